Source: an optimization exercise on an open RTL-to-GDS flow (aim: small area). Production flows keep margins and buffers that such runs may drop.
RTL that was checked went through simulation tests only; none was proved equivalent to the original.
Order is by start time. A run may have started before the one above it ended, and the first run may already hold edits.
The series may have gaps, and a smaller design here may also do less where the tests do not look.
Function not checked in runs 2, 3 and 10: the RTL went through the layout flow alone.
In runs 5 to 11 and 15 the design's own scripts or RTL, not TritonCTS, make the clock network.
The clock port is modelled as an ideal driver, which makes a skipped or thinned clock tree look cheaper than it is; a real chip needs a root buffer or a tree.
Power figures rest on the tool's default switching activity, not on a simulated workload.

[design/flow/run.sh]
#!/bin/bash
# synth_recipe.tcl (not shown) runs the flow's synth.tcl, then flattens the netlist and writes it again
# the make line also repeats each setting of config.mk as NAME=value (left out here)
make -C /OpenROAD-flow-scripts/flow DESIGN_CONFIG=/design/flow/config.mk WORK_HOME=/design/flow/orfs CLKGATE_MAP_FILE= SYNTH_SCRIPT=/design/flow/synth_recipe.tcl finish
[design/flow/config.mk]
export PLATFORM = sky130hd
export DESIGN_NAME = vending_machine
export DESIGN_NICKNAME = vending_machine
export VERILOG_FILES = /design/flow/design.v
export SDC_FILE = /design/flow/constraint.sdc
export NUM_CORES = 4
export LEC_CHECK = 0
export CAP_MARGIN = 20
export CORE_MARGIN = 2
export CORE_UTILIZATION = 40
export SLEW_MARGIN = 20
[design/flow/constraint.sdc]
create_clock -name core_clock -period 10.0 [get_ports {CLK}]
set_input_delay 2.0000 -clock core_clock [delete_from_list [all_inputs] [get_ports {CLK}]]
set_output_delay 2.0000 -clock core_clock [all_outputs]
set_load 0.01 [all_outputs]
[design/flow/design.v]
module vending_machine(input CLK,
		       input RESET,
		       input RELOAD,
		       input CARD_IN,
		       input [3:0] ITEM_CODE,
		       input KEY_PRESS,
		       input VALID_TRAN,
		       input DOOR_OPEN,
		       output reg VEND,
		       output reg INVALID_SEL,
		       output reg [2:0] COST,
		       output reg FAILED_TRAN
		       );
   reg [3:0] 		      current_state;
   reg [3:0] 		      next_state; 		      
   reg [3:0] 		      counters [19:0];
   reg [3:0] 		      num1;
   reg [3:0] 		      num2; 		      
   reg 			      DOOR_CYCLED;
   reg 			      DOOR_OPENED;
   reg 			      INVALID_SEL_DETECT;
   reg 			      CODE1_STORED;
   reg 			      CODE2_STORED;			      
   parameter IDLE = 4'd0;
   parameter RELOADING = 4'd1;
   parameter CODE1 = 4'd2;
   parameter CODE2 = 4'd3;
   parameter TRANSACT = 4'd4;
   parameter VENDING = 4'd5;
   parameter RESETTING = 4'd6;
   reg [2:0] 		      TIMER;
   reg 			      TIMEOUT;
   reg [3:0] 		      timer_state;			      
   reg [4:0] 		      index;
   reg 			      decremented;
   reg [8:0] 		      tmp; 
   always@ (posedge CLK) begin
      if (RESET) begin
	 current_state <= RESETTING;
	 TIMER <= 0;
	 TIMEOUT <= 0;
      end else begin
	 TIMER <= TIMER + 3'b1;
	 if (next_state != current_state) begin
	    TIMER <= 0;
	    TIMEOUT <= 0;
	 end else if (TIMER + 3'b1 == 3'd5) begin
	    TIMEOUT <= 1;
	 end
	 current_state <= next_state;
      end
   end
   always @(*) begin
     case(current_state)
       RESETTING: begin
	  if (RESET)
	    next_state = RESET;
	  else
	    next_state = IDLE;
       end
       IDLE: begin
	  if (RELOAD) begin
	     next_state = RELOADING;
	  end
	  else if (CARD_IN)
	    next_state = CODE1;
	  else
	    next_state = IDLE;
       end
       RELOADING: begin
	  next_state = RELOADING;
	  if (!RELOAD)
	    next_state = IDLE;
       end
       CODE1: begin
	  if (CODE1_STORED) begin
	     next_state = CODE2;
	  end
	  else if (!KEY_PRESS && TIMEOUT)
	    next_state = IDLE;
	  else
	    next_state = CODE1;
       end
       CODE2: begin
	  if (CODE2_STORED) begin
	     next_state = TRANSACT;
	  end
	  else if (!KEY_PRESS && TIMEOUT)
	    next_state = IDLE;
	  else
	    next_state = CODE2;
       end
       TRANSACT: begin
	  if (INVALID_SEL || (!VALID_TRAN && TIMEOUT))
	    next_state = IDLE;
	  else if (VALID_TRAN) begin
	     next_state = VENDING;
	  end else
	    next_state = TRANSACT;
       end
       VENDING: begin
	  if (DOOR_OPEN) begin
	     next_state = VENDING;
	  end else if (DOOR_CYCLED) begin
	     next_state = IDLE;
	  end else if (TIMEOUT)
	    next_state = IDLE;
	  else
	    next_state = VENDING;
       end
       default: begin
	  next_state = IDLE;
       end
     endcase  
   end
   always @(*) begin
      VEND = 0;
      INVALID_SEL = 0;
      FAILED_TRAN = 0;
      COST = 0;
      DOOR_CYCLED = 0;
      case (current_state)
	CODE1: begin
	   if (!KEY_PRESS && TIMEOUT)
	     INVALID_SEL = 1'b1;
	end
	CODE2: begin
	   if (!KEY_PRESS && TIMEOUT)
	     INVALID_SEL = 1'b1;
	end
	TRANSACT: begin
	   if (INVALID_SEL_DETECT)
	     INVALID_SEL = 1'b1;
	   else if (!VALID_TRAN && TIMEOUT)
	     FAILED_TRAN = 1'b1;
	   else begin
	      COST = find_cost(num1, num2);
	   end
	end
	VENDING: begin
	   VEND = 1'b1;
	   if (!DOOR_OPEN && TIMEOUT)
	     VEND = 0;
	   COST = find_cost(num1, num2);
	end
      endcase  
      if (DOOR_OPENED && (DOOR_OPEN == 0))
	DOOR_CYCLED = 1'b1;
   end
   integer 		      i;
   always @(posedge CLK) begin
      case (current_state)
	RESETTING: begin
	   for(i=0; i<=19; i=i+1) begin
	      counters[i] <= 0;
	   end
	end
	IDLE: begin
	   DOOR_OPENED <= 0;
	   decremented <= 0;
	   INVALID_SEL_DETECT <= 0;
	   CODE1_STORED <= 0;
	   CODE2_STORED <= 0;
	end
	RELOADING: begin
	   for(i=0; i<=19; i=i+1) begin
	      counters[i] <= 4'd10;   
	   end
	end
	CODE1: begin
	   if (KEY_PRESS) begin
	      num1 <= ITEM_CODE;
 	      if ((ITEM_CODE != 4'd0) && (ITEM_CODE != 4'd1)) begin
		 INVALID_SEL_DETECT <= 1'b1;
	      end
	      CODE1_STORED <= 1'b1;
	   end
	end
	CODE2: begin
	   if (KEY_PRESS) begin
	      num2 <= ITEM_CODE;
	      tmp = num1*10;
	      index <= ITEM_CODE + tmp[4:0];
	      if (ITEM_CODE > 4'd9) begin
		 INVALID_SEL_DETECT <= 1'b1;
	      end else if (counters[ITEM_CODE + tmp[4:0]] == 0) begin
		 INVALID_SEL_DETECT <= 1'b1;
	      end
	      CODE2_STORED <= 1'b1;
	   end
	end
	VENDING: begin
	   if (!decremented) begin
	      counters[index] <= counters[index] - 1'b1;
	      decremented <= 1'b1;
	   end
	   if (DOOR_OPEN == 1'b1)
	     DOOR_OPENED <= 1'b1;
	end
      endcase  
   end
   function [2:0] find_cost (input [3:0] num1, num2);
      begin
	 if (num1 == 4'd0) begin
	    if ((num2 >= 4'd0) && (num2 <= 4'd3))
	      find_cost = 3'd1;
	    else if ((num2 >= 4'd4) && (num2 <= 4'd7))
	      find_cost = 3'd2;
	    else
	      find_cost = 3'd3;
	 end
	 else begin  
	    if ((num2 >= 4'd0) && (num2 <= 4'd1))
	      find_cost = 3'd3;
	    else if ((num2 >= 4'd2) && (num2 <= 4'd5))
	      find_cost = 3'd4;
	    else if ((num2 >= 4'd6) && (num2 <= 4'd7))
	      find_cost = 3'd5;
	    else
	      find_cost = 3'd6;
	 end
      end
   endfunction  
endmodule  
==> run notes, run 1 <==
Yosys mapped a number of flops with a built-in enable equal to ~150. The signed area change from the synthesized netlist to the final layout came out at 12.1%. The floorplan has 51 rows. Before antenna repair, the detailed router went through 5 iterations. The floorplan die height came out at 144 um. The data required time at the worst endpoint is 8.00 ns. The number of levels the H-tree was split into came out at 4. In the post-synthesis netlist, the cell with the most instances is edfxtp_1.

The global-route usage over all layers is around a fifth. The time the worst path needs with I/O delays and setup came out at 5.77 ns. The via count of the first global-routing pass came to between 5000 and 6000. The number of antenna violations at the first check in global routing is 0.

The synthesized area per cell is around 12 sq um. Using the TritonRoute via totals, the vias-per-cell ratio works out to 6.01. For this run the aggregate overflow at the end of global routing stands at 0. The data arrival time at the worst-slack endpoint came out at 3.77 ns. Detailed placement ended at an HPWL of about 14 mm. STA classifies the critical path startpoint as an input port. The number of hold-repair buffers added at the cts stage is 0.

The fraction of final layout cells with drive strength greater than 1 is about an eighth. The later-pin clock latency in the skew report is about 0.43 ns. The setup skew after layout is around 0.012 ns. The area after detailed placement came out at 8280 sq um.

The placeable core area is roughly 19000 sq um. The commonest cells after synthesis are edfxtp_1, nor2_1, nand2_1, clkbuf_1, o21ai_0. Counting along the longest clock path gives a buffer depth of 2. The TritonCTS buffer count is 17. The final RePlAce weighted congestion came out at 0.899. The count of endpoints failing setup in the final report came out at 0. The number of buffers inserted by post-CTS setup repair came out at 0.

The finished layout holds roughly 930 standard cells, fillers aside. Static timing analysis puts the maximum clock frequency at ~0.17 GHz. Yosys attributes the largest share of cell area to edfxtp_1, mux4_2, nor2_1. The diode insertion count for antenna repair came out at 0.

The total design power is 1.67 mW. The run finished with no timing, DRC or antenna violations. The TritonCTS clock tree is yes. The tool flagged a number of max-cap violations equal to 0.

The detailed router's first-iteration violation count is approximately 600. Across all hold checks on the routed design, the worst slack comes to 0.452 ns. Setup repair after global routing left no endpoint under its margin.

The signal on the critical path passes through clkdlybuf4s50_1 > nand2b_1 > nand4b_1 > and2_1 > nor3_1 > clkdlybuf4s50_1. The number of design rule violations left after detail routing is 0. The most critical setup path has its startpoint at VALID_TRAN. The count of clock tree sinks is between 150 and 200.

The total negative slack for setup checks is 0 ns. The count of pins over their slew limit is 0. The slew at the pin with the worst max-slew slack came out at around 1.1 ns.

After clock tree synthesis, the clock-pin slew on the worst setup and hold paths is about 0.06 ns. The worst setup path is captured at a primary output. The power per cell area came out at around 190 nW/um^2. The most instantiated flip-flop cell in the synthesis netlist is edfxtp_1.

The portion of synthesized cell area occupied by the leading cell type is 55.2%. The master cell of the clock root buffer is clkbuf_16. The post-detailed-routing wire length came out at 20.3 mm. The first-pass GRT wire length came out at approximately 32 mm. The number of placed instances with taps included came out at 899. The detailed router placed roughly 5600 vias in this run. The post-cts sizing count is 0.

Entering global routing, the biggest net connects 37 pins. The portion of the post-synthesis area used by sequential elements is roughly 58%. The buffers plus inverters on the worst setup path is 2. The maximum fanout along the worst path came out at 3. The number of different library cells in the post-synthesis netlist came out at 55. The starting density of the core came out at 40.7%.

The floorplan step defined a die boundary enclosing 20900 sq um. The net count of the mapped netlist came out at 670. For this design, the slowest cell found on the critical path is clkdlybuf4s50_1. The number of top-level pins is 17. The post-route antenna net violation count came out at 0. For this run, the slowest stage of the critical path takes 0.56 ns. The flip-flop and latch count after synthesis came out at around 160. After the last flow step, the layout net total stands at roughly 670. The worst-case IR drop observed on VDD is ~0.14 mV. The post-synthesis instance total is about 650.

The number of endpoints with negative hold slack in the final report came to 0. The overall die width is between 100 and 150 um. Of all cell types, the one taking the most synthesized area is edfxtp_1. The relative slew slack is 27.0%. The number of warnings reported in the yosys synthesis log is 1. By instance count, the cell type seen most on the critical path is clkdlybuf4s50_1.

After routing the design area is roughly 9000 sq um. The period utilization is between 50% and 60%. In the final routed layout, each cell accounts on average for about 22 um.

Broken down by cell family, the worst path's largest delay share belongs to buffers and inverters. In this run the cell area of the synthesized design comes to about 7900 sq um. The startpoint identified for the worst hold timing path is TIMER[0]. For this run, asynchronously set or reset flops after synthesis account for 0%. By startpoint and endpoint, the worst setup path is classified as in -> out.

The number of port buffers came out at 16. The leakage power figure came out at between 3 and 4 nW. In this run the worst hold path is classified as reg -> reg.
-- worst paths after layout --
kind | to | slack [ns] | depth (start not counted)
hold / removal | TIMER[0] | 0.45 | 1
setup / recovery | COST[2] | 4.23 | 6
setup reg to reg | counters[28][1] | 5.26 | 9
hold reg to reg | TIMER[0] | 0.45 | 1
-- routing by layer --
| layer | track usage (%) | vias up | routed length [um] |
|---|---|---|---|
| li1 | - | 2508 | - |
| met1 | 28.0 | 2816 | 8620 |
| met2 | 34.0 | 246 | 9980 |
| met3 | 4.17 | 26 | 1360 |
| met4 | 7.46 | 0 | 361 |
| met5 | 0 | - | 0 |
-- cell type report --
cell class,instances,area (sq um)
fill,1797,10600
sequential,157,4590
multi-input combinational,429,3040
clock buffer,18,429
tap,265,332
timing repair buffer,25,228
clock inverter,14,138
inverter,23,86.3
-- worst reg2reg max path, delay by kind of cell (launching register included) --
family                     cells  cell delay (ns)
buffers and inverters          3             1.44
adders and majority gates      1             1.06
and+or+nand+nor                2             0.88
AOI/OAI and AO/OA              2             0.51
DFF                            1             0.31
muxes                          1             0.17
-- through the flow --
step,setup WS [ns],utilization [%]
after CTS,4.25,45.6
after floorplan,5.28,-
final,4.23,45.6
after global placement,4.26,42.7
after global routing,4.15,45.6
after detailed placement,4.24,42.7
-- power by group --
group,switching [mW],total [mW],internal (mW)
clock,0.269,0.616,0.347
sequential,0.0334,0.819,0.786
combinational,0.161,0.235,0.0739
total,0.464,1.67,1.21
-- state kept, by name (all words and copies together) (netlist names), 3 cells and up, named ones only --
name / count
current_state: 3
num2: 4
counters: 128
index: 4
num1: 4
TIMER: 3
-- kinds of logic after synthesis --
family          after synthesis  share of synthesized area (%)
simple gates                247                           15.7
xor+xnor                      7                          0.777
fa+ha+maj                     8                           1.36
mux                          52                           10.9
buf+inv                      65                           3.36
flops                       157                           58.2
compound gates              115                           9.65
-- placed cells by master, fill, tap and decap left out, types with 17 or more instances in the layout --
| master | instances |
|---|---|
| inv_1 | 21 |
| mux4_2 | 26 |
| o21ai_0 | 29 |
| mux2i_1 | 22 |
| edfxtp_1 | 145 |
| or4_1 | 24 |
| nor2_1 | 82 |
| nand2_1 | 65 |
| a21oi_1 | 19 |
| clkbuf_16 | 17 |
==> run 2: changes to the inputs <==
==> design/flow/design.v (replaced) <==
module vending_machine(input CLK,
		       input RESET,
		       input RELOAD,
		       input CARD_IN,
		       input [3:0] ITEM_CODE,
		       input KEY_PRESS,
		       input VALID_TRAN,
		       input DOOR_OPEN,
		       output reg VEND,
		       output reg INVALID_SEL,
		       output reg [2:0] COST,
		       output reg FAILED_TRAN
		       );
   localparam [2:0] IDLE = 3'd0, RELOADING = 3'd1, CODE1 = 3'd2, CODE2 = 3'd3,
		    TRANSACT = 3'd4, VENDING = 3'd5, RESETTING = 3'd6;
   reg [2:0] st;
   reg 	     flag;    
   reg [2:0] tm;      
   reg 	     det;     
   reg 	     n1;      
   reg [3:0] num2;    
   reg [79:0] cnt;    
   wire tmo   = tm[2] & ~tm[1];
   wire first = ~tm[2] & ~tm[0];
   wire [2:0] tm_inc = tmo ? tm : {tm[1], tm[0], ~tm[2]};
   wire s_c1 = (st == CODE1);
   wire s_c2 = (st == CODE2);
   wire s_tr = (st == TRANSACT);
   wire s_vd = (st == VENDING);
   wire b3 = num2[3], b2 = num2[2], b1 = num2[1];
   wire [2:0] cost;
   assign cost[2] = n1 & (b3 | b2 | b1);
   assign cost[1] = n1 ? (b3 | ~(b2 | b1)) : (b3 | b2);
   assign cost[0] = n1 ? (~(b3 | b2 | b1) | (b2 & b1)) : (b3 | ~b2);
   wire [19:0] isel, dsel, empty;
   wire vsel = s_vd & first;
   item_decode udec (.n1(n1), .num2(num2), .en(vsel), .isel(isel), .dsel(dsel));
   wire zsel = |(isel & empty);
   wire inv2 = (num2[3] & (num2[2] | num2[1])) | zsel;
   wire bad1 = (ITEM_CODE[3:1] != 3'd0);
   wire invalid = det | inv2;
   always @(*) begin
      VEND = 1'b0;
      INVALID_SEL = 1'b0;
      FAILED_TRAN = 1'b0;
      COST = 3'd0;
      if (s_c1 | s_c2)
	INVALID_SEL = ~KEY_PRESS & tmo;
      if (s_tr) begin
	 INVALID_SEL = invalid;
	 FAILED_TRAN = ~invalid & ~VALID_TRAN & tmo;
	 if (~invalid & (VALID_TRAN | ~tmo))
	   COST = cost;
      end
      if (s_vd) begin
	 VEND = DOOR_OPEN | ~tmo;
	 COST = cost;
      end
   end
   reg [2:0] nst;
   reg 	     stay;
   always @(*) begin
      nst = IDLE;
      stay = 1'b0;
      case (st)
	IDLE: nst = RELOAD ? RELOADING : (CARD_IN ? CODE1 : IDLE);
	RELOADING: nst = RELOAD ? RELOADING : IDLE;
	CODE1: begin
	   stay = ~flag & (KEY_PRESS | ~tmo);
	   nst = flag ? CODE2 : (stay ? CODE1 : IDLE);
	end
	CODE2: begin
	   stay = ~flag & (KEY_PRESS | ~tmo);
	   nst = flag ? TRANSACT : (stay ? CODE2 : IDLE);
	end
	TRANSACT: begin
	   stay = ~invalid & ~VALID_TRAN & ~tmo;
	   nst = (invalid | (tmo & ~VALID_TRAN)) ? IDLE : (VALID_TRAN ? VENDING : TRANSACT);
	end
	VENDING: begin
	   stay = DOOR_OPEN | (~flag & ~tmo);
	   nst = stay ? VENDING : IDLE;
	end
	default: nst = IDLE;
      endcase
   end
   always @(posedge CLK) begin
      st <= RESET ? RESETTING : nst;
      tm <= stay ? tm_inc : 3'b000;
      flag <= stay & (flag | ((s_c1 | s_c2) & KEY_PRESS) | (s_vd & DOOR_OPEN));
      det <= (s_c1 & (det | (KEY_PRESS & bad1))) | (s_c2 & (det | (flag & inv2)));
      if (s_c1 & KEY_PRESS)
	n1 <= ITEM_CODE[0];
      if (s_c2 & KEY_PRESS)
	num2 <= ITEM_CODE;
   end
   wire clr = (st == RESETTING);
   wire rld = (st == RELOADING);
   genvar gi;
   generate
      for (gi = 0; gi < 20; gi = gi + 1) begin : stock
	 wire [3:0] d;
	 stock_next u (.q(cnt[4*gi +: 4]), .sel(dsel[gi]), .clr(clr), .rld(rld), .d(d), .empty(empty[gi]));
	 always @(posedge CLK)
	   cnt[4*gi +: 4] <= d;
      end
   endgenerate
endmodule
module item_decode(input n1, input [3:0] num2, input en, output [19:0] isel, output [19:0] dsel);
   wire [3:0] lo;
   wire [5:0] hi;
   assign lo[0] = ~num2[1] & ~num2[0];
   assign lo[1] = ~num2[1] &  num2[0];
   assign lo[2] =  num2[1] & ~num2[0];
   assign lo[3] =  num2[1] &  num2[0];
   assign hi[0] = ~n1 & ~num2[3] & ~num2[2];
   assign hi[1] = ~n1 & ~num2[3] &  num2[2];
   assign hi[2] = ~n1 &  num2[3] & ~num2[2] & ~num2[1];
   assign hi[3] =  n1 & ~num2[3] & ~num2[2];
   assign hi[4] =  n1 & ~num2[3] &  num2[2];
   assign hi[5] =  n1 &  num2[3] & ~num2[2] & ~num2[1];
   genvar i;
   generate
      for (i = 0; i < 20; i = i + 1) begin : d
	 localparam H = (i / 10) * 3 + (i % 10) / 4;
	 assign isel[i] = hi[H] & lo[(i % 10) % 4];
	 assign dsel[i] = isel[i] & en;
      end
   endgenerate
endmodule
module stock_next(input [3:0] q, input sel, input clr, input rld, output [3:0] d, output empty);
   wire hold = ~(sel | clr | rld);
   assign d[3] = (hold & q[3]) | (sel & q[2]) | rld;
   assign d[2] = (hold & q[2]) | (sel & q[1]) | clr;
   assign d[1] = (hold & q[1]) | (sel & q[0]) | clr;
   assign d[0] = (hold & q[0]) | (sel & ~(q[0] & q[3]));
   assign empty = ~(q[0] | q[3]);
endmodule
--- a/design/flow/config.mk
+++ b/design/flow/config.mk
@@ -6,4 +6,5 @@
 export NUM_CORES = 4
 export LEC_CHECK = 0
+export ABC_AREA = 1
 export CAP_MARGIN = 20
 export CORE_MARGIN = 2
==> run 2 against run 1 <==
Combinational power shrank 54%. Synthesized cell count decreased by 15%. Still clean on timing, DRC and antenna. Flip-flop and latch count down 64. Largest power group unchanged. Clock power fell by 54%. Design area decreased by 49%. Worst setup slack gained 0.25 ns.
==> run notes, run 2 <==
In this run the remaining antenna-violating nets after routing total 0. For this run, the slowest stage of the critical path takes 0.56 ns. Across the run, the number of max-cap violations was 0. The worst slack at placement is roughly 4.5 ns. The TritonCTS buffer count is 9. The number of top-level pins is 17.

The share of the synthesized netlist area taken by xor and xnor gates is 0%. The type of the tightest min-delay check is reg -> reg. The leakage power figure is roughly 2.0 nW. The synthesized area per cell is about 7.2 sq um.

The highest attainable clock frequency came out at between 0.15 and 0.2 GHz. The sequential cell area is approximately 1900 sq um. The number of detailed-route iterations in the first pass came out at 6. The first global-routing pass estimated between 10 and 15 mm of wire.

In this run the horizontal extent of the chip is 104 um. The buffers plus inverters on the worst setup path came out at 3. Walking the worst path, the cells encountered are clkdlybuf4s50_1 > inv_1 > nand2_1 > nand4_2 > a21oi_1 > clkdlybuf4s50_1. Sorting the synthesized cells by area gives the leading types as dfxtp_1, nand2_1, nand3_1.

The data required time at the worst endpoint is 8.00 ns. Counting flops per register, the top entry is cnt. The number of warnings reported in the yosys synthesis log came out at 1.

The maximum number of pins on one net before global-route repair is 41. The largest registers in the layout are cnt: 80 flops, num2: 4 flops. STA classifies the critical path endpoint as a primary output.

The flip-flop count of the largest register after layout is 80. The final RePlAce weighted congestion is roughly 0.84. The HPWL after detailed placement is between 6 and 7 mm. The count of pins over their slew limit is 0. In this run the cell area measured after placement is approximately 4300 sq um. The time the worst path needs with I/O delays and setup is 5.52 ns. The worst supply voltage drop on vdd is approximately 0.087 mV. Along the worst path, the maximum fanout reaches 4.

The starting density of the core came out at about two fifths. The portion of synthesized cell area occupied by the leading cell type is about 44%. The count of endpoints failing setup in the final report came out at 0.

The number of buffers inserted by post-CTS setup repair is 0. Summing internal, switching and leakage power gives between 800 and 900 uW. The flip-flop and latch count after synthesis came out at slightly above 90. The die outline area is about 11000 sq um. The number of placed instances with taps included is around 700. The worst setup path is launched from an input port.

The via count is approximately 3600. The floorplan die height is around 100 um. The synthesized area came out at between 3000 and 4000 sq um. During placement, the flow inserted port buffers numbering 16. The number of nets in the finished design came out at between 500 and 600.

The post-cts sizing count came out at 0. The clock drives between 90 and 100 sinks. The TritonCTS clock tree is yes.

The diode insertion count for antenna repair is 0. The finished layout cell area is 4510 sq um. The count of placed standard cells in the final layout, fillers left out came out at 709. The library cell appearing most often on the critical path is clkdlybuf4s50_1.

By area, the combinational part of the netlist is dominated by simple AND/OR/NAND/NOR gates. Setup repair after global routing left no endpoint under its margin. The post-synthesis adder-cell area fraction is 0%.

The clock tree buffer depth came out at 2. The biggest area contributor in the post-synthesis netlist is dfxtp_1. The power per cell area came out at about 190 nW/um^2. The final core utilization is between 40 and 50%.

Sequential cells were found to cover between 40% and 50% of the synthesized design area. In the synthesized netlist the dominant register cell turns out to be dfxtp_1. Data on the critical path arrives at its endpoint at ~3.5 ns.

The master cell of the clock root buffer is clkbuf_8. The vias per cell came out at approximately 5. The via count of the first global-routing pass came out at approximately 3200. The number of design rule violations left after detail routing is 0. The most frequent standard cell in the layout excluding fill and tap cells is nand2_1.

Sorting the synthesized cells by how often they occur yields nand2_1, dfxtp_1, nor2_1, nand3_1, inv_1. The count of fill cells added during filler insertion is a little over 1000. The multi-input combinational cells in the finished layout cover a total of 1890 sq um. The number of antenna violations at the first check in global routing came out at 0. The placeable core area is 9730 sq um. The async set-reset flop share out of synthesis came out at 0%. The critical path is of the in -> out type. The fraction of final layout cells with drive strength greater than 1 is a little over 7%. The share of synthesized area spent on multiplexers came out at 0%. The flow ran to the end and the layout has no timing, DRC or antenna violations.

The number of hold-repair buffers added at the cts stage is 0. nand2_1 is the most common cell in the netlist. The slew at the pin with the worst max-slew slack came out at around 0.95 ns. The signed area change from the synthesized netlist to the final layout came out at 12.9%. Global routing used between 10% and 20% of the available tracks across all layers. The total negative slack for setup checks is 0 ns. The later pin in the worst-skew pair is clocked with a latency of 0.36 ns. The detailed router's first-iteration violation count is approximately 160.

The top cell types in the final layout, fill and taps aside, are nand2_1, dfxtp_1, nor2_1. The number of different library cells in the post-synthesis netlist came out at 31. The post-synthesis instance total came out at 553. The relative slew slack is a little over a third. The setup skew after layout is approximately 0.010 ns.

The number of levels the H-tree was split into came out at 3. The floorplan row count came out at 36. The cell with the largest stage delay on the worst path is clkdlybuf4s50_1. The worst hold margin came out at around 0.47 ns.

The count of flip-flops with a built-in enable after synthesis is 5. The number of endpoints with negative hold slack in the final report came out at 0. The worst path uses 55.2% of the clock period. The routed wire length per instance came out at between 10 and 15 um. The post-detailed-routing wire length is around 8.7 mm. On the critical path the largest part of the delay comes from buffers and inverters.

Of the total synthesized cell area, the portion taken by AND, OR, NAND and NOR gates is between 30% and 40%. The final worst slack is around 4.5 ns. The complex-gate fraction of the synthesized area is under 10%.

Clock-pin slew was measured on the worst setup and hold paths at around 0.090 ns. The overall overflow remaining after global route is 0. The net count of the mapped netlist is approximately 560.
-- run 2: tightest hold or removal path, stage by stage (launching register included) --
cell	delay [ns]
dfxtp_1	0.34
nand2_1	0.05
nand3_1	0.05
-- run 2: routing by layer --
metal	track usage, %	wire length, um	vias up
li1	-	-	1859
met1	21.2	4150	1629
met2	28.0	4120	62
met3	2.88	270	15
met4	7.43	167	0
met5	0	0	-
-- run 2: area by class of cell --
type | count | share of cell area [%]
sequential | 93 | 42.4
multi-input combinational | 412 | 41.9
timing repair buffer | 18 | 3.88
tap | 133 | 3.69
inverter | 37 | 3.08
clock buffer | 10 | 3.05
clock inverter | 6 | 2.03
-- run 2: power by group --
part           switching (mW)  internal [mW]  leakage, nW  total, mW
clock network           0.136          0.150        0.118      0.286
registers              0.0295          0.427        0.771      0.457
logic                  0.0674         0.0401         1.15      0.107
total                   0.232          0.617         2.04      0.850
-- run 2: kinds of logic (layout without fill, tap and decap cells) --
logic type / Yosys count / count (layout)
AOI/OAI and AO/OA: 61 / 61
and+or+nand+nor: 351 / 351
buffers and inverters: 48 / 71
DFF: 93 / 93
-- run 2: final timing paths --
| path | cells past startpoint | from | slack (ns) | to |
|---|---|---|---|---|
| setup / recovery | 6 | VALID_TRAN | 4.48 | COST[1] |
| hold / removal | 2 | cnt[62] | 0.47 | cnt[62] |
| setup reg to reg | 6 | st[0] | 7.49 | cnt[44] |
| hold reg to reg | 2 | cnt[62] | 0.47 | cnt[62] |
==> run 3: changes to the inputs <==
--- a/design/flow/config.mk
+++ b/design/flow/config.mk
@@ -9,4 +9,6 @@
 export CAP_MARGIN = 20
 export CORE_MARGIN = 2
-export CORE_UTILIZATION = 40
+export CORE_UTILIZATION = 65
+export CTS_BUF_LIST = sky130_fd_sc_hd__clkbuf_4 sky130_fd_sc_hd__clkbuf_8
+export CTS_CLUSTER_SIZE = 30
 export SLEW_MARGIN = 20
==> run 3 against run 2 <==
First-iteration DRC count is 35% higher. Cell count is 8.0% lower. Die area is 37% lower. Synthesized area stayed put. Synthesized cell count stayed put. Sequential share of layout area is 0.68 points higher. Combinational power hardly changed. Clock skew is 0.0011 ns higher. Sequential power hardly changed. Critical path type unchanged. Highest routed layer unchanged.
==> run notes, run 3 <==
The number of levels the H-tree was split into came out at 3. The diode insertion count for antenna repair is 0. The post-route netlist has 7.28% of its cells at a drive strength greater than 1. The post-route antenna net violation count is 0. The category of the critical setup timing path is in -> out.

VDD sags by at most ~0.12 mV. The count of endpoints failing setup in the final report came out at 0. The overall die width came out at roughly 80 um. The number of detailed-route iterations in the first pass is 5. The number of endpoints with negative hold slack in the final report is 0.

The via count of the first global-routing pass came out at 3331. Sorting the synthesized cells by area gives the leading types as dfxtp_1, nand2_1, nand3_1. STA classifies the critical path startpoint as an input port.

The portion of the post-synthesis area used by sequential elements came out at approximately 48%. The placed wire-length estimate is between 6 and 7 mm. Across all hold checks on the routed design, the worst slack comes to 0.463 ns. At the end of the flow the core is filled with cells to between 70% and 80%. In the synthesized netlist, the number of instances is about 550. TritonCTS built the clock tree. CTS placed an instance of clkbuf_8 at the clock tree root. The final RePlAce weighted congestion is between 0.8 and 0.9. Ranked by instance count, the synthesized netlist is headed by nand2_1, dfxtp_1, nor2_1, nand3_1, inv_1. The data arrival time at the worst-slack endpoint is about 3.5 ns. Setup repair after global routing left no endpoint under its margin.

Max-cap violations in this run came to 0. Between clock sinks in the finished design, the worst skew comes to about 0.011 ns. Counting flops with an async set or reset pin after synthesis yields a share of 0%. The largest registers in the layout are cnt: 80 flops, num2: 4 flops. The highest attainable clock frequency is about 0.18 GHz. The vias per cell is approximately 5.5.

After clock tree synthesis, the clock-pin slew on the worst setup and hold paths is approximately 0.090 ns. The count of placed standard cells in the final layout, fillers left out came out at approximately 650. The final route contains 3589 vias. Once the floorplan was initialized, standard cells occupied between 60% and 70% of the core. Of the post-synthesis cell area, the dominant cell type holds around 44%. In this run the static leakage power is slightly above 2 nW. The count of pins over their slew limit is 0. The flow ran to the end and the layout has no timing, DRC or antenna violations. The later-pin clock latency in the skew report came out at between 0.3 and 0.4 ns.

STA classifies the critical path endpoint as a primary output. The type of the tightest min-delay check is reg -> reg. The maximum fanout along the worst path is 4. The maximum number of pins on one net before global-route repair came out at 41. The number of placed instances with taps included is about 640.

The number of design rule violations left after detail routing came out at 0. The placeable core area is 5920 sq um. The post-cts sizing count came out at 0. The most common cell in the synthesized netlist is nand2_1. The detailed router's first-iteration violation count is 220.

No sink is reached through more buffers than the 2 on the longest clock path. The routed wire length per instance came out at around 13 um. The relative slew slack is 56.4%. The number of antenna violations at the first check in global routing is 0. The synthesized area per cell is around 7.2 sq um.

The number of warnings reported in the yosys synthesis log is 1. The first-pass GRT wire length came out at approximately 14 mm. The number of port buffers came out at 16. The overall overflow remaining after global route is 0. The most area-hungry cell type in the Yosys netlist is dfxtp_1. The power per cell area came out at roughly 190 nW/um^2. Global routing used between 20 and 30% of the available tracks across all layers.

At the worst endpoint, the required time is roughly 8 ns. The die outline area came out at just under 7000 sq um. The count of flip-flops with a built-in enable after synthesis came out at 5. Synthesis inferred 93 register bits. For this run, the post-layout net count is between 500 and 600. The floorplan die height came out at roughly 82 um. The floorplan row count is 28. The total negative slack for setup checks came out at 0 ns. The time the worst path needs with I/O delays and setup is around 5.5 ns. The net count of the mapped netlist is 564. The clock drives between 90 and 100 sinks. After synthesis the cells add up to roughly 4000 sq um. The post-detailed-routing wire length is 8.68 mm.

The number of hold-repair buffers added at the cts stage came out at 0. Yosys mapped the design onto 31 distinct sky130hd cell types. The TritonCTS buffer count came out at 9.

The library cells used most frequently in the layout, excluding fill and tap cells, are nand2_1, dfxtp_1, nor2_1. Leaving out fill and tap cells, the most frequent cell in the layout is nand2_1. The signed area change from the synthesized netlist to the final layout came out at 11.1%.

The largest register by flop count is cnt. For this run, the leading register cell type out of synthesis is dfxtp_1. For the pin with the worst max-slew slack, the measured transition is 0.653 ns. After clock tree synthesis, the setup repair step added 0 buffers.

The period utilization came out at between 50% and 60%. For this design the top-level I/O count stands at 17. The register with the most flip-flops in the layout has 80 of them.
## run 3: cell counts after synthesis
No cell type changed its count.
## run 3: layout make-up
cell class,instances,area (sq um)
Inverter,37,139
Clock inverter,7,98.8
Tap cell,75,93.8
Clock buffer,9,124
Sequential cell,93,1910
Multi-Input combinational cell,412,1890
Timing Repair Buffer,19,183
Fill cell,479,1480
## run 3: worst paths after layout
kind	startpoint	depth (start not counted)	slack, ns	end
setup / recovery	VALID_TRAN	6	4.46	COST[0]
hold / removal	cnt[9]	2	0.46	cnt[9]
setup reg to reg	st[2]	7	8.07	cnt[12]
hold reg to reg	cnt[9]	2	0.46	cnt[9]
## run 3: where the power goes
group	internal, mW	switching (mW)	total (mW)
registers	0.427	0.0289	0.456
clock network	0.143	0.134	0.277
logic	0.0408	0.0684	0.109
total	0.611	0.232	0.842
## run 3: cells by family (layout without fill, tap and decap cells)
kind of cell / Yosys count / after routing / synth area share, %
buffers and inverters: 48 / 72 / 4.86
AO/OA/AOI/OAI: 61 / 61 / 8.80
AND/OR/NAND/NOR: 351 / 351 / 38.5
flip-flops: 93 / 93 / 47.9
## run 3: layer usage
metal	GRT usage [%]	up-vias	routed length [um]
met5	0	-	0
met1	33.6	1644	4040
met4	8.17	0	72
met2	47.7	81	4160
li1	-	1857	-
met3	4.57	7	403
## run 3: worst max-delay path, stage by stage
cell	delay [ns]
clkdlybuf4s50_1	0.49
inv_1	0.07
nand2_1	0.08
nand4_2	0.14
a21oi_1	0.18
clkdlybuf4s50_1	0.57
## run 3: per-stage QoR
stage	cell area [sq um]	power [mW]	setup slack (ns)
after detailed placement	4220	0.574	4.46
after global routing	4440	0.880	4.34
after global placement	4220	0.566	4.54
after floorplan	3990	0.540	5.53
final	4440	0.842	4.46
after CTS	4440	0.843	4.47
==> run 4: changes to the inputs <==
--- a/design/flow/design.v
+++ b/design/flow/design.v
@@ -21,4 +21,5 @@
    reg [3:0] num2;    
    reg [79:0] cnt;    
+   reg 	      allz;   
    wire tmo   = tm[2] & ~tm[1];
    wire first = ~tm[2] & ~tm[0];
@@ -36,5 +37,5 @@
    wire vsel = s_vd & first;
    item_decode udec (.n1(n1), .num2(num2), .en(vsel), .isel(isel), .dsel(dsel));
-   wire zsel = |(isel & empty);
+   wire zsel = allz | (|(isel & empty));
    wire inv2 = (num2[3] & (num2[2] | num2[1])) | zsel;
    wire bad1 = (ITEM_CODE[3:1] != 3'd0);
@@ -97,9 +98,11 @@
    wire clr = (st == RESETTING);
    wire rld = (st == RELOADING);
+   always @(posedge CLK)
+     allz <= clr | (allz & ~rld);
    genvar gi;
    generate
       for (gi = 0; gi < 20; gi = gi + 1) begin : stock
 	 wire [3:0] d;
-	 stock_next u (.q(cnt[4*gi +: 4]), .sel(dsel[gi]), .clr(clr), .rld(rld), .d(d), .empty(empty[gi]));
+	 stock_next u (.q(cnt[4*gi +: 4]), .sel(dsel[gi]), .rld(rld), .d(d), .empty(empty[gi]));
 	 always @(posedge CLK)
 	   cnt[4*gi +: 4] <= d;
@@ -129,9 +132,9 @@
    endgenerate
 endmodule
-module stock_next(input [3:0] q, input sel, input clr, input rld, output [3:0] d, output empty);
-   wire hold = ~(sel | clr | rld);
+module stock_next(input [3:0] q, input sel, input rld, output [3:0] d, output empty);
+   wire hold = ~(sel | rld);
    assign d[3] = (hold & q[3]) | (sel & q[2]) | rld;
-   assign d[2] = (hold & q[2]) | (sel & q[1]) | clr;
-   assign d[1] = (hold & q[1]) | (sel & q[0]) | clr;
+   assign d[2] = (hold & q[2]) | (sel & q[1]);
+   assign d[1] = (hold & q[1]) | (sel & q[0]);
    assign d[0] = (hold & q[0]) | (sel & ~(q[0] & q[3]));
    assign empty = ~(q[0] | q[3]);
==> design/flow/flow/run.sh (new file) <==
#!/bin/bash
# Own layout flow: the standard flow (standard.sh), with
#  - synthesis by synth_recipe.tcl with an area-oriented ABC script (flow/abc_proc.tcl),
#  - port buffers of the smallest buffer cell,
#  - a clock tree of clkbuf_8 cells without dummy loads.
set -euo pipefail
W=$PWD
export MY_ABC_SCRIPT=$W/flow/abc_area.script
export BUFFER_PORTS_ARGS="-buffer_cell sky130_fd_sc_hd__buf_1"
export CTS_ARGS="-sink_clustering_enable -repair_clock_nets -dont_use_dummy_load -buf_list sky130_fd_sc_hd__clkbuf_8 -sink_clustering_size 50"
cat flow/abc_proc.tcl synth_recipe.tcl > my_synth.tcl
sed "s|SYNTH_SCRIPT=[^ ]*|SYNTH_SCRIPT=$W/my_synth.tcl|" standard.sh > my_standard.sh
grep -q "SYNTH_SCRIPT=$W/my_synth.tcl" my_standard.sh
bash my_standard.sh synth > synth.log 2>&1
bash my_standard.sh > layout.log 2>&1
==> design/flow/flow/abc_area.script (new file) <==
&get -n
&st
&dch
&nf -a
&put
topo
==> design/flow/flow/abc_proc.tcl (new file) <==
# Prepended to synth_recipe.tcl: ABC maps the logic with an area-oriented script
# (flow/abc_area.script) instead of ORFS's, and without a delay target.
proc abc {args} {
  set out {}
  set skip 0
  foreach a $args {
    if {$skip} { set skip 0; continue }
    if {$a in {-script -constr -D}} { set skip 1; continue }
    lappend out $a
  }
  yosys abc -script $::env(MY_ABC_SCRIPT) {*}$out
}
==> design/flow/standard.sh (new file) <==
#!/bin/bash
# synth_recipe.tcl (not shown) runs the flow's synth.tcl, then flattens the netlist and writes it again
# the make line also repeats each setting of config.mk as NAME=value (left out here)
make -C /OpenROAD-flow-scripts/flow DESIGN_CONFIG=/design/flow/config.mk WORK_HOME=/design/flow/orfs CLKGATE_MAP_FILE= SYNTH_SCRIPT=/design/flow/synth_recipe.tcl "${@:-finish}"
==> design/flow/config.mk (replaced) <==
export PLATFORM = sky130hd
export DESIGN_NAME = vending_machine
export DESIGN_NICKNAME = vending_machine
export VERILOG_FILES = /design/flow/design.v
export SDC_FILE = /design/flow/constraint.sdc
export NUM_CORES = 4
export LEC_CHECK = 0
export CAP_MARGIN = 20
export CORE_MARGIN = 2
export CORE_UTILIZATION = 40
export SLEW_MARGIN = 20
removed: design/flow/run.sh
==> run 4 against run 3 <==
Wire length decreased by 11%. Die area increased by 43%. Flip-flop and latch count increased by 1. Clock skew increased by 0.0047 ns. Core utilization decreased by 30 points. Critical path depth increased by 1. Sequential power increased by 2%.
==> run notes, run 4 <==
The run finished with no timing, DRC or antenna violations. The diode insertion count for antenna repair came out at 0. The post-synthesis instance total is approximately 360. The flip-flop count of the largest register after layout came out at 80. The leakage power figure is ~1.4 nW. The number of design rule violations left after detail routing is 0. The async set-reset flop share out of synthesis is 0%. For this run, the number of standard cells in the final layout without fillers is approximately 500. The layer flagged by global routing as most heavily used is met2.

The number of different library cells in the post-synthesis netlist is 39. Data arrives at the worst endpoint at 3.06 ns. The buffers plus inverters on the worst setup path is 1. The final RePlAce weighted congestion is around 0.84. The sequential cell area came out at between 1500 and 2000 sq um. The most area-hungry cell type in the Yosys netlist is dfxtp_1. The count of fill cells added during filler insertion came out at 828. The maximum fanout along the worst path came out at 11. The register clock-pin slew on the reported worst setup and hold paths is 0.07 ns. The count of endpoints failing setup in the final report is 0.

The fraction of final layout cells with drive strength greater than 1 is between 3 and 4%. Global routing consumed, on the met2 layer, 25.5% of the routing resources. The worst supply voltage drop on vdd came out at ~0.08 mV. The largest register by flop count is cnt. Dividing the detail-routed via count by the number of cells gives 5.81. The global-route usage over all layers is about 16%. The number of endpoints with negative hold slack in the final report is 0. The clock tree buffer depth came out at 2. Dividing the detail-routed wire length by the instance count gives around 16 um. The via count is approximately 2900. The worst pin sits at a relative slew slack of about two fifths. Counting instances in the post-synthesis netlist gives the leading cell types as dfxtp_1, a22o_1, nor2_1, nand2_1, a22oi_1. At the pin with the least slew margin, the transition time is between 0.9 and 1 ns.

Clock tree synthesis found a total of 94 sinks. The TritonCTS buffer count came out at 9. The portion of the post-synthesis area used by sequential elements came out at between 50% and 60%. The largest registers in the layout are cnt: 80 flops, num2: 4 flops. The number of nets in the finished design is roughly 400.

The overall overflow remaining after global route is 0. The wire-length estimate of the detail-placed layout is approximately 5.2 mm. The starting density of the core came out at between 40% and 50%. The delay of the slowest cell on the worst path is ~0.65 ns.

The count of flip-flops with a built-in enable after synthesis is 5. The total negative slack for setup checks is 0 ns. Before antenna repair, the detailed router went through 5 iterations. The count of pins over their slew limit came out at 0. The maximum number of pins on one net before global-route repair is 41. The number of max-capacitance violations reported came out at 0. The via count of the first global-routing pass came out at about 2600. The period utilization came out at 50.6%. The number of port buffers came out at 16.

The overall die width came out at about 98 um. The post-detailed-routing wire length came out at 7.72 mm. The signal on the critical path passes through or2_0 > a211oi_1 > o31ai_1 > nor4_1 > nand3_1 > a2111oi_0 > buf_1. The power per cell area came out at between 150 and 200 nW/um^2. The synthesized area per cell came out at roughly 9.9 sq um. The number of levels the H-tree was split into is 3. For met3 alone, demand over resource in global routing was between 3 and 4%. Ranked by total cell area, the synthesized netlist is headed by dfxtp_1, a22o_1, a22oi_1. Leaving out fill and tap cells, the most frequent cells in the layout are dfxtp_1, a22o_1, nor2_1. The worst setup path is captured at a primary output. STA classifies the critical path startpoint as a flop. Setup repair after global routing left no endpoint under its margin. 17 I/O pins were placed.

The net count of the mapped netlist is 370. The signed area change from the synthesized netlist to the final layout is 9.52%. The most common cell in the synthesized netlist is dfxtp_1. In the synthesized netlist the dominant register cell turns out to be dfxtp_1. For this design, the slowest cell found on the critical path is nor4_1. The synthesized area came out at 3560 sq um. The number of antenna violations at the first check in global routing is 0. The floorplan step defined a die boundary enclosing between 9000 and 10000 sq um. Timing would allow up to just under 0.2 GHz.

The placeable core area is slightly below 9000 sq um. The time the worst path needs with I/O delays and setup is ~5.1 ns. In the final layout, the multi-input gates occupy around 1600 sq um. The floorplan row count is 34. Clock tree synthesis selected as its root buffer the cell clkbuf_8.

Broken down by cell family, the worst path's largest delay share belongs to simple AND/OR/NAND/NOR gates. On the final layout, the worst clock skew is 0.0158 ns. The synthesized design contains 94 register bits. The library cell used most frequently in the layout, excluding fill and tap cells, is dfxtp_1. The post-route antenna net violation count came out at 0. Buffers added to address setup during post-CTS repair amount to 0.

The first global-routing pass estimated around 13 mm of wire. The data required time at the worst endpoint came out at ~8 ns. The post-cts sizing count is 0. The type of the tightest min-delay check is reg -> reg. The clock reaches the later pin of the worst-skew pair after 0.35 ns.

The setup path with the least slack is of type reg -> out. Overall power consumption after layout is estimated at 728 uW. After the first detailed-routing iteration, the DRC count stood at 107. The worst hold margin came out at between 0.4 and 0.5 ns. The die is approximately 98 um tall. The met1 capacity usage during global routing is 21.9%. TritonCTS built the clock tree.

The portion of synthesized cell area occupied by the leading cell type is around 50%. Once placement completed, the tool counted placed cells totaling between 400 and 500. The number of warnings reported in the yosys synthesis log came out at 1. The number of hold-repair buffers added at the cts stage is 0.
run 4: changes by cell type after synthesis, sizes merged, moves of 7 or more:
cell	change
clkbuf	-7
a21oi	-7
a22o	+40
a22oi	+24
nor2	-45
nand2	-156
nand3	-61
nor4	+18
nand4	-7
a31oi	+7
inv	-36
run 4: worst reg2reg max path, stage by stage (launching register included):
cell	delay (ns)
dfxtp_1	0.55
nand3b_1	0.21
or3_1	0.65
nor4_1	0.80
nor2_1	0.17
a22oi_1	0.19
nand2_1	0.07
run 4: power breakdown:
group | leakage [nW] | internal [mW] | switching, mW
Combinational | 0.562 | 0.0358 | 0.0361
Sequential | 0.771 | 0.425 | 0.0393
Clock | 0.0647 | 0.0809 | 0.111
run 4: area by class of cell:
type,instances,area share (%)
multi-input cells,259,41.3
inverters,6,0.577
clock buffers,9,3.18
repair buffers,18,1.92
flip-flops and latches,94,49.5
well taps,108,3.46
run 4: cell families after synthesis:
logic type             share of synthesized area, %
buffers and inverters                         0.632
and+or+nand+nor                                19.5
AOI/OAI and AO/OA                              25.6
DFF                                            54.2
run 4: path summary, 6_finish.rpt:
path / start / endpoint / slack [ns] / cells after the start
max: num2[1] / COST[1] / 4.94 / 7
min: tm[0] / tm[1] / 0.46 / 2
max reg2reg: st[2] / cnt[59] / 7.26 / 6
min reg2reg: tm[0] / tm[1] / 0.46 / 2
run 4: per-stage QoR:
step | util [%] | worst slack, ns | area (sq um)
6_report | 45.0 | 4.94 | 3900
5_1_grt | 45.0 | 4.48 | 3900
4_1_cts | 45.0 | 4.91 | 3900
3_3_place_gp | 43.5 | 5.02 | 3780
2_1_floorplan | - | 5.06 | 3560
3_5_place_dp | 43.5 | 4.99 | 3780
run 4: layer usage:
layer / vias to the layer above / share of wire [%]
li1: 1473 / -
met1: 1332 / 50
met2: 57 / 46
met3: 10 / 2.7
met4: 0 / 1.4
met5: - / 0
==> run 5: changes to the inputs <==
==> design/flow/flow/run.sh (replaced) <==
#!/bin/bash
# Own layout flow: the standard flow (standard.sh), with
#  - synthesis by synth_recipe.tcl with an area-oriented ABC script (flow/abc_proc.tcl),
#  - port buffers of the smallest buffer cell,
#  - a small clock tree built by flow/clock_buf.tcl in place of clock_tree_synthesis.
set -euo pipefail
W=$PWD
export MY_ABC_SCRIPT=$W/flow/abc_area.script
export BUFFER_PORTS_ARGS="-buffer_cell sky130_fd_sc_hd__buf_1"
export PRE_CTS_TCL=$W/flow/clock_buf.tcl
export CLOCK_BUF_CELL=sky130_fd_sc_hd__clkbuf_8
export CLOCK_BUF_COUNT=${CLOCK_BUF_COUNT:-6}
export CLOCK_ROOT_CELL=sky130_fd_sc_hd__clkbuf_4
cat flow/abc_proc.tcl synth_recipe.tcl > my_synth.tcl
sed "s|SYNTH_SCRIPT=[^ ]*|SYNTH_SCRIPT=$W/my_synth.tcl|" standard.sh > my_standard.sh
grep -q "SYNTH_SCRIPT=$W/my_synth.tcl" my_standard.sh
bash my_standard.sh synth > synth.log 2>&1
bash my_standard.sh > layout.log 2>&1
==> design/flow/flow/clock_buf.tcl (new file) <==
proc clock_buf_centre {items} {
  set xs 0.0; set ys 0.0
  foreach it $items { set xs [expr {$xs + [lindex $it 1]}]; set ys [expr {$ys + [lindex $it 2]}] }
  return [list [expr {$xs / [llength $items]}] [expr {$ys / [llength $items]}]]
}

proc clock_tree_synthesis {args} {
  set block [ord::get_db_block]
  set dbu [$block getDbUnitsPerMicron]
  set net [$block findNet CLK]
  set items {}
  foreach it [$net getITerms] {
    set inst [$it getInst]
    set bb [$inst getBBox]
    lappend items [list "[$inst getName]/[[$it getMTerm] getName]" \
      [expr {([$bb xMin] + [$bb xMax]) / 2.0 / $dbu}] [expr {([$bb yMin] + [$bb yMax]) / 2.0 / $dbu}]]
  }
  # k-means on the register positions, started from a split along x
  set k $::env(CLOCK_BUF_COUNT)
  set items [lsort -real -index 1 $items]
  set n [llength $items]
  set centres {}
  for {set i 0} {$i < $k} {incr i} {
    lappend centres [clock_buf_centre [lrange $items [expr {$i * $n / $k}] [expr {($i + 1) * $n / $k - 1}]]]
  }
  for {set iter 0} {$iter < 50} {incr iter} {
    set groups {}
    for {set i 0} {$i < $k} {incr i} { lappend groups {} }
    foreach it $items {
      set best 0; set bd 1e30
      for {set i 0} {$i < $k} {incr i} {
        lassign [lindex $centres $i] cx cy
        set d [expr {abs([lindex $it 1] - $cx) + abs([lindex $it 2] - $cy)}]
        if {$d < $bd} { set bd $d; set best $i }
      }
      lset groups $best [concat [lindex $groups $best] [list $it]]
    }
    set centres {}
    foreach g $groups { if {[llength $g]} { lappend centres [clock_buf_centre $g] } }
    set k [llength $centres]
  }
  set i 0
  foreach g $groups {
    if {![llength $g]} { continue }
    lassign [clock_buf_centre $g] x y
    set pins {}
    foreach it $g { lappend pins [get_pins [lindex $it 0]] }
    set sbuf [insert_buffer -buffer_cell $::env(CLOCK_BUF_CELL) -net CLK -load_pins $pins \
      -location [list $x $y] -buffer_name clkbuf_$i -net_name clknet_$i]
    set buf [$block findInst [get_full_name $sbuf]]
    set out [[$buf findITerm X] getNet]
    $out setSigType CLOCK
    puts "clock_buf: [$buf getName] ([[$buf getMaster] getName]) at ($x, $y) drives [llength $g] clock pins"
    incr i
  }
  if {[info exists ::env(CLOCK_ROOT_CELL)] && $::env(CLOCK_ROOT_CELL) ne ""} {
    lassign [clock_buf_centre $items] x y
    set sbuf [insert_buffer -buffer_cell $::env(CLOCK_ROOT_CELL) -net CLK \
      -location [list $x $y] -buffer_name clkbuf_root -net_name clknet_root]
    set buf [$block findInst [get_full_name $sbuf]]
    [[$buf findITerm X] getNet] setSigType CLOCK
    puts "clock_buf: [$buf getName] ([[$buf getMaster] getName]) at ($x, $y) drives the $i buffers"
  }
  set_propagated_clock [all_clocks]
}
==> run 5 against run 4 <==
Sequential power is essentially flat. Core utilization decreased by 0.39 points. Critical endpoint is now COST[0]. Wire length fell by 1.2%. Cell count shrank 0.40%. Critical path depth unchanged. Worst setup slack lost 0.097 ns. Still clean. Highest routed layer unchanged.
==> run notes, run 5 <==
The run finished with no timing, DRC or antenna violations. The period utilization came out at between 50% and 60%. The flip-flop and latch count after synthesis is 94.

The net count of the mapped netlist is 370. The routed wire length per instance is about 16 um. The post-synthesis adder-cell area fraction came out at 0%. The HPWL after detailed placement is roughly 5.2 mm. The number of antenna violations at the first check in global routing came to 0.

The synthesized area is approximately 3600 sq um. The flop-to-flop setup slack came out at 7.26 ns. In this run the most critical hold path is launched from cnt[43]. The total negative slack for setup checks is 0 ns. The count of endpoints failing setup in the final report came out at 0. The final RePlAce weighted congestion is approximately 0.84. The vias per cell is just under 6. The switching component of the power is around 180 uW. Setup repair after global routing left no endpoint under its margin. Data arrives at the worst endpoint at around 3.2 ns.

The switching power as a share of total power came out at around a quarter. The number of cells on the worst hold path came out at 1. After detailed placement, the design holds a cell count of just under 500. During placement, the flow inserted port buffers numbering 16. The total design power came out at 700 uW. The overall overflow remaining after global route came out at 0. The diode insertion count for antenna repair is 0. The most instantiated flip-flop cell in the synthesis netlist is dfxtp_1. The simple-gate share of the synthesized area is approximately a fifth. For this design the ratio of total power to cell area is approximately 180 nW/um^2. The maximum number of pins on one net before global-route repair is 41. The post-route antenna net violation count is 0.

The synthesized area per cell came out at slightly below 10 sq um. The end point of the most critical hold path is cnt[40]. The most area-hungry cell type in the Yosys netlist is dfxtp_1. The number of max-capacitance violations reported is 0. OpenSTA, run right after detailed placement, puts the worst setup slack at approximately 5.0 ns. The register clock-pin slew on the reported worst setup and hold paths came out at 0.10 ns. The relative slew slack is 40.4%.

Combinational cells account for approximately 10% of the total power. The starting density of the core came out at around 41%. The via count of the first global-routing pass came out at approximately 2600.

The placeable core area is 8680 sq um. After clock tree synthesis, the flow added hold-fix buffers numbering 0. cnt holds more flip-flops than any other register. The largest family of logic cells by synthesized area is compound AO/OA/AOI/OAI gates. The worst register-to-register path ends at cnt[59].

The maximum fanout along the worst path is 11. The most frequent standard cell in the layout excluding fill and tap cells is dfxtp_1. The sort of element at the start of the critical path is a flop. In this run the post-CTS setup repair buffer count came out at 0.

The floorplan die height is 98.4 um. The number of warnings reported in the yosys synthesis log came out at 1. The setup skew after layout is roughly 0.020 ns. The type of destination of the critical path is a primary output. The count of flip-flops with a built-in enable after synthesis came out at 5. The most common cell in the synthesized netlist is dfxtp_1. The share of total power in the clock network came out at between 20% and 30%.

The fraction of power consumed by sequential logic came out at between 60 and 70%. In this run the horizontal extent of the chip is 98.4 um. The top cell type by area accounts for about half of the synthesized area.

The number of different library cells in the post-synthesis netlist is 39. For the pin with the worst max-slew slack, the measured transition is roughly 0.89 ns. The worst supply voltage drop on vdd is roughly 0.10 mV. The worst register-to-register path begins at st[2].

The min-delay analysis places its worst path in the category reg -> reg. The flip-flop count of the largest register after layout came out at 80. The via count came out at approximately 2900. The fraction of final layout cells with drive strength greater than 1 came out at under 10%. The share of the synthesized netlist area taken by xor and xnor gates came out at 0%.

In the final layout, the registers with the most flip-flops are cnt: 80 flops, num2: 4 flops. In the post-synthesis netlist, the biggest area contributors are dfxtp_1, a22o_1, a22oi_1. The first detailed-routing pass took 4 iterations. The final worst slack came out at ~4.8 ns. The worst register-to-register path has a depth of 6. The detailed router's first-iteration violation count came out at roughly 100. The signed area change from the synthesized netlist to the final layout came out at 8.57%. Data on the critical path is required at its endpoint by about 8.0 ns. By count the netlist is led by dfxtp_1, a22o_1, nor2_1, nand2_1, a22oi_1. The number of nets in the finished design came out at ~400. The post-synthesis instance total is about 360. The worst path needs 5.15 ns of the cycle, external delays included.

The share of the Yosys chip area taken by registers is 54.2%. The leakage power figure is ~1.4 nW. The category of the critical setup timing path is reg -> out.

The die covers roughly 9700 sq um. The final layout contains routed wiring with a total length of roughly 7.6 mm. The floorplan row count came out at 34. For this run, asynchronously set or reset flops after synthesis account for 0%. The highest attainable clock frequency is between 0.15 and 0.2 GHz. The number of endpoints with negative hold slack in the final report came out at 0.

The complex-gate fraction of the synthesized area came out at between 20% and 30%. The internal cell power came out at approximately 520 uW. The first-pass GRT wire length came out at 12.3 mm. The post-cts sizing count is 0. The number of top-level pins is 17. The share of synthesized area spent on multiplexers came out at 0%. The top cell types in the final layout, fill and taps aside, are dfxtp_1, a22o_1, nor2_1. In the routed design, unresolved DRC markers number 0. The count of pins over their slew limit is 0. The global-route usage over all layers came out at about 15%.

The count of placed standard cells in the final layout, fillers left out came out at roughly 500. The later-pin clock latency in the skew report is 0.42 ns.
## run 5: cell count changes in the layout (fill, tap and decap cells not counted)
cell | before | now
clkbuf_8 | 9 | 6
clkbuf_4 | 0 | 1
## run 5: power groups by stage
| stage | Sequential [mW] | Combinational (mW) | Clock [mW] |
|---|---|---|---|
| finish | 0.464 | 0.0714 | 0.165 |
| global route | 0.471 | 0.0822 | 0.183 |
| CTS | 0.463 | 0.0725 | 0.173 |
| detailed placement | 0.472 | 0.0718 | 0 |
| global placement | 0.471 | 0.0703 | 0 |
| floorplan | 0.461 | 0.0581 | 0 |
## run 5: layer usage
layer / track usage (%) / vias up / part of all wire (%) / routed length [um]
met2: 25.7 / 48 / 46 / 3500
met4: 2.00 / 0 / 1.3 / 102
met3: 1.79 / 9 / 4.3 / 330
met5: 0 / - / 0 / 0
met1: 20.7 / 1316 / 48 / 3700
li1: - / 1479 / - / -
## run 5: cell families (layout without fill, tap and decap cells)
kind of cell           Yosys count  count (layout)
DFF                             94              94
and+or+nand+nor                132             132
buffers and inverters            6              31
AOI/OAI and AO/OA              127             127
## run 5: critical path: stages (launching register included)
cell	delay [ns]
edfxtp_1	0.53
or2_0	0.32
a211oi_1	0.25
o31ai_1	0.12
nor4_1	0.68
nand3_1	0.23
a2111oi_0	0.43
buf_1	0.19
## run 5: stage by stage
stage / hold WS (ns) / utilization, % / area, sq um
4_1_cts: 0.467 / 44.6 / 3870
5_1_grt: 0.480 / 44.6 / 3870
3_5_place_dp: 0.452 / 43.5 / 3780
6_report: 0.464 / 44.6 / 3870
2_1_floorplan: 0.432 / - / 3560
3_3_place_gp: 0.450 / 43.5 / 3780
## run 5: worst max-delay path by stage
stage / startpoint / end / depth (start not counted)
floorplan: VALID_TRAN / COST[0] / 3
global placement: VALID_TRAN / COST[1] / 5
detailed placement: VALID_TRAN / COST[0] / 5
CTS: num2[1] / COST[0] / 7
global route: num2[1] / COST[1] / 7
finish: num2[1] / COST[0] / 7
## run 5: final cells by class, without the clock buffers
cell class	instances	area, sq um
Sequential cell	94	1930
Multi-Input combinational cell	259	1610
Timing Repair Buffer	18	75.1
Inverter	6	22.5
Fill cell	836	4810
Tap cell	108	135
==> run 6: changes to the inputs <==
--- a/design/flow/flow/run.sh
+++ b/design/flow/flow/run.sh
@@ -9,7 +9,7 @@
 export BUFFER_PORTS_ARGS="-buffer_cell sky130_fd_sc_hd__buf_1"
 export PRE_CTS_TCL=$W/flow/clock_buf.tcl
-export CLOCK_BUF_CELL=sky130_fd_sc_hd__clkbuf_8
-export CLOCK_BUF_COUNT=${CLOCK_BUF_COUNT:-6}
-export CLOCK_ROOT_CELL=sky130_fd_sc_hd__clkbuf_4
+export CLOCK_BUF_CELL=sky130_fd_sc_hd__clkbuf_16
+export CLOCK_BUF_COUNT=${CLOCK_BUF_COUNT:-3}
+export CLOCK_ROOT_CELL=
 cat flow/abc_proc.tcl synth_recipe.tcl > my_synth.tcl
 sed "s|SYNTH_SCRIPT=[^ ]*|SYNTH_SCRIPT=$W/my_synth.tcl|" standard.sh > my_standard.sh
==> design/flow/flow/abc_area.script (replaced) <==
&get -n
&st
&dch -f
&nf -R 1000 -F 10
&put
--- a/design/flow/config.mk
+++ b/design/flow/config.mk
@@ -8,4 +8,4 @@
 export CAP_MARGIN = 20
 export CORE_MARGIN = 2
-export CORE_UTILIZATION = 40
+export CORE_UTILIZATION = 70
 export SLEW_MARGIN = 20
==> run 6 against run 5 <==
Synthesized cell count is 3.9% higher. Sequential power is 1% higher. Power fell by 0.78%. Flip-flop and latch count is the same. Largest power group unchanged. Critical path depth rose by 3. Worst setup slack gained 0.27 ns.
==> run notes, run 6 <==
The run finished with no timing, DRC or antenna violations. The final RePlAce weighted congestion is around 0.92. The number of nets in the finished design came out at 406. STA classifies the critical path endpoint as a primary output. The async set-reset flop share out of synthesis is 0%.

The synthesized area per cell came out at approximately 9.4 sq um. The relative slew slack is between 30% and 40%. Timing would allow up to 0.205 GHz.

Summed over all instances, the cell type with the most area after synthesis is dfxtp_1. The most used flip-flop cell after synthesis is dfxtp_1. Once detailed placement completed, the half-perimeter wirelength came to approximately 4.8 mm. The endpoint of the most critical register-to-register path is tm[0].

The first global-routing pass estimated around 12 mm of wire. In this run the horizontal extent of the chip is 74.9 um. For this design the ratio of total power to cell area is 185 nW/um^2.

The slew at the pin with the worst max-slew slack is approximately 0.98 ns. The number of buffers inserted by post-CTS setup repair came out at 0. The worst path in the final design needs a cycle of just under 5 ns, including I/O delays and setup. The signed area change from the synthesized netlist to the final layout came out at 6.75%. The data required time at the worst endpoint came out at roughly 8.0 ns.

The number of detailed-route iterations in the first pass came out at 5. The total negative slack for setup checks came out at 0 ns. Clock-pin slew was measured on the worst setup and hold paths at ~0.11 ns. For this design the top-level I/O count stands at 17. The launch point of the worst hold path is allz.

The post-detailed-routing wire length is ~7 mm. Across the routed clock network, the largest skew measured is approximately 0.009 ns. The via count is slightly below 3000. The number of hold-repair buffers added at the cts stage is 0. The portion of the post-synthesis area used by sequential elements is a little over half. The mapped netlist covers about 3500 sq um.

The number of max-capacitance violations reported is 0. After synthesis, the most frequently instantiated cells are dfxtp_1, nor2_1, a22o_1, nand2_1, a21oi_1. The number of cells on the worst hold path is 2. The routed wire length per instance came out at between 15 and 20 um. The floorplan row count came out at 25. The most common cell in the synthesized netlist is dfxtp_1. For the worst-skew pair, the clock arrives at the later sink with an insertion delay of approximately 0.17 ns. The via count of the first global-routing pass was ~2600. The end point of the most critical hold path is allz. Synthesis inferred 94 register bits.

The largest register by flop count is cnt. Setup repair after global routing left no endpoint under its margin. The count of pins over their slew limit is 0.

Port buffering added 16 buffers. By area the synthesized netlist is led by dfxtp_1, a22o_1, nor2_1. The number of antenna violations at the first check in global routing came out at 0. The top cell types in the final layout, fill and taps aside, are dfxtp_1, nor2_1, nand2_1, a22o_1, a21oi_1. The number of nets in the synthesized netlist is approximately 380. The post-route antenna net violation count came out at 0. The overall overflow remaining after global route is 0. In the final layout, the share of cells above drive strength 1 is under 10%. In this run, synthesis inferred 5 flip-flops with an integrated enable.

The diode insertion count for antenna repair is 0. The floorplan die height came out at between 70 and 80 um. For this run, global-route usage on met2 was measured as 45.9%. The most frequent standard cell in the layout excluding fill and tap cells is dfxtp_1. The data arrival time at the worst-slack endpoint is 2.88 ns. The number of design rule violations left after detail routing came out at 0.

The worst register-to-register path has a setup slack of between 7 and 8 ns. The portion of synthesized cell area occupied by the leading cell type came out at between 50 and 60%. The largest registers in the layout are cnt: 80 flops, num2: 4 flops. The final core utilization came out at 78.5%. The placeable core area is approximately 4800 sq um.

The detailed router's first-iteration violation count came out at roughly 270. The die outline area is 5610 sq um. The number of endpoints with negative hold slack in the final report is 0. The worst hold margin is around 0.45 ns.

In the global route stage, met3 resource usage came out at 1.07%. The number of different library cells in the post-synthesis netlist is 31. The tightest min-delay check is of the reg -> reg type. The sort of element at the start of the critical path is a flop.

The register with the most flip-flops in the layout has 80 of them. The post-cts sizing count is 0. The number of cells on the worst reg-to-reg path is 9. Entering global routing, the biggest net connects 42 pins.

For this run, the number of Yosys warnings is 1. The met1 capacity usage during global routing is between 30 and 40%. Setup violations remaining at the end of the flow were counted as 0. Global routing used 25.5% of the available tracks across all layers. The analysis attributes to cell leakage a power of around 1.4 nW.

The maximum fanout along the worst path came out at 11. In the routed layout, each cell is associated on average with a via count of approximately 6.3. The setup path with the least slack is of type reg -> out.

The layer flagged by global routing as most heavily used is met2. The period utilization is between 40 and 50%. The post-synthesis instance total came out at 373.

The starting density of the core is roughly three quarters. The critical register-to-register path startpoint is num2[0]. Across the VDD grid, the largest voltage drop is 0.187 mV.
==> run 6: where the power goes <==
part           internal [mW]  total, mW  switching [mW]
registers              0.427      0.470          0.0427
clock network         0.0559      0.145          0.0894
logic                 0.0398     0.0798          0.0400
total                  0.523      0.695           0.172
==> run 6: worst max-delay path by stage <==
stage	cells past startpoint	from	to	slack (ns)
2_1_floorplan	4	VALID_TRAN	COST[0]	5.41
3_3_place_gp	6	VALID_TRAN	COST[0]	5.21
3_5_place_dp	6	VALID_TRAN	COST[0]	5.15
4_1_cts	10	num2[0]	COST[0]	5.14
5_1_grt	10	num2[3]	COST[0]	4.94
6_report	10	num2[3]	COST[0]	5.12
==> run 6: layer usage <==
layer | up-vias | wire length [um]
met5 | - | 0
met4 | 0 | 19
met3 | 2 | 307
met2 | 74 | 3380
met1 | 1383 | 3270
li1 | 1458 | -
==> run 6: logic make-up (layout without fill, tap and decap cells) <==
group,count (synthesis),count (layout),synth area share [%]
AO/OA/AOI/OAI,120,120,24.3
buffers and inverters,4,24,0.426
flip-flops,94,94,54.9
AND/OR/NAND/NOR,155,155,20.4
==> run 6: stage by stage <==
stage / power, mW / setup slack, ns / std cells / area, sq um
floorplan: 0.530 / 5.41 / 373 / 3520
global placement: 0.552 / 5.21 / 457 / 3680
detailed placement: 0.557 / 5.15 / 457 / 3680
CTS: 0.697 / 5.14 / 460 / 3760
global route: 0.726 / 4.94 / 460 / 3760
finish: 0.695 / 5.12 / 460 / 3760
==> run 6: final cells by class, without the clock buffers <==
| cell class | instances | area (sq um) |
|---|---|---|
| Fill cell | 343 | 1030 |
| Inverter | 4 | 15.0 |
| Multi-Input combinational cell | 275 | 1580 |
| Sequential cell | 94 | 1930 |
| Tap cell | 67 | 83.8 |
| Timing Repair Buffer | 17 | 67.6 |
==> run 6: worst max-delay path: stages (launching register included) <==
cell	delay (ns)
edfxtp_1	0.55
nor3b_1	0.78
nand2_1	0.18
nor3_1	0.22
nor3_1	0.11
nand4_1	0.12
or3_1	0.23
a21oi_1	0.09
nor2_1	0.19
nor3_1	0.08
buf_1	0.17
==> run 7: changes to the inputs <==
--- a/design/flow/config.mk
+++ b/design/flow/config.mk
@@ -8,4 +8,4 @@
 export CAP_MARGIN = 20
 export CORE_MARGIN = 2
-export CORE_UTILIZATION = 70
+export CORE_UTILIZATION = 80
 export SLEW_MARGIN = 20
==> run 7 against run 6 <==
Maximum frequency is 0.74% higher. Critical path depth unchanged. Critical path type unchanged. Core utilization is 8.6 points higher. Combinational power rose by 2.6%. Highest routed layer unchanged. Register-to-register slack hardly changed. Worst setup slack better by 0.036 ns. Worst hold slack got worse by 0.0062 ns. Sequential power about the same. Flip-flop and latch count did not move. Power up 0.32%. Die area fell by 12%. First-iteration DRC count is 23% lower.
==> run notes, run 7 <==
The run finished with no timing, DRC or antenna violations. The power per cell area came out at 186 nW/um^2. The netlist uses 31 different library cells.

The overall overflow remaining after global route is 0. The number of buffers inserted by post-CTS setup repair is 0. The number of nets in the finished design came out at 406. The post-synthesis instance total is 373. The largest registers in the layout are cnt: 80 flops, num2: 4 flops. For the final routed database, the setup TNS stands at 0 ns. Setup repair after global routing left no endpoint under its margin. Port buffering added 16 buffers. The number of max-capacitance violations reported is 0. The later-pin clock latency in the skew report is between 0.15 and 0.2 ns. The fraction of power consumed by sequential logic is ~68%. In the post-synthesis netlist, the biggest area contributors are dfxtp_1, a22o_1, nor2_1. The number of detailed-route iterations in the first pass is 5. In the finished design, the share of the clock period the worst path needs comes to about 48%. The slew at the pin with the worst max-slew slack came out at 1.00 ns. The proportion of power drawn by combinational gates came out at about an eighth.

The count of endpoints failing setup in the final report came out at 0. The count of flip-flops with a built-in enable after synthesis is 5. The critical path is of the reg -> out type. Among the stages of the critical path, the cell type that occurs most often is nor3_1. The synthesized design spends more area on one cell type than any other, namely dfxtp_1. After synthesis, the largest area contributor takes up 50.6% of total cell area.

The vias per cell came out at around 6.8. The detailed router's first-iteration violation count came out at roughly 200. The number of top-level pins is 17. The via count of the first global-routing pass came out at approximately 2900. The delay of the slowest cell on the worst path came out at 0.59 ns. The count of pins over their slew limit came out at 0. The data arrival time at the worst-slack endpoint is around 2.8 ns. Wires add up to 7.42 mm. In this run the worst hold path is classified as reg -> reg. The register clock-pin slew on the reported worst setup and hold paths is 0.11 ns.

The sort of element at the start of the critical path is a flop. Averaged over all synthesized cells, the footprint is around 9.4 sq um. The switching component of the power is ~170 uW.

In the layout the commonest cells are dfxtp_1, nor2_1, nand2_1, a22o_1, a21oi_1. The fraction of final layout cells with drive strength greater than 1 is under 10%. The floorplan has 24 rows. Summing over every cut layer, the via total after detailed routing is approximately 3000. The internal cell power is between 500 and 600 uW. The most common cell in the synthesized netlist is dfxtp_1. The clock period could shrink to 4.84 ns.

The number of warnings reported in the yosys synthesis log is 1. The setup skew after layout came out at ~0.0053 ns. The worst setup path is captured at a primary output.

The most used flip-flop cell after synthesis is dfxtp_1. The number of design rule violations left after detail routing is 0. The relative slew slack is 33.3%.

The initial utilization of the core area, before any placement, comes to about four fifths. Global routing used between 20% and 30% of the available tracks. The placeable core area is ~4300 sq um. For this design, the slowest cell found on the critical path is edfxtp_1. In this run the worst path has a maximum fanout of 13. STA puts the critical path data required time at about 8 ns. Counting flops with an async set or reset pin after synthesis yields a share of 0%.

The signed area change from the synthesized netlist to the final layout is 6.22%. The post-cts sizing count came out at 0. In this run the cell area of the synthesized design comes to between 3000 and 4000 sq um.

The net count of the mapped netlist came out at between 300 and 400. The critical path goes through nor2b_1 > nand2_1 > nor3_1 > nor4_1 > nand4_1 > or3_1 > a21oi_1 > nor2_1 > nor3_1 > buf_1. The highest attainable clock frequency came out at 0.206 GHz. The switching power as a share of total power came out at 25.0%. The largest register by flop count is cnt.

The number of endpoints with negative hold slack in the final report came out at 0. The diode insertion count for antenna repair came out at 0. The first-pass GRT wire length is approximately 13 mm.

The placed wire-length estimate is just over 5 mm. The library cell used most frequently in the layout, excluding fill and tap cells, is dfxtp_1. The register with the most flip-flops in the layout has 80 of them.

Per report_power, the clock group accounts for between 20% and 30% of the total. The final worst slack came out at 5.16 ns. For this run, the register share of the synthesized area comes to between 50% and 60%. The floorplan die height came out at roughly 70 um.

The leakage power figure is ~1.4 nW. The flip-flop and latch count after synthesis came out at 94. The worst hold margin is 0.442 ns. The post-route antenna net violation count came out at 0. The number of antenna violations at the first check in global routing is 0.

The maximum number of pins on one net before global-route repair is 42. The worst supply voltage drop on vdd came out at between 0.15 and 0.2 mV. In the final routed layout, each cell accounts on average for approximately 17 um. The final RePlAce weighted congestion came out at 0.903.

The worst slack at placement came out at about 5.2 ns. The die outline area is just under 5000 sq um. By count the netlist is led by dfxtp_1, nor2_1, a22o_1, nand2_1, a21oi_1. The number of hold-repair buffers added at the cts stage is 0.

The overall die width came out at 70.3 um.
-- run 7: cell type report, without the clock buffers --
cell class,instances,area (sq um)
flip-flops and latches,94,1930
fillers,259,556
multi-input cells,275,1580
repair buffers,17,67.6
inverters,4,15.0
well taps,52,65.1
-- run 7: cell families after synthesis --
family	count (synthesis)	synth area share, %
compound gates	120	24.3
buf+inv	4	0.426
flops	94	54.9
simple gates	155	20.4
-- run 7: worst max-delay path, delay by kind of cell, from the launching register on --
| family | cells | cell delay, ns |
|---|---|---|
| AND/OR/NAND/NOR | 8 | 1.71 |
| flip-flops | 1 | 0.59 |
| buffers and inverters | 1 | 0.17 |
| AO/OA/AOI/OAI | 1 | 0.20 |
-- run 7: metrics by stage --
stage          util [%]  total power [mW]  instance area (sq um)  std cells
2_1_floorplan         -             0.530                   3520        373
3_3_place_gp       85.3             0.552                   3660        442
3_5_place_dp       85.3             0.559                   3660        442
4_1_cts            87.1             0.694                   3740        445
5_1_grt            87.1             0.724                   3740        445
6_report           87.1             0.697                   3740        445
-- run 7: final timing paths --
check	startpoint	to	slack [ns]	depth (start not counted)
hold reg to reg	allz	allz	0.44	2
setup / recovery	num2[0]	COST[0]	5.16	10
hold / removal	allz	allz	0.44	2
setup reg to reg	num2[0]	tm[0]	7.29	9
-- run 7: per-layer routing --
metal  global-route usage [%]  vias to the layer above  routed length (um)
met5                        0                        -                   0
met3                     2.60                       14                 333
met4                     7.05                        0                  97
met2                     54.7                       88                3750
met1                     38.4                     1448                3240
li1                         -                     1462                   -
-- run 7: power by group through the flow --
stage               Clock [mW]  Combinational [mW]  Sequential [mW]
global placement             0              0.0762            0.475
CTS                      0.142              0.0823            0.470
detailed placement           0              0.0811            0.478
finish                   0.144              0.0819            0.472
global route             0.154              0.0930            0.477
floorplan                    0              0.0645            0.466
==> run 8: changes to the inputs <==
--- a/design/flow/config.mk
+++ b/design/flow/config.mk
@@ -6,6 +6,6 @@
 export NUM_CORES = 4
 export LEC_CHECK = 0
-export CAP_MARGIN = 20
+export CAP_MARGIN = 0
 export CORE_MARGIN = 2
 export CORE_UTILIZATION = 80
-export SLEW_MARGIN = 20
+export SLEW_MARGIN = 0
==> run 8 against run 7 <==
Still clean. Sequential power about the same. Clock skew unchanged. First-iteration DRC count unchanged. Worst hold slack unchanged. Sequential share of layout area unchanged. Maximum frequency unchanged. Via count unchanged. Critical path depth unchanged. Design area unchanged. Register-to-register slack about the same. Synthesized cell count unchanged. Critical endpoint unchanged. Largest cell class unchanged.
==> run notes, run 8 <==
The final RePlAce weighted congestion came out at 0.903. Setup repair after global routing left no endpoint under its margin. The total design power came out at 697 uW.

The number of buffers inserted by post-CTS setup repair came out at 0. Following the worst setup path forward leads to its endpoint at COST[0]. The placed wire-length estimate is between 5 and 6 mm.

The met2 wirelength from detailed routing came out at between 3 and 4 mm. After routing, the total negative slack on setup checks comes to 0 ns. The register with the most flip-flops in the final layout is cnt. The count of nets left with antenna violations once routing finished came out at 0. The die outline area is 4950 sq um. The slew at the pin with the worst max-slew slack is ~1.0 ns. The later-pin clock latency in the skew report is 0.17 ns.

The number of cells on the worst hold path came out at 2. The number of max-capacitance violations reported is 0. Timing would allow up to between 0.2 and 0.25 GHz.

Dividing the final minimum period by the clock period gives between 40% and 50%. The overall overflow remaining after global route is 0. For the worst setup path, the data required time is 8.00 ns. The leakage power figure came out at between 1 and 1.5 nW. The worst register-to-register path ends at tm[0]. The worst pin sits at a relative slew slack of 33.3%. The number of port buffers came out at 16. The flop-to-flop setup slack is roughly 7.3 ns. The most instantiated flip-flop cell in the synthesis netlist is dfxtp_1. Row generation in the floorplan step produced 24 rows. The wire length on met1 is between 3 and 4 mm. In the final layout, the registers with the most flip-flops are cnt: 80 flops, num2: 4 flops. The maximum fanout along the worst path is 13. For the worst setup path, the data arrival time is between 2 and 3 ns. The async set-reset flop share out of synthesis is 0%. The number of antenna violations at the first check in global routing came out at 0. The net count of the mapped netlist came out at about 380. The placeable core area is about 4300 sq um. The maximum number of pins on one net before global-route repair is 42.

The register with the most flip-flops in the layout has 80 of them. The category of the critical setup timing path is reg -> out. The first TritonRoute pass finished after 5 iterations. The number of different library cells in the post-synthesis netlist came out at 31. The count of pins over their slew limit was 0. Measured along the y axis, the die boundary spans 70.3 um. The diode insertion count for antenna repair came out at 0. Of all cell types, the one taking the most synthesized area is dfxtp_1.

Tracing the worst setup path back leads to its startpoint at num2[0]. The first-pass GRT wire length is ~13 mm. In this run the critical register-to-register path is launched from num2[0]. In the post-synthesis netlist, the cell with the most instances is dfxtp_1. In this run the biggest area consumer among cell types represents between 50% and 60% of the synthesized area.

The top cell types in the final layout, fill and taps aside, are dfxtp_1, nor2_1, nand2_1, a22o_1, a21oi_1. The number of nets in the finished design came out at between 400 and 500. For this run, the register share of the synthesized area comes to a little over half.

The number of endpoints with negative hold slack in the final report came out at 0. Clock-pin slew was measured on the worst setup and hold paths at around 0.11 ns. By count the netlist is led by dfxtp_1, nor2_1, a22o_1, nand2_1, a21oi_1. The signed area change from the synthesized netlist to the final layout is 6.22%.

Counting cells, the worst reg-to-reg path comes to 9. The post-detailed-routing wire length is 7.42 mm. The number of warnings reported in the yosys synthesis log is 1. The fraction of final layout cells with drive strength greater than 1 is roughly 1.3%. Setup violations remaining at the end of the flow were counted as 0.

The post-cts sizing count came out at 0. The via count of the first global-routing pass is 2889. The starting density of the core came out at roughly four fifths. The synthesized area came out at about 3500 sq um. The detailed router's first-iteration violation count is a little over 200. IR analysis of the VDD net gives a maximum drop of 0.176 mV. The synthesized design contains 94 register bits. Measured along the x axis, the die boundary spans 70.3 um.

The count of flip-flops with a built-in enable after synthesis came out at 5. The time the worst path needs with I/O delays and setup came out at roughly 4.8 ns. The setup skew after layout came out at roughly 0.0053 ns. The type of the tightest min-delay check is reg -> reg. The routed wire length per instance is roughly 17 um. The post-synthesis instance total is 373. The synthesized area per cell came out at 9.44 sq um. The detailed route wirelength on metal3 came out at between 300 and 400 um. The worst setup path is captured at a primary output. The sort of element at the start of the critical path is a flop. The run finished with no timing, DRC or antenna violations. The power per cell area is 186 nW/um^2. The via count came out at about 3000. The number of hold-repair buffers added at the cts stage came out at 0. By area the synthesized netlist is led by dfxtp_1, a22o_1, nor2_1.

In the routed design, unresolved DRC markers number 0. Leaving out fill and tap cells, the most frequent cell in the layout is dfxtp_1. The global-route usage over all layers is 30.0%. The vias per cell came out at 6.77. The count of fill cells added during filler insertion is roughly 260. After detailed routing, no signal wire sits above met4. 17 I/O pins were placed.
-- run 8: cell counts in the layout (fill, tap and decap cells not counted) --
Identical to the previous run, type by type.
-- run 8: final cells by class, without the clock buffers --
type	count	area, sq um	share of cell area [%]
inverters	4	15.0	0.402
flip-flops and latches	94	1930	51.7
well taps	52	65.1	1.74
repair buffers	17	67.6	1.81
multi-input cells	275	1580	42.4
-- run 8: worst min path at each step --
| stage | startpoint | end | slack [ns] |
|---|---|---|---|
| 2_1_floorplan | allz | allz | 0.42 |
| 3_3_place_gp | allz | allz | 0.43 |
| 3_5_place_dp | allz | allz | 0.43 |
| 4_1_cts | allz | allz | 0.44 |
| 5_1_grt | allz | allz | 0.46 |
| 6_report | allz | allz | 0.44 |
-- run 8: critical path, stage by stage, from the launching register on --
cell and delay, ns:
edfxtp_1 0.59, nor2b_1 0.26, nand2_1 0.14, nor3_1 0.06, nor4_1 0.35, nand4_1 0.17
or3_1 0.44, a21oi_1 0.20, nor2_1 0.10, nor3_1 0.19, buf_1 0.17
-- run 8: metrics by stage --
stage	utilization [%]	hold slack (ns)	worst slack (ns)	std cells	instance area (sq um)
after global placement	85.3	0.427	5.17	442	3660
final	87.1	0.442	5.16	445	3740
after floorplan	-	0.416	5.41	373	3520
after detailed placement	85.3	0.429	5.16	442	3660
after global routing	87.1	0.464	4.99	445	3740
after CTS	87.1	0.444	5.16	445	3740
-- run 8: power breakdown --
group          switching [mW]  internal (mW)
Sequential             0.0445          0.427
Combinational          0.0421         0.0398
Clock                  0.0878         0.0558
Total                   0.174          0.523
-- run 8: logic make-up after synthesis --
| logic type | count (synthesis) | share of synthesized area, % |
|---|---|---|
| buffers and inverters | 4 | 0.426 |
| and+or+nand+nor | 155 | 20.4 |
| DFF | 94 | 54.9 |
| AOI/OAI and AO/OA | 120 | 24.3 |
-- run 8: layer usage --
layer  vias up  global-route usage [%]
li1       1462                       -
met4         0                    7.05
met5         -                       0
met3        14                    2.60
met1      1448                    38.4
met2        88                    54.7
==> run 9: changes to the inputs <==
--- a/design/flow/design.v
+++ b/design/flow/design.v
@@ -12,6 +12,5 @@
 		       output reg FAILED_TRAN
 		       );
-   localparam [2:0] IDLE = 3'd0, RELOADING = 3'd1, CODE1 = 3'd2, CODE2 = 3'd3,
-		    TRANSACT = 3'd4, VENDING = 3'd5, RESETTING = 3'd6;
+   localparam [2:0] IDLE = 3'd0, RELOADING = 3'd3, CODE1 = 3'd5, CODE2 = 3'd4, TRANSACT = 3'd6, VENDING = 3'd2, RESETTING = 3'd1;
    reg [2:0] st;
    reg 	     flag;    
@@ -34,8 +33,35 @@
    assign cost[1] = n1 ? (b3 | ~(b2 | b1)) : (b3 | b2);
    assign cost[0] = n1 ? (~(b3 | b2 | b1) | (b2 & b1)) : (b3 | ~b2);
-   wire [19:0] isel, dsel, empty;
+   wire [19:0] dsel, empty;
    wire vsel = s_vd & first;
-   item_decode udec (.n1(n1), .num2(num2), .en(vsel), .isel(isel), .dsel(dsel));
-   wire zsel = allz | (|(isel & empty));
+   wire zsel_item;
+   wire [3:0] lo;
+   wire [5:0] hi;
+   assign lo[0] = ~num2[1] & ~num2[0];
+   assign lo[1] = ~num2[1] &  num2[0];
+   assign lo[2] =  num2[1] & ~num2[0];
+   assign lo[3] =  num2[1] &  num2[0];
+   assign hi[0] = ~n1 & ~num2[3] & ~num2[2];
+   assign hi[1] = ~n1 & ~num2[3] &  num2[2];
+   assign hi[2] = ~n1 &  num2[3] & ~num2[2] & ~num2[1];
+   assign hi[3] =  n1 & ~num2[3] & ~num2[2];
+   assign hi[4] =  n1 & ~num2[3] &  num2[2];
+   assign hi[5] =  n1 &  num2[3] & ~num2[2] & ~num2[1];
+   wire [5:0] hv = hi & {6{vsel}};
+   wire [5:0] zg;
+   genvar i;
+   generate
+      for (i = 0; i < 20; i = i + 1) begin : dec
+	 assign dsel[i] = hv[(i / 10) * 3 + (i % 10) / 4] & lo[(i % 10) % 4];
+      end
+   endgenerate
+   assign zg[0] = empty[num2[1:0]];
+   assign zg[1] = empty[4 + num2[1:0]];
+   assign zg[2] = num2[0] ? empty[9] : empty[8];
+   assign zg[3] = empty[10 + num2[1:0]];
+   assign zg[4] = empty[14 + num2[1:0]];
+   assign zg[5] = num2[0] ? empty[19] : empty[18];
+   assign zsel_item = |(hi & zg);
+   wire zsel = allz | zsel_item;
    wire inv2 = (num2[3] & (num2[2] | num2[1])) | zsel;
    wire bad1 = (ITEM_CODE[3:1] != 3'd0);
@@ -97,5 +123,5 @@
    end
    wire clr = (st == RESETTING);
-   wire rld = (st == RELOADING);
+   wire rld = st[1] & st[0];    
    always @(posedge CLK)
      allz <= clr | (allz & ~rld);
@@ -110,26 +136,4 @@
    endgenerate
 endmodule
-module item_decode(input n1, input [3:0] num2, input en, output [19:0] isel, output [19:0] dsel);
-   wire [3:0] lo;
-   wire [5:0] hi;
-   assign lo[0] = ~num2[1] & ~num2[0];
-   assign lo[1] = ~num2[1] &  num2[0];
-   assign lo[2] =  num2[1] & ~num2[0];
-   assign lo[3] =  num2[1] &  num2[0];
-   assign hi[0] = ~n1 & ~num2[3] & ~num2[2];
-   assign hi[1] = ~n1 & ~num2[3] &  num2[2];
-   assign hi[2] = ~n1 &  num2[3] & ~num2[2] & ~num2[1];
-   assign hi[3] =  n1 & ~num2[3] & ~num2[2];
-   assign hi[4] =  n1 & ~num2[3] &  num2[2];
-   assign hi[5] =  n1 &  num2[3] & ~num2[2] & ~num2[1];
-   genvar i;
-   generate
-      for (i = 0; i < 20; i = i + 1) begin : d
-	 localparam H = (i / 10) * 3 + (i % 10) / 4;
-	 assign isel[i] = hi[H] & lo[(i % 10) % 4];
-	 assign dsel[i] = isel[i] & en;
-      end
-   endgenerate
-endmodule
 module stock_next(input [3:0] q, input sel, input rld, output [3:0] d, output empty);
    wire hold = ~(sel | rld);
==> run 9 against run 8 <==
Still clean on timing, DRC and antenna. Worst hold slack gained 0.025 ns. Flip-flop and latch count is the same. Synthesized area fell by 1.1%. Clock power about the same. Power is 1.7% higher. Die area decreased by 1.0%. Synthesized cell count fell by 0.80%. Cell count decreased by 0.90%. Sequential share of layout area grew 0.61 points. Global-route usage rose by 0.45 points. Via count down 2.3%. Wire length decreased by 1.3%. Largest power group unchanged.
==> run notes, run 9 <==
Of the total power, the share spent switching nets is between 20% and 30%. The relative slew slack is around 46%. The simple-gate share of the synthesized area is between 10% and 20%. The congestion estimate from routability-driven global placement came to between 0.8 and 0.9.

0 antenna diodes ended up in the layout. The post-detailed-routing wire length is around 7.3 mm. The most used flip-flop cell after synthesis is dfxtp_1.

The number of cells on the worst reg-to-reg path is 7. At the end of the flow, the number of nets in the layout was between 400 and 500. The worst setup path startpoint is num2[1].

Cell internal power was estimated by the tool at 526 uW. The global-route usage over all layers came out at 30.4%. For this run, the slowest stage of the critical path takes between 0.5 and 0.6 ns. For the pin with the worst max-slew slack, the measured transition is roughly 0.80 ns. In this run, flip-flops and latches consume 65.8% of the power.

The vias per cell is 6.67. The number of max-capacitance violations reported is 0. The flip-flop count of the largest register after layout is 80. Leaving out fill and tap cells, the most frequent cells in the layout are dfxtp_1, nor2_1, a22o_1.

The proportion of power drawn by combinational gates is 14.3%. The category of the critical setup timing path is reg -> out. After synthesis, the share of cell area in mux cells is 0%. The overall die width came out at between 60 and 70 um. The worst path in the final design needs a cycle of between 4 and 5 ns, including I/O delays and setup. The count of pins over their slew limit is 0.

The synthesized area is about 3500 sq um. The flip-flop and latch count after synthesis came out at 94. The count of flip-flops with a built-in enable after synthesis came out at 5.

The later-pin clock latency in the skew report came out at 0.17 ns. The total stage count of the critical path is 11. The number of nets in the synthesized netlist is between 300 and 400. The core region is ~4100 sq um. The number of endpoints with negative hold slack in the final report is 0. The number of detailed-route iterations in the first pass came out at 5. The portion of the post-synthesis area used by sequential elements came out at 55.5%. The worst supply voltage drop on vdd is between 0.2 and 0.25 mV. At the worst endpoint, the required time is 8.00 ns. The setup check on the worst reg-to-reg path leaves a slack of around 7 ns. The data arrival time at the worst-slack endpoint came out at approximately 3 ns. The run finished with no timing, DRC or antenna violations. The period utilization is around half. The worst slack at placement is between 5 and 6 ns. The sort of element at the start of the critical path is a flop. The async set-reset flop share out of synthesis is 0%. The first-pass GRT wire length is 12.5 mm. The total overflow left after global routing is 0. Static timing analysis puts the maximum clock frequency at between 0.2 and 0.25 GHz. The worst setup path is captured at a primary output. The number of top-level pins is 17. By area, the combinational part of the netlist is dominated by compound AO/OA/AOI/OAI gates.

The cell with the largest stage delay on the worst path is edfxtp_1. The number of antenna violations at the first check in global routing is 0. The leakage power figure is between 1 and 1.5 nW. Buffers inserted to repair hold after CTS numbered 0. The largest registers in the layout are cnt: 80 flops, num2: 4 flops. The count of fill cells added during filler insertion came out at ~190. The library cell used most frequently in the layout, excluding fill and tap cells, is dfxtp_1. The portion of synthesized cell area occupied by the leading cell type is about half.

The path class of the tightest hold or removal check is reg -> reg. The synthesized area per cell is ~9.4 sq um. The switching component of the power is between 150 and 200 uW. In the final timing run, aggregate negative setup slack is 0 ns. The post-cts sizing count is 0.

The die outline area came out at 4900 sq um. The share of total power in the clock network came out at 19.9%. The worst hold path terminates at tm[1].

The floorplan die height is between 60 and 70 um. By count the netlist is led by dfxtp_1, nor2_1, a22o_1, nand2_1, a21oi_1. The floorplan row count is 23. In the routed design, unresolved DRC markers number 0. The maximum number of pins on one net before global-route repair came out at 41. Once detail routing completed, the nets flagged for antenna violations numbered 0. The post-synthesis instance total is 370. For this block, the via count after detailed routing is a little under 3000. The most area-hungry cell type in the Yosys netlist is dfxtp_1. cnt holds more flip-flops than any other register. The complex-gate fraction of the synthesized area is 27.1%.

The post-synthesis adder-cell area fraction is 0%. Buffers placed on the I/O ports in this run total 16. Setup violations remaining at the end of the flow were counted as 0.

Clock-pin slew was measured on the worst setup and hold paths at about 0.1 ns. By instance count, the leading cell after synthesis is dfxtp_1. Power spread over the standard cell area amounts to around 190 nW/um^2. In this run the critical register-to-register path is launched from st[1]. After Yosys synthesis, XOR and XNOR cells account for 0% of the synthesized area. The endpoint identified for the worst register-to-register timing path is cnt[55]. Grouping stages by cell kind, the critical path spends the most delay in simple AND/OR/NAND/NOR gates.

The final core utilization is between 90% and 100%. For this run, the number of Yosys warnings is 1. The number of buffers inserted by post-CTS setup repair came out at 0.

After synthesis, the netlist uses 31 different library cells. Along the worst hold path, the cell count comes to 2. The first routing iteration left 310 violations. The setup skew after layout came out at ~0.013 ns.

The most numerous cell type found on the critical path is o21ai_0. The signal on the critical path passes through nand2b_1 > o21ai_0 > a21oi_1 > nand3_1 > o21ai_0 > nor4_1 > o21ai_0 > nor2_1 > nor2_1 > nor3_1 > buf_1. Relative to the synthesized area, the layout overhead comes to 6.11%. The maximum fanout along the worst path came out at 12. Dividing the detail-routed wire length by the instance count gives between 15 and 20 um. The via count of the first global-routing pass came out at around 2800.

The final worst slack came out at 5.01 ns. The startpoint identified for the worst hold timing path is tm[0]. By area the synthesized netlist is led by dfxtp_1, a22o_1, nor2_1. Setup repair after global routing left no endpoint under its margin.

The buffers plus inverters on the worst setup path came out at 1. The fraction of final layout cells with drive strength greater than 1 is roughly 1.3%. After legalization and detailed placement, the total HPWL measured 5.26 mm. The starting density of the core is between 80 and 90%.
## run 9: changes by cell type in the layout (fill, tap and decap cells not counted), sizes merged, moves of 3 or more
cell    change
nor2       +21
nor3       -20
o21ai      +13
nand2      -11
nor4        -6
nand2b      +3
o211ai      +3
## run 9: logic make-up after synthesis
logic type,count (synthesis)
buffers and inverters,2
flip-flops,94
AO/OA/AOI/OAI,136
AND/OR/NAND/NOR,138
## run 9: worst max-delay path by stage
stage | to | slack, ns
6_report | COST[0] | 5.01
5_1_grt | COST[0] | 4.64
4_1_cts | COST[0] | 5.00
3_5_place_dp | COST[0] | 5.11
3_3_place_gp | COST[0] | 5.19
2_1_floorplan | COST[0] | 5.38
## run 9: area by class of cell, without the clock buffers
| class | instances | area, sq um | area share (%) |
|---|---|---|---|
| Tap cell | 50 | 62.6 | 1.69 |
| Inverter | 2 | 7.51 | 0.203 |
| Timing Repair Buffer | 18 | 75.1 | 2.03 |
| Multi-Input combinational cell | 274 | 1540 | 41.8 |
| Sequential cell | 94 | 1930 | 52.3 |
## run 9: power groups by stage
stage | logic [mW] | clock network (mW) | registers, mW
after floorplan | 0.0758 | 0 | 0.462
after global placement | 0.0949 | 0 | 0.470
after detailed placement | 0.100 | 0 | 0.472
after CTS | 0.101 | 0.141 | 0.465
after global routing | 0.115 | 0.153 | 0.472
final | 0.101 | 0.141 | 0.466
## run 9: layer usage
| layer | track usage [%] | up-vias | part of all wire [%] | wire length [um] |
|---|---|---|---|---|
| li1 | - | 1435 | - | - |
| met1 | 39.6 | 1366 | 42 | 3080 |
| met2 | 56.0 | 125 | 51 | 3720 |
| met3 | 2.74 | 17 | 5.5 | 400 |
| met4 | 5.13 | 0 | 1.6 | 119 |
| met5 | 0 | - | 0 | 0 |
## run 9: worst min-delay path: cells and delay by family (launching register included)
kind	cells	cell delay [ns]
flip-flops	1	0.34
AND/OR/NAND/NOR	2	0.09
## run 9: metrics by stage
step | area [sq um] | instances | hold slack (ns) | power (mW)
after floorplan | 3480 | 370 | 0.424 | 0.538
after global placement | 3620 | 438 | 0.439 | 0.565
after detailed placement | 3620 | 438 | 0.450 | 0.573
after CTS | 3690 | 441 | 0.465 | 0.707
after global routing | 3690 | 441 | 0.485 | 0.741
final | 3690 | 441 | 0.468 | 0.709
==> run 10: changes to the inputs <==
--- a/design/flow/design.v
+++ b/design/flow/design.v
@@ -12,5 +12,6 @@
 		       output reg FAILED_TRAN
 		       );
-   localparam [2:0] IDLE = 3'd0, RELOADING = 3'd3, CODE1 = 3'd5, CODE2 = 3'd4, TRANSACT = 3'd6, VENDING = 3'd2, RESETTING = 3'd1;
+   localparam [2:0] IDLE = 3'd0, RELOADING = 3'd1, CODE1 = 3'd2, CODE2 = 3'd3,
+		    TRANSACT = 3'd4, VENDING = 3'd5, RESETTING = 3'd6;
    reg [2:0] st;
    reg 	     flag;    
@@ -123,5 +124,5 @@
    end
    wire clr = (st == RESETTING);
-   wire rld = st[1] & st[0];    
+   wire rld = (st == RELOADING);
    always @(posedge CLK)
      allz <= clr | (allz & ~rld);
==> run 10 against run 9 <==
Still clean on timing, DRC and antenna. Power decreased by 5.5%. Clock skew increased by 0.0063 ns. Cell count up 0.45%. Sequential share of layout area shrank 0.28 points. Via count increased by 1.4%. Maximum frequency is 3.2% lower. Sequential power decreased by 4%. Worst hold slack worse by 0.0076 ns. Worst setup slack worse by 0.16 ns. Synthesized cell count unchanged. Critical path type unchanged. Largest power group unchanged.
==> run notes, run 10 <==
The run finished with no timing, DRC or antenna violations. The count of flip-flops with a built-in enable after synthesis is 5. The portion of synthesized cell area occupied by the leading cell type is between 50% and 60%.

The library cells used most frequently in the layout, excluding fill and tap cells, are dfxtp_1, nor2_1, a22o_1. The most instantiated flip-flop cell in the synthesis netlist is dfxtp_1. The number of antenna violations at the first check in global routing is 0. Headroom to the max-slew limit came out at between 30% and 40%. The number of top-level pins came out at 17. Entering global routing, the biggest net connects between 40 and 50 pins. The highest attainable clock frequency came out at approximately 0.19 GHz.

The floorplan die height is approximately 70 um. The largest family of logic cells by synthesized area is compound AO/OA/AOI/OAI gates. By area the synthesized netlist is led by dfxtp_1, a22o_1, nor2_1. The fraction of power consumed by sequential logic came out at between 60% and 70%. The later-pin clock latency in the skew report came out at between 0.15 and 0.2 ns.

The global-route usage over all layers came out at between 20 and 30%. The floorplan step defined a die boundary enclosing between 4000 and 5000 sq um. The category of the critical setup timing path is reg -> out. The flip-flop count of the largest register after layout is 80.

Clock-pin slew was measured on the worst setup and hold paths at about 0.11 ns. The power per cell area is 180 nW/um^2. Wire segments on met2 add up to around 3.5 mm in the final route. The largest registers in the layout are cnt: 80 flops, num2: 4 flops.

The first routing iteration left about 170 violations. Setup repair after global routing left no endpoint under its margin. The synthesized netlist devotes roughly 17% of its cell area to simple gates. The number of hold-repair buffers added at the cts stage is 0.

The proportion of power drawn by combinational gates came out at a little under an eighth. The synthesized area is roughly 3500 sq um. The finished cells cover around 3700 sq um. The share of total power in the clock network came out at a little over a fifth. The worst hold margin is 0.460 ns. The number of placed instances with taps included came out at between 400 and 500. Dividing the final minimum period by the clock period gives roughly 52%. The most area-hungry cell type in the Yosys netlist is dfxtp_1.

The setup skew after layout came out at 0.0188 ns. The starting density of the core is about four fifths. The data required time at the worst endpoint came out at roughly 8.0 ns. Global routing finished with a remaining overflow of 0. The type of destination of the critical path is a primary output. The routed wire length per instance came out at roughly 17 um. The number of nets handed over by synthesis was 381. The net count of the finished layout is ~400.

The share of synthesized area spent on multiplexers came out at 0%. The post-cts sizing count came out at 0. The post-route antenna net violation count is 0.

At the worst endpoint, the arrival time is 3.15 ns. The wire length on met1 is approximately 3.3 mm. The post-synthesis instance total came out at 370. The signed area change from the synthesized netlist to the final layout is 6.30%. The sort of element at the start of the critical path is a flop.

The total negative slack for setup checks is 0 ns. The worst supply voltage drop on vdd is 0.173 mV. Routed signal wires occupy layers up through met4. The most common cell in the synthesized netlist is dfxtp_1. The diode insertion count for antenna repair is 0.

The count of placed standard cells in the final layout, fillers left out came out at between 400 and 500. The placed wire-length estimate is 5.17 mm. The vias per cell came out at 6.73. After synthesis, the most frequently instantiated cells are dfxtp_1, nor2_1, a22o_1, nand2_1, a21oi_1.

The complex-gate fraction of the synthesized area came out at 27.7%. The number of endpoints with negative hold slack in the final report was 0. The count of pins over their slew limit is 0.

The number of design rule violations left after detail routing is 0. Buffers placed on the I/O ports in this run total 16. The number of max-capacitance violations reported came out at 0. The number of cells on the worst hold path came out at 2. The synthesized area per cell is 9.44 sq um. The placeable core area came out at 4290 sq um. The portion of the post-synthesis area used by sequential elements came out at around 55%. The number of detailed-route iterations in the first pass is 5. The overall die width came out at approximately 70 um.

The number of warnings reported in the yosys synthesis log came out at 1. The number of different library cells in the post-synthesis netlist came out at 32. The fraction of final layout cells with drive strength greater than 1 is roughly 1.5%. In this run the static leakage power is 1.38 nW. The post-synthesis adder-cell area fraction came out at 0%.

The placed instances occupy a cell area of around 3600 sq um. The async set-reset flop share out of synthesis is 0%. The synthesized netlist devotes 0% of its cell area to XOR and XNOR gates.

The number of cells on the worst reg-to-reg path is 8. Setup violations remaining at the end of the flow were counted as 0. The flip-flop and latch count after synthesis is between 90 and 100. The internal cell power is 508 uW.

The slew at the pin with the worst max-slew slack is roughly 0.99 ns. At the end of routability-driven placement, the weighted congestion stood at approximately 0.86. The routed design could run at a clock period as short as 5.15 ns. The via count came out at roughly 3000. Ranked by flip-flop count, first place goes to cnt. The maximum fanout along the worst path came out at 11. Summed over all nets, the switching power comes to 162 uW. The first global-routing pass estimated ~12 mm of wire. The number of buffers inserted by post-CTS setup repair came out at 0. Summed over all layers, the routed wires come to between 7 and 8 mm. The switching power as a share of total power is 24.2%. The detailed route wirelength on metal3 is around 370 um. The path class of the tightest hold or removal check is reg -> reg. After floorplanning, the core was divided into 24 placement rows. Leaving out fill and tap cells, the most frequent cell in the layout is dfxtp_1. The via count of the first global-routing pass is between 2000 and 3000.
## run 10: cell types whose count changed after synthesis, sizes merged, moves of 2 or more
cell | previous run | this run
clkinv | 2 | 4
o2111ai | 1 | 3
nor2 | 75 | 73
a21oi | 25 | 23
## run 10: power groups by stage
stage,combinational (mW),sequential [mW],clock [mW]
2_1_floorplan,0.0576,0.448,0
3_3_place_gp,0.0734,0.454,0
3_5_place_dp,0.0764,0.455,0
4_1_cts,0.0785,0.447,0.142
5_1_grt,0.0883,0.454,0.152
6_report,0.0795,0.449,0.142
## run 10: per-layer routing
metal  up-vias  global-route usage (%)
met2       105                    50.3
li1       1442                       -
met4         0                    7.69
met1      1418                    41.0
met3        18                    2.74
met5         -                       0
## run 10: worst paths after layout
path	endpoint	from	slack [ns]
worst max-delay path	COST[1]	num2[1]	4.85
worst min-delay path	tm[1]	tm[0]	0.46
worst max register to register	cnt[43]	st[0]	6.95
worst min register to register	tm[1]	tm[0]	0.46
## run 10: cells by family after synthesis
logic type / count (synthesis)
buffers and inverters: 4
flip-flops: 94
AO/OA/AOI/OAI: 138
AND/OR/NAND/NOR: 134
## run 10: final cells by class, without the clock buffers
type	count	area, sq um
Fill cell	232	579
Tap cell	52	65.1
Multi-Input combinational cell	272	1550
Inverter	4	15.0
Timing Repair Buffer	18	75.1
Sequential cell	94	1930
## run 10: critical path: stages, from the launching register on
cell and delay [ns]:
edfxtp_1 0.52, nand2b_1 0.37, o22ai_1 0.21, nor2_1 0.05
o21ai_0 0.07, o21ai_0 0.12, nor4_1 0.76, o21ai_0 0.27
nor2_1 0.15, nor2_1 0.10, nor2_1 0.20, buf_1 0.17
## run 10: stage by stage
step                worst slack, ns  power, mW  util, %
finish                         4.85      0.670     86.5
global route                   4.49      0.694     86.5
CTS                            4.91      0.667     86.5
detailed placement             5.12      0.532     84.8
global placement               5.13      0.527     84.8
floorplan                      5.41      0.506        -
==> run 11: changes to the inputs <==
--- a/design/flow/design.v
+++ b/design/flow/design.v
@@ -12,6 +12,5 @@
 		       output reg FAILED_TRAN
 		       );
-   localparam [2:0] IDLE = 3'd0, RELOADING = 3'd1, CODE1 = 3'd2, CODE2 = 3'd3,
-		    TRANSACT = 3'd4, VENDING = 3'd5, RESETTING = 3'd6;
+   localparam [2:0] IDLE = 3'd0, RELOADING = 3'd3, CODE1 = 3'd5, CODE2 = 3'd4, TRANSACT = 3'd6, VENDING = 3'd2, RESETTING = 3'd1;
    reg [2:0] st;
    reg 	     flag;    
@@ -124,5 +123,5 @@
    end
    wire clr = (st == RESETTING);
-   wire rld = (st == RELOADING);
+   wire rld = st[1] & st[0];    
    always @(posedge CLK)
      allz <= clr | (allz & ~rld);
--- a/design/flow/config.mk
+++ b/design/flow/config.mk
@@ -6,6 +6,7 @@
 export NUM_CORES = 4
 export LEC_CHECK = 0
-export CAP_MARGIN = 0
+export CAP_MARGIN = 20
 export CORE_MARGIN = 2
 export CORE_UTILIZATION = 80
-export SLEW_MARGIN = 0
+export GPL_TIMING_DRIVEN = 0
+export SLEW_MARGIN = 20
==> run 11 against run 10 <==
Synthesized cell count stayed put. Worst hold slack got worse by 0.0021 ns. Critical path depth did not move. Global-route usage increased by 2.4 points. Clock skew decreased by 0.0054 ns. Wire length up 7.2%. Maximum frequency decreased by 0.54%. Flip-flop and latch count did not move. Register-to-register slack better by 0.05 ns. Sequential share of layout area is 0.46 points higher. Largest power group unchanged.
==> run notes, run 11 <==
The run finished with no timing, DRC or antenna violations. Of the post-synthesis cell area, the dominant cell type holds between 50 and 60%. The proportion of power drawn by combinational gates is around 14%.

The via count came out at 3092. Setup repair after global routing left no endpoint under its margin. The post-detailed-routing wire length is between 7 and 8 mm. The setup skew after layout came out at around 0.013 ns. The placeable core area came out at about 4100 sq um. After synthesis, the cell types taking the most area are dfxtp_1, a22o_1, nor2_1.

Sequential cells burn roughly two thirds of the power. STA classifies the critical path endpoint as a primary output. The die covers 4900 sq um. The synthesized area is 3480 sq um.

The number of antenna violations at the first check in global routing came out at 0. The number of endpoints with negative hold slack in the final report is 0. The post-route antenna net violation count is 0. The via count of the first global-routing pass is 2915. The leakage power figure came out at 1.39 nW.

The diode insertion count for antenna repair is 0. The path class of the tightest hold or removal check is reg -> reg. The vias per cell is roughly 7.0. The switching component of the power came out at 188 uW. dfxtp_1 is the most common cell in the netlist. The first-pass GRT wire length is around 13 mm. The starting density of the core came out at between 80 and 90%. For this run, the leading register cell type out of synthesis is dfxtp_1. After clock tree synthesis, the flow added hold-fix buffers numbering 0. The slew at the pin with the worst max-slew slack is 0.968 ns. The number of buffers inserted by post-CTS setup repair is 0.

STA puts the critical path data arrival time at roughly 3.2 ns. In the final design database the tool counted roughly 400 nets. Along the worst hold path, the cell count comes to 2.

The total negative slack for setup checks came out at 0 ns. During placement, the flow inserted port buffers numbering 16. The floorplan die height is between 60 and 70 um. The post-synthesis instance total came out at 370. The register clock-pin slew on the reported worst setup and hold paths came out at about 0.11 ns. The largest registers in the layout are cnt: 80 flops, num2: 4 flops. The routed wire length per instance came out at ~18 um. The final RePlAce weighted congestion is 0.892. The sort of element at the start of the critical path is a flop.

The worst setup path is of the reg -> out kind. The register with the most flip-flops in the layout has 80 of them. Row generation in the floorplan step produced 23 rows. The data required time at the worst endpoint came out at ~8.0 ns.

The sequential cell area came out at between 1500 and 2000 sq um. At the later pin of the worst-skew pair, clock insertion delay measures between 0.15 and 0.2 ns. In this run, distinct cell masters in the synthesized netlist total 31.

The async set-reset flop share out of synthesis is 0%. In this run the power density over the cells is between 150 and 200 nW/um^2. The signed area change from the synthesized netlist to the final layout is 5.75%. The period utilization is a little over 50%. The area after detailed placement is ~3600 sq um. The worst register-to-register path begins at st[1].

In this run the worst path has a maximum fanout of 12. The synthesized area per cell came out at approximately 9.4 sq um. The number of detailed-route iterations in the first pass is 5. The count of endpoints failing setup in the final report is 0.

In this run, synthesis produced a sequential element count of 94. The library cell used most frequently in the layout, excluding fill and tap cells, is dfxtp_1. In the routed design, unresolved DRC markers number 0. The worst hold path begins at tm[0]. The count of flip-flops with a built-in enable after synthesis is 5. The detailed router finished its first iteration with between 300 and 400 violations.

The overall die width is around 70 um. The finished layout cell area is 3680 sq um. By count the netlist is led by dfxtp_1, nor2_1, a22o_1, nand2_1, a21oi_1. The portion of the post-synthesis area used by sequential elements came out at between 50% and 60%.

The number of placed instances with taps included came out at approximately 440. The count of placed standard cells in the final layout, fillers left out is 439. The time the worst path needs with I/O delays and setup came out at ~5.2 ns.

For this run the aggregate overflow at the end of global routing stands at 0. The net count of the mapped netlist is roughly 380. The count of fill cells added during filler insertion is ~190. The multi-input logic area came out at about 1500 sq um. Across the VDD grid, the largest voltage drop is 0.181 mV. Net switching is between 20% and 30% of the power.

Headroom to the max-slew limit came out at 35.5%. In the layout the commonest cells are dfxtp_1, nor2_1, a22o_1. The highest attainable clock frequency came out at slightly below 0.2 GHz.

For this run, the number of Yosys warnings is 1. dfxtp_1 takes more of the synthesized area than any other cell. The placed wire-length estimate is 5.43 mm. The internal cell power came out at around 530 uW. The number of max-capacitance violations reported came out at 0. The register with the most flip-flops in the final layout is cnt. The number of top-level pins came out at 17.

The global-route usage over all layers came out at around a third. The fraction of final layout cells with drive strength greater than 1 came out at slightly above 1%. The maximum number of pins on one net before global-route repair came out at 41. The post-cts sizing count came out at 0.

The count of pins over their slew limit was 0. Measured in cells, the most critical reg-to-reg path has a length of 7. The share of total power in the clock network came out at ~20%. The critical path starts at num2[1].
==> run 11: per-layer routing <==
metal | share of wire (%) | wire length, um | global-route usage (%) | up-vias
met2 | 51 | 4000 | 58.1 | 147
li1 | - | - | - | 1439
met5 | 0 | 0 | 0 | -
met3 | 5.8 | 457 | 3.03 | 31
met1 | 41 | 3210 | 40.5 | 1475
met4 | 2.6 | 202 | 9.19 | 0
==> run 11: critical path, cell delays in order, from the launching register on <==
cell and delay (ns):
edfxtp_1 0.54, nand2b_1 0.41, o21ai_0 0.32, a21oi_1 0.07, nand3_1 0.09, o21ai_0 0.09, nor4_1 0.54, o21ai_0 0.25
nor2_1 0.21, nor2_1 0.09, nor3_1 0.22, buf_1 0.17
==> run 11: metrics by stage <==
stage / total power [mW] / worst slack, ns / util (%) / hold WS, ns
2_1_floorplan: 0.538 / 5.38 / - / 0.424
3_3_place_gp: 0.560 / 5.09 / 88.2 / 0.438
3_5_place_dp: 0.571 / 5.09 / 88.3 / 0.446
4_1_cts: 0.708 / 4.91 / 90.1 / 0.459
5_1_grt: 0.742 / 4.49 / 90.1 / 0.481
6_report: 0.714 / 4.82 / 90.1 / 0.458
==> run 11: layout make-up, without the clock buffers <==
| class | count | share of cell area (%) |
|---|---|---|
| well taps | 50 | 1.70 |
| multi-input cells | 274 | 42.0 |
| inverters | 2 | 0.204 |
| repair buffers | 16 | 1.63 |
| flip-flops and latches | 94 | 52.5 |
==> run 11: kinds of logic after synthesis <==
logic type,after synthesis,synth area share [%]
DFF,94,55.5
and+or+nand+nor,138,17.2
AOI/OAI and AO/OA,136,27.1
buffers and inverters,2,0.216
==> run 11: worst paths after layout <==
kind / slack, ns / end
worst max-delay path: 4.82 / COST[0]
worst min register to register: 0.46 / tm[1]
worst max register to register: 7.00 / cnt[63]
worst min-delay path: 0.46 / tm[1]
==> run 11: power groups by stage <==
| stage | combinational (mW) | sequential [mW] | clock, mW |
|---|---|---|---|
| floorplan | 0.0758 | 0.462 | 0 |
| global placement | 0.0912 | 0.469 | 0 |
| detailed placement | 0.0969 | 0.474 | 0 |
| CTS | 0.0994 | 0.466 | 0.143 |
| global route | 0.113 | 0.474 | 0.155 |
| finish | 0.100 | 0.470 | 0.144 |
==> run 12: changes to the inputs <==
--- a/design/flow/flow/run.sh
+++ b/design/flow/flow/run.sh
@@ -9,6 +9,7 @@
 export BUFFER_PORTS_ARGS="-buffer_cell sky130_fd_sc_hd__buf_1"
 export PRE_CTS_TCL=$W/flow/clock_buf.tcl
-export CLOCK_BUF_CELL=sky130_fd_sc_hd__clkbuf_16
-export CLOCK_BUF_COUNT=${CLOCK_BUF_COUNT:-3}
+export CLOCK_BUF_CELL=sky130_fd_sc_hd__clkbuf_8
+export CLOCK_BALANCED=1
+export CLOCK_BUF_COUNT=${CLOCK_BUF_COUNT:-4}
 export CLOCK_ROOT_CELL=
 cat flow/abc_proc.tcl synth_recipe.tcl > my_synth.tcl
--- a/design/flow/flow/clock_buf.tcl
+++ b/design/flow/flow/clock_buf.tcl
@@ -16,8 +16,18 @@
       [expr {([$bb xMin] + [$bb xMax]) / 2.0 / $dbu}] [expr {([$bb yMin] + [$bb yMax]) / 2.0 / $dbu}]]
   }
-  # k-means on the register positions, started from a split along x
+  # balanced split: halves along x, then each half into halves along y (CLOCK_BUF_COUNT 4),
+  # or k-means (other counts)
   set k $::env(CLOCK_BUF_COUNT)
+  set n [llength $items]
+  if {$k == 4 && [info exists ::env(CLOCK_BALANCED)]} {
+    set items [lsort -real -index 1 $items]
+    set groups {}
+    foreach half [list [lrange $items 0 [expr {$n / 2 - 1}]] [lrange $items [expr {$n / 2}] end]] {
+      set half [lsort -real -index 2 $half]
+      set m [llength $half]
+      lappend groups [lrange $half 0 [expr {$m / 2 - 1}]] [lrange $half [expr {$m / 2}] end]
+    }
+  } else {
   set items [lsort -real -index 1 $items]
-  set n [llength $items]
   set centres {}
   for {set i 0} {$i < $k} {incr i} {
@@ -39,4 +49,5 @@
     foreach g $groups { if {[llength $g]} { lappend centres [clock_buf_centre $g] } }
     set k [llength $centres]
+  }
   }
   set i 0
--- a/design/flow/config.mk
+++ b/design/flow/config.mk
@@ -8,5 +8,5 @@
 export CAP_MARGIN = 20
 export CORE_MARGIN = 2
-export CORE_UTILIZATION = 80
+export CORE_UTILIZATION = 90
 export GPL_TIMING_DRIVEN = 0
 export SLEW_MARGIN = 20
==> run 12 against run 11 <==
The run now fails in 3_1_place_gp_skip_io. Synthesized cell count unchanged. Synthesized area is the same.
==> run notes, run 12 <==
The most instantiated flip-flop cell in the synthesis netlist is dfxtp_1. The starting density of the core is between 90% and 100%. In the post-synthesis netlist, the biggest area contributors are dfxtp_1, a22o_1, nor2_1. The flip-flop and latch count after synthesis is 94. From bottom edge to top edge, the die measures roughly 66 um.

The synthesized design spends more area on one cell type than any other, namely dfxtp_1. Counting every instance in the synthesized netlist gives between 300 and 400. The number of different library cells in the post-synthesis netlist came out at 31. The overall die width is 66.2 um.

The floorplan has 22 rows. The halt point of the flow is 3_1_place_gp_skip_io. For this run, asynchronously set or reset flops after synthesis account for 0%. The count of flip-flops with a built-in enable after synthesis came out at 5.

The first error in the log reads "[ERROR GPL-0301] Utilization 109.054 % exceeds 100%". The portion of synthesized cell area occupied by the leading cell type came out at between 50% and 60%. A synthesized cell averages roughly 9.4 sq um.

Sequential elements use a little under three fifths of the synthesized area. By count the netlist is led by dfxtp_1, nor2_1, a22o_1, nand2_1, a21oi_1. The run stopped with a tool error. The synthesized area came out at approximately 3500 sq um. The most common cell in the synthesized netlist is dfxtp_1.

The net count of the mapped netlist is between 300 and 400. The number of warnings reported in the yosys synthesis log is 1.
[run 12: cell families after synthesis]
kind of cell | Yosys count | share of synthesized area, %
compound gates | 136 | 27.1
simple gates | 138 | 17.2
buf+inv | 2 | 0.216
flops | 94 | 55.5
==> run 13: changes to the inputs <==
--- a/design/flow/config.mk
+++ b/design/flow/config.mk
@@ -8,5 +8,5 @@
 export CAP_MARGIN = 20
 export CORE_MARGIN = 2
-export CORE_UTILIZATION = 90
+export CORE_UTILIZATION = 85
 export GPL_TIMING_DRIVEN = 0
 export SLEW_MARGIN = 20
==> run 13 against run 12 <==
The flow again stops in 3_1_place_gp_skip_io. Synthesized cell count unchanged. Synthesized area unchanged.
==> run notes, run 13 <==
The most common cell in the synthesized netlist is dfxtp_1. The synthesized design spends more area on one cell type than any other, namely dfxtp_1. The floorplan die height came out at slightly below 70 um.

In this run, synthesis inferred 5 flip-flops with an integrated enable. Among all flip-flop cells after synthesis, the most frequent one is dfxtp_1. The post-synthesis instance total came out at between 300 and 400. In this run the mean area of a mapped cell was ~9.4 sq um. The net count of the mapped netlist came out at around 380. Counting distinct cell types in the post-synthesis netlist gives 31. The flip-flop and latch count after synthesis is 94. It got as far as 3_1_place_gp_skip_io and failed there.

The portion of synthesized cell area occupied by the leading cell type came out at between 50% and 60%. By area the synthesized netlist is led by dfxtp_1, a22o_1, nor2_1. The cell area that synthesis handed to floorplanning was 3480 sq um. For this run, the number of Yosys warnings is 1. The overall die width is around 68 um. The starting density of the core came out at 87.7%. The first error in the log reads "[ERROR GPL-0301] Utilization 101.234 % exceeds 100%". In the synthesized netlist the async set-or-reset flop fraction comes to 0%. Ranked by instance count, the synthesized netlist is headed by dfxtp_1, nor2_1, a22o_1, nand2_1, a21oi_1. The floorplan row count is 23. The run stopped with a tool error. The portion of the post-synthesis area used by sequential elements came out at 55.5%.
## run 13: cell counts after synthesis
Identical to the previous run, type by type.
## run 13: kinds of logic after synthesis
kind of cell           share of synthesized area [%]
AO/OA/AOI/OAI                                   27.1
buffers and inverters                          0.216
flip-flops                                      55.5
AND/OR/NAND/NOR                                 17.2
==> run 14: changes to the inputs <==
--- a/design/flow/flow/run.sh
+++ b/design/flow/flow/run.sh
@@ -9,7 +9,6 @@
 export BUFFER_PORTS_ARGS="-buffer_cell sky130_fd_sc_hd__buf_1"
 export PRE_CTS_TCL=$W/flow/clock_buf.tcl
-export CLOCK_BUF_CELL=sky130_fd_sc_hd__clkbuf_8
-export CLOCK_BALANCED=1
-export CLOCK_BUF_COUNT=${CLOCK_BUF_COUNT:-4}
+export CLOCK_BUF_CELL=sky130_fd_sc_hd__clkbuf_16
+export CLOCK_BUF_COUNT=${CLOCK_BUF_COUNT:-3}
 export CLOCK_ROOT_CELL=
 cat flow/abc_proc.tcl synth_recipe.tcl > my_synth.tcl
==> run 14 against run 13 <==
The run again fails in 3_1_place_gp_skip_io. Synthesized area unchanged. Synthesized cell count unchanged.
==> run notes, run 14 <==
After synthesis, the most frequently instantiated cells are dfxtp_1, nor2_1, a22o_1, nand2_1, a21oi_1. In the post-synthesis netlist, the cell with the most instances is dfxtp_1. The starting density of the core came out at between 80 and 90%.

The async set-reset flop share out of synthesis is 0%. From bottom edge to top edge, the die measures slightly below 70 um. The post-synthesis instance total came out at between 300 and 400. The die is around 68 um wide. The synthesized area per cell is roughly 9.4 sq um. The flip-flop and latch count after synthesis came out at 94. The net count of the mapped netlist came out at between 300 and 400. Ranked by total cell area, the synthesized netlist is headed by dfxtp_1, a22o_1, nor2_1. The number of warnings reported in the yosys synthesis log came out at 1. After floorplanning, the core was divided into 23 placement rows.

The run stopped with a tool error. The synthesized design contains 5 enable-type register cells. The portion of synthesized cell area occupied by the leading cell type is between 50% and 60%. After synthesis, the netlist uses 31 different library cells. The most area-hungry cell type in the Yosys netlist is dfxtp_1. The synthesized area is 3480 sq um. In the synthesized netlist the dominant register cell turns out to be dfxtp_1.

The first error in the log reads "[ERROR GPL-0301] Utilization 101.234 % exceeds 100%". Progress stopped at 3_1_place_gp_skip_io. The portion of the post-synthesis area used by sequential elements came out at 55.5%.
-- run 14: logic make-up after synthesis --
| logic type | count (synthesis) | synth area share, % |
|---|---|---|
| AO/OA/AOI/OAI | 136 | 27.1 |
| buffers and inverters | 2 | 0.216 |
| flip-flops | 94 | 55.5 |
| AND/OR/NAND/NOR | 138 | 17.2 |
==> run 15: changes to the inputs <==
--- a/design/flow/design.v
+++ b/design/flow/design.v
@@ -12,5 +12,6 @@
 		       output reg FAILED_TRAN
 		       );
-   localparam [2:0] IDLE = 3'd0, RELOADING = 3'd3, CODE1 = 3'd5, CODE2 = 3'd4, TRANSACT = 3'd6, VENDING = 3'd2, RESETTING = 3'd1;
+   localparam [2:0] IDLE = 3'd0, RESETTING = 3'd1, VENDING = 3'd2, RELOADING = 3'd3,
+		    CODE2 = 3'd4, CODE1 = 3'd5, TRANSACT = 3'd6;
    reg [2:0] st;
    reg 	     flag;    
--- a/design/flow/flow/clock_buf.tcl
+++ b/design/flow/flow/clock_buf.tcl
@@ -16,18 +16,8 @@
       [expr {([$bb xMin] + [$bb xMax]) / 2.0 / $dbu}] [expr {([$bb yMin] + [$bb yMax]) / 2.0 / $dbu}]]
   }
-  # balanced split: halves along x, then each half into halves along y (CLOCK_BUF_COUNT 4),
-  # or k-means (other counts)
+  # k-means on the register positions, started from a split along x
   set k $::env(CLOCK_BUF_COUNT)
+  set items [lsort -real -index 1 $items]
   set n [llength $items]
-  if {$k == 4 && [info exists ::env(CLOCK_BALANCED)]} {
-    set items [lsort -real -index 1 $items]
-    set groups {}
-    foreach half [list [lrange $items 0 [expr {$n / 2 - 1}]] [lrange $items [expr {$n / 2}] end]] {
-      set half [lsort -real -index 2 $half]
-      set m [llength $half]
-      lappend groups [lrange $half 0 [expr {$m / 2 - 1}]] [lrange $half [expr {$m / 2}] end]
-    }
-  } else {
-  set items [lsort -real -index 1 $items]
   set centres {}
   for {set i 0} {$i < $k} {incr i} {
@@ -49,5 +39,4 @@
     foreach g $groups { if {[llength $g]} { lappend centres [clock_buf_centre $g] } }
     set k [llength $centres]
-  }
   }
   set i 0
--- a/design/flow/config.mk
+++ b/design/flow/config.mk
@@ -8,5 +8,5 @@
 export CAP_MARGIN = 20
 export CORE_MARGIN = 2
-export CORE_UTILIZATION = 85
+export CORE_UTILIZATION = 80
 export GPL_TIMING_DRIVEN = 0
 export SLEW_MARGIN = 20
==> run 15 against run 14 <==
The run now finishes clean. Synthesized area unchanged. Synthesized cell count unchanged.
==> run notes, run 15 <==
The flow ran to the end and the layout has no timing, DRC or antenna violations. The count of nets left with antenna violations once routing finished came out at 0. The worst hold path begins at tm[0]. The min-delay analysis places its worst path in the category reg -> reg. The count of pins over their slew limit is 0.

The number of top-level pins is 17. For this design the ratio of total power to cell area is approximately 190 nW/um^2. The worst setup path startpoint is num2[1].

Among all flip-flop cells after synthesis, the most frequent one is dfxtp_1. The area after detailed placement is 3610 sq um. The first-pass GRT wire length is approximately 13 mm. Counting every net in the synthesized netlist gives 381. In the layout the commonest cells are dfxtp_1, nor2_1, a22o_1. Power comes to a little over 700 uW. After filler insertion, the fill cell instance count of the layout stands at ~190. The number of cells on the worst reg-to-reg path is 7. met2 is the most crowded layer.

After clock tree synthesis, the repair step resized 0 gates. Setup repair after global routing left no endpoint under its margin. The via count of the first global-routing pass came to slightly below 3000. The overall die width came out at between 60 and 70 um. The flip-flop count of the largest register after layout is 80. By count the netlist is led by dfxtp_1, nor2_1, a22o_1, nand2_1, a21oi_1. The relative slew slack is a little over a third. The number of placed instances with taps included is 436.

The most frequent standard cell in the layout excluding fill and tap cells is dfxtp_1. The diode insertion count for antenna repair came out at 0. The finished layout cell area is 3680 sq um. The number of max-capacitance violations reported came out at 0. The count of cells in the finished layout, fillers not included, comes to about 440. The number of detailed-route iterations in the first pass is 5. The via count is just over 3000. The startpoint identified for the worst register-to-register timing path is st[1]. The number of warnings reported in the yosys synthesis log is 1. The worst slack at placement came out at approximately 5.1 ns. The die outline area is 4900 sq um. The fraction of final layout cells with drive strength greater than 1 came out at 1.03%.

The vias per cell came out at 7.04. The slew at the pin with the worst max-slew slack is between 0.9 and 1 ns. The maximum fanout along the worst path is 12. The synthesized area per cell is around 9.4 sq um. The portion of synthesized cell area occupied by the leading cell type came out at between 50 and 60%. Summed over all failing endpoints, the final setup total negative slack is 0 ns.

The number of endpoints with negative hold slack in the final report came out at 0. The worst path in the final design needs a cycle of 5.18 ns, including I/O delays and setup. The floorplan row count is 23. The number of antenna violations at the first check in global routing is 0. The data arrival time at the worst-slack endpoint came out at 3.18 ns.

The count of flip-flops with a built-in enable after synthesis is 5. Compared with the post-synthesis result, the final layout area differs by 5.75%. The worst hold margin is 0.458 ns. The met3 track demand over resource in global routing came out at ~3.0%. Synthesis produced a netlist whose cell count is 370. The category of the critical setup timing path is reg -> out. The most common cell in the synthesized netlist is dfxtp_1. Sequential elements use between 50% and 60% of the synthesized area.

The synthesized area came out at 3480 sq um. The register with the most flip-flops in the final layout is cnt. In this run the critical register-to-register path is captured at cnt[63]. The largest registers in the layout are cnt: 80 flops, num2: 4 flops. Setup violations remaining at the end of the flow were counted as 0.

The leakage power figure came out at about 1.4 nW. For this configuration, the core starts out at a cell density of about 85%. After synthesis, the cell types taking the most area are dfxtp_1, a22o_1, nor2_1. At the end of routability-driven placement, the weighted congestion stood at 0.892. The number of hold-repair buffers added at the cts stage is 0.

The total area inside the core boundary comes to about 4100 sq um. The worst path uses between 50 and 60% of the clock period. At the worst endpoint, the required time is ~8 ns. The number of design rule violations left after detail routing came out at 0. After detailed routing, the total wire length is between 7 and 8 mm. The later-pin clock latency in the skew report came out at between 0.15 and 0.2 ns.

The biggest area contributor in the post-synthesis netlist is dfxtp_1. The routed wire length per instance is approximately 18 um. The worst supply voltage drop on vdd is between 0.15 and 0.2 mV. The flip-flop and latch count after synthesis came out at 94. After clock tree synthesis, the clock-pin slew on the worst setup and hold paths is 0.11 ns.

Summed over all nets, the half-perimeter wirelength after detailed placement is 5.43 mm. Cells fill 90.1% of the core in the end. The worst hold path terminates at tm[1].

The overall overflow remaining after global route is 0. The highest attainable clock frequency is just under 0.2 GHz. The floorplan die height is roughly 70 um. The final worst slack is around 4.8 ns.

The sort of element at the start of the critical path is a flop. The async set-reset flop share out of synthesis is 0%. The number of different library cells in the post-synthesis netlist came out at 31.

In this run, the number of DRC markers left after iteration 0 of detailed routing was 337. The flop-to-flop setup slack came out at 7.00 ns. Global routing consumed, on the met1 layer, 40.5% of the routing resources.

The global-route usage over all layers came out at 32.0%. Entering global routing, the biggest net connects 41 pins. The worst hold path was traced through 2 stages.

In the global route stage, met2 resource usage came out at about three fifths. The setup skew after layout came out at 0.0134 ns. STA classifies the critical path endpoint as a primary output. The number of port buffers came out at 16. In the final design database the tool counted about 400 nets.

The number of buffers inserted by post-CTS setup repair came out at 0.
==> run 15: area by class of cell, without the clock buffers <==
type | count | area [sq um] | area share, %
Sequential cell | 94 | 1930 | 52.5
Multi-Input combinational cell | 274 | 1550 | 42.0
Tap cell | 50 | 62.6 | 1.70
Timing Repair Buffer | 16 | 60.1 | 1.63
Inverter | 2 | 7.51 | 0.204
==> run 15: how the worst max path moves through the flow <==
| stage | end | slack [ns] |
|---|---|---|
| finish | COST[0] | 4.82 |
| global route | COST[0] | 4.49 |
| CTS | COST[0] | 4.91 |
| detailed placement | COST[0] | 5.09 |
| global placement | COST[0] | 5.09 |
| floorplan | COST[0] | 5.38 |
==> run 15: report_power, final <==
group	total, mW	internal [mW]	switching (mW)
Combinational	0.100	0.0441	0.0560
Sequential	0.470	0.426	0.0433
Clock	0.144	0.0558	0.0883
Total	0.714	0.526	0.188
==> run 15: routing by layer <==
layer / vias up / wire length (um)
li1: 1439 / -
met1: 1475 / 3210
met2: 147 / 4000
met3: 31 / 457
met4: 0 / 202
met5: - / 0
==> run 15: cell families (layout without fill, tap and decap cells) <==
logic type / after synthesis / in the layout / share of synthesized area [%]
AOI/OAI and AO/OA: 136 / 136 / 27.1
buffers and inverters: 2 / 21 / 0.216
and+or+nand+nor: 138 / 138 / 17.2
DFF: 94 / 94 / 55.5
==> run 15: critical path: stages (launching register included) <==
cell	delay [ns]
edfxtp_1	0.54
nand2b_1	0.41
o21ai_0	0.32
a21oi_1	0.07
nand3_1	0.09
o21ai_0	0.09
nor4_1	0.54
o21ai_0	0.25
nor2_1	0.21
nor2_1	0.09
nor3_1	0.22
buf_1	0.17

separate check: timing with driven ports:
The results above use ideal ports. As a check the final layouts listed here were re-extracted and re-timed, cells and wires unchanged. Step 1: set_driving_cell puts a clkbuf_16 on CLK and a buf_2 on each other input, an assumption about the parent block. Step 2, shift: input delay + t, output delay - t, t = (earliest + latest rising clock arrival at the registers) / 2. This alone moves slack from input paths to output paths. Slacks: no drivers / after step 1 / after step 2; pairs: no drivers / after step 1.
run	t, ns	slack for setup (ns)	clock arrival spread, ns	worst data-port slew with drivers (ns)
run 1	0.469	4.234 / 4.213 / 4.213	0.012 / 0.012	0.03
run 2	0.385	4.481 / 4.458 / 4.458	0.011 / 0.011	0.04
run 3	0.379	4.464 / 4.442 / 4.442	0.011 / 0.011	0.04
run 4	0.371	4.944 / 4.911 / 4.973	0.016 / 0.017	0.03
run 5	0.437	4.846 / 4.818 / 4.967	0.020 / 0.020	0.03
run 6	0.227	5.121 / 5.061 / 5.138	0.013 / 0.013	0.03
run 7	0.224	5.156 / 5.098 / 5.137	0.006 / 0.007	0.03
run 8	0.224	5.156 / 5.098 / 5.137	0.006 / 0.007	0.03
run 9	0.226	5.012 / 4.952 / 5.081	0.014 / 0.013	0.03
run 10	0.226	4.850 / 4.786 / 5.013	0.019 / 0.019	0.03
run 11	0.223	4.822 / 4.764 / 4.987	0.015 / 0.014	0.03
run 15	0.223	4.822 / 4.764 / 4.987	0.015 / 0.014	0.03
After both steps setup and hold are still met in every run listed. The setup slack of run 2, which loses most, moves by -0.023 ns with the drivers and by -0.023 ns with both steps.
